Source: an optimization exercise on an open RTL-to-GDS flow (aim: small area). Production flows keep margins and buffers that such runs may drop. Function was checked by simulation only, so behaviour that the tests miss may differ from the original. Runs are listed by start time; runs that overlapped did not see each other's results, and the first one shown may already differ from the original design. Some runs may be left out. An edit can pass the tests and still lose a function that they never use. The clock cells of runs 5 to 7 come from the design's own scripts or RTL, not from TritonCTS. The flow treats the clock pin as an ideal source. Dropping or thinning the clock tree relies on that and would not hold on a real chip. No activity file was given, so power comes from the tool's default toggle rates.

--- flow/constraint.sdc ---
create_clock -name core_clock -period 5.0 [get_ports {clk}]
set_input_delay 1.0000 -clock core_clock [delete_from_list [all_inputs] [get_ports {clk}]]
set_output_delay 1.0000 -clock core_clock [all_outputs]
set_load 0.01 [all_outputs]
--- flow/config.mk ---
export PLATFORM = sky130hd
export DESIGN_NAME = mfe_lcd1602_controller_wrapper
export DESIGN_NICKNAME = mfe_lcd1602_controller_wrapper
export VERILOG_FILES = /design/flow/design.v
export SDC_FILE = /design/flow/constraint.sdc
export NUM_CORES = 4
export LEC_CHECK = 0
export CAP_MARGIN = 20
export CORE_MARGIN = 2
export CORE_UTILIZATION = 40
export SLEW_MARGIN = 20
--- flow/design.v ---
`timescale 1ns / 1ps
module mfe_lcd1602_controller(
    clk,
    rst,
    cmd,
    dat,
    vld,
    lwt,
    ready,
    lcd_rs,
    lcd_rw,
    lcd_en,
    lcd_data
);
parameter T_AS_MAX          = 6;          
parameter T_PW_MAX          = 24;         
parameter T_LW_MAX          = 180000;     
parameter T_SW_MAX          = 5000;       
parameter T_WIDTH           = 18;         
parameter SHORT_WAIT_ENABLE = 1;          
localparam S_IDLE = 2'b00;                
localparam S_INST = 2'b01;                
localparam S_ENAB = 2'b10;                
localparam S_WAIT = 2'b11;                
input          clk;
input          rst;
input          cmd;
input  [7 : 0] dat;
input          vld;
input          lwt;
output         ready;
output         lcd_rs;
output         lcd_rw;
output         lcd_en;
output [7 : 0] lcd_data;
reg [1 : 0] cur_state;
reg [1 : 0] nxt_state;
reg [7 : 0] dat_reg;
reg         cmd_reg;
reg         enb_reg;
reg         lwt_reg;
reg [T_WIDTH - 1 : 0] cnt;
wire                  cnt_enb;
wire                  cnt_max_vld;
always @(posedge clk) begin
    if (rst) begin
        dat_reg <= 8'b0;
        cmd_reg <= 1'b0;
        lwt_reg <= 1'b0;
    end
    else if (vld) begin
        dat_reg <= dat;
        cmd_reg <= ~cmd;
        lwt_reg <= lwt;
    end
end
assign lcd_rs   = cmd_reg;
assign lcd_data = dat_reg;
assign lcd_rw   = 1'b0;
assign lcd_en   = enb_reg;
assign ready    = cur_state == S_IDLE;
always @(posedge clk) begin
    if (rst) begin
        cur_state <= S_IDLE;
    end
    else begin
        cur_state <= nxt_state;
    end
end
always @(*) begin
    if (rst) begin
        nxt_state = S_IDLE;
    end
    else begin
        case (cur_state)
            S_IDLE: begin
                nxt_state = vld ? S_INST : S_IDLE;
            end
            S_INST: begin
                nxt_state = cnt_max_vld ? S_ENAB : S_INST;
            end
            S_ENAB: begin
                nxt_state = cnt_max_vld ? S_WAIT : S_ENAB;
            end
            S_WAIT: begin
                nxt_state = cnt_max_vld ? S_IDLE : S_WAIT;
            end
            default: begin
                nxt_state = S_IDLE;
            end
        endcase
    end
end
always @(posedge clk) begin
    if (rst) begin
        enb_reg <= 1'b0;
    end
    else begin
        enb_reg <= cur_state == S_ENAB;
    end
end
generate;
    if (SHORT_WAIT_ENABLE) begin
        assign cnt_max_vld = (cur_state == S_INST) ? cnt == T_AS_MAX :
                     (cur_state == S_ENAB) ? cnt == T_PW_MAX :
                     (cur_state == S_WAIT) ? lwt_reg ? cnt == T_LW_MAX : cnt == T_SW_MAX : 1'b0;
    end
    else begin
        assign cnt_max_vld = (cur_state == S_INST) ? cnt == T_AS_MAX :
                     (cur_state == S_ENAB) ? cnt == T_PW_MAX :
                     (cur_state == S_WAIT) ? cnt == T_LW_MAX : 1'b0;
    end
endgenerate
assign cnt_enb = cur_state != S_IDLE;
always @(posedge clk) begin
    if (rst) begin
        cnt <= {T_WIDTH{1'b0}};
    end
    else if (cnt_enb) begin
        cnt <= (cnt_max_vld) ? {T_WIDTH{1'b0}} : cnt + 1'b1;
    end
end
endmodule
`timescale 1ns / 1ps
module mfe_lcd1602_controller_wrapper(
    clk,
    rst,
    clear,
    home,
    cenb,
    disp,
    dat,
    cmd,
    vld,
    shift,
    ready,
    lcd_rs,
    lcd_rw,
    lcd_en,
    lcd_data
    );
parameter T_AS_MAX          = 6;          
parameter T_PW_MAX          = 24;         
parameter T_LW_MAX          = 200000;     
parameter T_SW_MAX          = 5000;       
parameter T_WIDTH           = 18;         
parameter SHORT_WAIT_ENABLE = 0;          
parameter CURSOR_ON         = 0;
parameter SHIFT_CNT_MAX     = 25'd31249999;
parameter SHIFT_CNT_WIDTH   = 25;
parameter FSM_WIDTH         = 3;
localparam S_IDLE           = 'd0;       
localparam S_INIT           = 'd1;       
localparam S_LCMD           = 'd2;       
localparam S_SCMD           = 'd3;       
localparam S_SHIF           = 'd4;       
localparam S_DATA           = 'd5;       
input           clk;
input           rst;
input           clear;
input           home;
input           cenb;
input           disp;
input  [7 : 0]  dat;
input           cmd;
input           vld;
input  [1 : 0]  shift;
output          ready;
output          lcd_rs;
output          lcd_rw;
output          lcd_en;
output [7 : 0]  lcd_data;
reg [FSM_WIDTH - 1 : 0] cur_state;
reg [FSM_WIDTH - 1 : 0] nxt_state;
reg [            4 : 0] func_reg;
reg [            7 : 0] data_reg;
reg         lcdctrl_cmd;
reg [7 : 0] lcdctrl_dat;
reg         lcdctrl_vld;
reg         lcdctrl_lwt;
reg         lcdctrl_ready_cache;
wire        lcdctrl_ready;
wire        lcdctrl_accept;
wire        lcdctrl_done;
reg         init_reg;
reg [2 : 0] init_cnt;
wire        init_cnt_max_vld;
wire        lcmd_cnt_max_vld;
reg [SHIFT_CNT_WIDTH - 1 : 0] shift_cnt;
wire                          shift_vld;
wire                          disp_vld;
assign lcdctrl_accept = lcdctrl_ready & lcdctrl_vld;
assign lcdctrl_done   = ~lcdctrl_ready_cache & lcdctrl_ready;
always @(posedge clk) begin
    func_reg <= {cmd, disp, cenb, home, clear};
    data_reg <= dat;
    lcdctrl_ready_cache <= lcdctrl_ready;
end
assign disp_vld = disp ^ func_reg[3];
always @(posedge clk) begin
    if (rst) begin
        cur_state <= S_INIT;
    end
    else begin
        cur_state <= nxt_state;
    end
end
always @(*) begin
    case (cur_state)
        S_IDLE: begin
            lcdctrl_cmd = 1'b0;
            lcdctrl_dat = 8'b0;
            lcdctrl_vld = 1'b0;
            lcdctrl_lwt = 1'b0;
            if (!init_reg) begin
                nxt_state = lcdctrl_ready ? S_INIT : S_IDLE;
            end
            else begin
                nxt_state = (clear | home) ? S_LCMD :
                            (disp_vld | cenb | cmd) ? S_SCMD :
                            (|shift)       ? S_SHIF :
                            (vld)          ? S_DATA : S_IDLE;
            end
        end
        S_INIT: begin    
            lcdctrl_cmd = 1'b1;
            lcdctrl_vld = 1'b1;
            lcdctrl_lwt = 1'b1;
            case (init_cnt)
                3'd0: lcdctrl_dat = 8'h38;   
                3'd1: lcdctrl_dat = 8'h0C;   
                3'd2: lcdctrl_dat = 8'h01;   
                3'd3: lcdctrl_dat = 8'h06;   
                3'd4: lcdctrl_dat = 8'h80;   
                default: begin
                    lcdctrl_dat = 8'h80;
                    lcdctrl_vld = 1'b0;
                end
            endcase
            nxt_state = (init_cnt_max_vld & lcdctrl_done) ? S_IDLE : S_INIT;
        end
        S_LCMD: begin
            lcdctrl_cmd = 1'b1;
            lcdctrl_vld = 1'b1;
            lcdctrl_lwt = 1'b1;
            lcdctrl_dat = {6'b0, func_reg[1:0]};     
            nxt_state = lcdctrl_done ? S_IDLE : S_LCMD;
        end
        S_SCMD: begin
            lcdctrl_cmd = 1'b1;
            lcdctrl_vld = lcdctrl_ready & ~lcdctrl_done;
            lcdctrl_lwt = 1'b0;
            if (func_reg[4]) begin
                lcdctrl_dat = {1'b1, data_reg[6:0]};     
            end
            else begin
                lcdctrl_dat = {5'b1, func_reg[3:2], 1'b0};
            end
            nxt_state = lcdctrl_done ? S_IDLE : S_SCMD;
        end
        S_DATA: begin
            lcdctrl_cmd = 1'b0;
            lcdctrl_vld = lcdctrl_ready & ~lcdctrl_done;
            lcdctrl_lwt = 1'b0;
            lcdctrl_dat = data_reg;
            nxt_state = lcdctrl_done ? S_IDLE : S_DATA;
        end
        S_SHIF: begin
            lcdctrl_cmd = 1'b1;
            lcdctrl_vld = shift_vld;
            lcdctrl_lwt = 1'b0;
            lcdctrl_dat = {4'b0001, shift, 2'b00};
            nxt_state = (~|shift & lcdctrl_done) ? S_IDLE : S_SHIF;
        end
        default: begin
            nxt_state = S_IDLE;
            lcdctrl_cmd = 1'b0;
            lcdctrl_dat = 8'b0;
            lcdctrl_vld = 1'b0;
            lcdctrl_lwt = 1'b0;
        end
    endcase
end
assign ready = (cur_state == S_IDLE) & init_reg;
localparam INIT_CNT_MAX = 3'd5;
always @(posedge clk) begin
    if (rst) begin
        init_reg <= 1'b0;
    end
    else if (init_cnt_max_vld) begin
        init_reg <= 1'b1;
    end
end
assign init_cnt_max_vld = init_cnt == INIT_CNT_MAX;
always @(posedge clk) begin
    if (rst) begin
        init_cnt <= 3'b0;
    end
    else if (cur_state == S_INIT) begin
        init_cnt <= (lcdctrl_accept) ? init_cnt + 1'b1 : init_cnt;
    end
    else begin
        init_cnt <= 3'b0;
    end
end
assign shift_vld = shift_cnt == 25'b0;
always @(posedge clk) begin
    if (rst)begin
        shift_cnt <= 25'b0;
    end
    else if (cur_state == S_SHIF) begin
        shift_cnt <= (shift_vld) ? SHIFT_CNT_MAX : shift_cnt - 1'b1;
    end
end
mfe_lcd1602_controller 
    #(
    .T_AS_MAX           (T_AS_MAX),
    .T_PW_MAX           (T_PW_MAX),
    .T_LW_MAX           (T_LW_MAX),
    .T_SW_MAX           (T_SW_MAX),
    .T_WIDTH            (T_WIDTH),
    .SHORT_WAIT_ENABLE  (SHORT_WAIT_ENABLE)
    )
lcd_ctrl_i (
    .clk                (clk),
    .rst                (rst),
    .cmd                (lcdctrl_cmd),
    .dat                (lcdctrl_dat),
    .vld                (lcdctrl_vld),
    .lwt                (lcdctrl_lwt),
    .ready              (lcdctrl_ready),
    .lcd_rs             (lcd_rs),
    .lcd_rw             (lcd_rw),
    .lcd_en             (lcd_en),
    .lcd_data           (lcd_data)
);
endmodule
--- flow/run.sh ---
#!/bin/bash
# synth_recipe.tcl (not shown) runs the flow's synth.tcl, then flattens the netlist and writes it again
# the make line also repeats each setting of config.mk as NAME=value (left out here)
make -C /OpenROAD-flow-scripts/flow DESIGN_CONFIG=/design/flow/config.mk WORK_HOME=/design/flow/orfs CLKGATE_MAP_FILE= SYNTH_SCRIPT=/design/flow/synth_recipe.tcl finish
==> impl_results.md, run 1 <==
- Routed vias: 3,003
- Post-synthesis mux area share: 0.0110
- DR WL/cell: around 14 µm
- First-pass GRT wire length: 13,300 µm
- Post-Syn Instances: 407
- Final Wtd Congestion: ~0.81
- Most frequent cell after synthesis: dfxtp_1
- Sequential share of the synthesized area: 0.419
- DR pass1 iterations: 4
- Layout cell share with drive strength beyond 1: 0.0845
- Min Clock Period, post-route: 3.06 ns
- FF-to-FF Start: cur_state[2]
- Vias per Instance: 5.50
- Top post-synthesis cells by area: dfxtp_1, nor2_1, xor2_1, ha_1, a21oi_1
- GRT Util Overall: 0.166
- Final worst path period share: 0.612
- DRC errors left: 0
- Multi-input gate area: 2000 µm²
- FF/Latch Area: 1520 µm²
- Initial antenna violation count: 0
- VDD IR max: 0.000158 V
- Share of flip-flops with an asynchronous set or reset: 0
- # Post-CTS Setup Buffers: 0
- Pwr/cell area: around 350 nW/µm²
- Status: no timing/DRC/antenna violations
- Clock Tree Root: clkbuf_8
- Non-filler cells, final: 546
- Placeable core area: just under 9000 µm²
- Pleak: around 1.5 nW
- Final net count: 462
- Crit-path max FO: 17
- Area Overhead vs Synth: 14.6%
- Syn nets: approximately 440
- Placed cell count: 530
- Worst min path class: flip-flop to flip-flop
- Worst-case reg-to-reg path depth: 5
- Setup TNS: 0 ns
- Synth top cells by count: dfxtp_1, nor2_1, nand2_1
- Required time worst endpoint: ~4.0 ns
- Final WS setup: between 1.5 and 2 ns
- Fin Hold WS: ~0.48 ns
- R2r setup slk: 2.51 ns
- Die Ht: 99.3 µm
- # rows: 34
- Class of the most critical setup path: flip-flop to primary output
- Worst Hold Path EP: lcd_ctrl_i.dat_reg[6]
- Gr ovfl total: 0
- Max Fclk: 327 MHz
- Cell taking the most area after synthesis: dfxtp_1
- Hold path depth: 2
- Detailed placer's ending HPWL: between 5000 and 6000 µm
- Die Wd: slightly below 100 µm
- Most flops, register: shift_cnt
- Adder-cell share of the synthesized area: 0.0379
- Max-Cap Viols: 0
- End of the worst register-to-register path: shift_cnt[12]
- Main combinational cell family by area after synthesis: simple AND/OR/NAND/NOR gates
- Worst rel slew slack: 0.496
- Port Buffers: 28
- CTS Sinks: 76
- Drt total wl: a little under 8000 µm
- Max-slew violations: 0
- Synth Area in Simple Gates: 0.285
- Vias in the first global route: 2,889
- PostCTS Resize Cnt: 0
- Clk_skew: a little over 0.02 ns
- Setup violations, final: 0
- Num CTS Buffers: 9
- Max reg flops: 25
- Hold_sp: lcd_ctrl_i.dat_reg[6]
- Iteration-0 DRC Markers: 118
- Ys Warns: 2
- Filler cell count: 864
- CTS max path bufs: 2
- Worst Setup End Kind: primary output
- Final hold violation count: 0
- Initial Util: 0.414
- CTS H-tree depth: 3
- Post-synth EDFFs: 0
- Die area: just under 10,000 µm²
- Hold Buf Count CTS: 0
- Startpoint class of the critical path: flip-flop
- Largest net degree at the start of global routing: 40
- I/O pins: 30
- Yosys cell types: 61
- Ys flop type: dfxtp_1
- Clk slew on worst S/H paths: about 0.090 ns
- Clock latency on the worst-skew pair: roughly 0.36 ns
- Place WS: ~2.3 ns
- #FFs+latches synth: 76
- Synth Area per Inst: 8.92 µm²
- Worst-Margin Slew: between 0.7 and 0.8 ns
- Cell area after placement: approximately 4000 µm²
- Antenna Nets Post-Route: 0
- XOR/XNOR Fraction of Synth Area: 0.0844
- Synth Area in Compound Gates: 0.131
- Synth Cell Area: approximately 3600 µm²
- Clock tree from TritonCTS: yes
- Worst Path Arrival: around 2.1 ns
- RSZ-0062 raised after global routing: false
- Final instance area: ~4200 µm²
- Share of the synthesized area in the top cell type: 0.419
- ANT cells: 0
[report_power, final]
part           switching [mW]  internal [mW]  total, mW  leakage (nW)
registers              0.0545          0.661      0.715         0.620
logic                   0.184          0.163      0.347         0.826
clock network           0.234          0.181      0.415        0.0760
total                   0.472           1.00       1.48          1.52
[per-stage QoR]
stage | power (mW) | utilization
after floorplan | 0.953 | -
after global placement | 1.07 | 0.456
after detailed placement | 1.07 | 0.456
after CTS | 1.49 | 0.475
after global routing | 1.56 | 0.475
final | 1.48 | 0.475
[logic make-up after synthesis]
group,count (synthesis)
simple gates,184
flops,76
compound gates,68
xor+xnor,35
buf+inv,28
fa+ha+maj,11
mux,4
other cells,1
[cell type report]
class | count | share of cell area
Multi-Input combinational cell | 303 | 0.480
Sequential cell | 76 | 0.365
Timing Repair Buffer | 29 | 0.0691
Tap cell | 108 | 0.0325
Clock buffer | 11 | 0.0316
Inverter | 14 | 0.0126
Clock inverter | 5 | 0.00872
[cell usage in the layout, fill, tap and decap left out, types with 6 or more instances in the layout]
cell / instances
xor2_1: 22
clkbuf_8: 9
or3_1: 8
a21oi_1: 24
nand2b_1: 6
xnor2_1: 13
nor3_1: 19
nor2_1: 52
o21ai_0: 9
clkdlybuf4s50_1: 28
dfxtp_1: 76
ha_1: 11
nand4_1: 7
or4_4: 6
nand3_1: 13
nand2_1: 27
inv_1: 14
[worst max path at each step]
stage | startpoint | end | slack [ns] | cells after the start
after detailed placement | rst | shift_cnt[4] | 2.33 | 5
after global placement | rst | shift_cnt[5] | 2.37 | 5
final | cur_state[0] | ready | 1.94 | 2
after CTS | cur_state[0] | ready | 1.93 | 2
after floorplan | cur_state[0] | ready | 2.70 | 3
after global routing | cur_state[0] | ready | 1.79 | 2
[layer usage]
layer	up-vias	part of all wire	track usage	wire length (µm)
met5	-	0	0	0
met4	0	0.019	0.0790	149
met1	1421	0.49	0.224	3840
li1	1516	-	-	-
met3	12	0.032	0.0274	252
met2	54	0.46	0.259	3570
[worst max-delay path, stage by stage (launching register included)]
cell and delay, ns:
dfxtp_1 0.50, nor4b_1 0.56, clkdlybuf4s50_1 0.64
==> run 2, diff against run 1 <==
==> flow/design.v (replaced) <==
module mfe_lcd1602_controller(
    input          clk,
    input          rst,
    input          start,      
    input          load,       
    input          cmd,
    input  [7 : 0] dat,
    output         ready,      
    output         done,       
    output         first,      
    output         lcd_rs,
    output         lcd_rw,
    output         lcd_en,
    output [7 : 0] lcd_data
);
reg [1 : 0]  cs;
reg [17 : 0] k;
reg [7 : 0]  dat_reg;
reg          rs_reg;
wire idle = cs == 2'b00;
wire tc_a = k[6];
wire tc_e = k[5] & k[17];
wire tc_w = k[0] & k[1] & ~k[2] & ~k[3] & ~k[4] & k[5] & k[6] & k[7] & ~k[8] & ~k[9] & ~k[10] & k[11] & ~k[12] & ~k[13] & ~k[14] & k[15] & ~k[16] & k[17];
wire clr  = rst | idle | (cs == 2'b01 & tc_a) | (cs == 2'b11 & tc_e);
always @(posedge clk) begin
    k <= clr ? 18'd0 : {k[16:0], ~(k[17] ^ k[10])};
end
always @(posedge clk) begin
    if (rst) begin
        cs <= 2'b00;
    end
    else begin
        case (cs)
            2'b00: cs <= start ? 2'b01 : 2'b00;
            2'b01: cs <= tc_a  ? 2'b11 : 2'b01;
            2'b11: cs <= tc_e  ? 2'b10 : 2'b11;
            default: cs <= tc_w ? 2'b00 : 2'b10;
        endcase
    end
end
always @(posedge clk) begin
    if (rst) begin
        dat_reg <= 8'b0;
        rs_reg  <= 1'b0;
    end
    else if (load) begin
        dat_reg <= dat;
        rs_reg  <= ~cmd;
    end
end
assign ready    = idle;
assign done     = idle & k[1];
assign first    = cs == 2'b01 & ~k[0];
assign lcd_rs   = rs_reg;
assign lcd_rw   = 1'b0;
assign lcd_en   = cs == 2'b11;
assign lcd_data = dat_reg;
endmodule
module mfe_lcd1602_controller_wrapper(
    clk,
    rst,
    clear,
    home,
    cenb,
    disp,
    dat,
    cmd,
    vld,
    shift,
    ready,
    lcd_rs,
    lcd_rw,
    lcd_en,
    lcd_data
    );
input           clk;
input           rst;
input           clear;
input           home;
input           cenb;
input           disp;
input  [7 : 0]  dat;
input           cmd;
input           vld;
input  [1 : 0]  shift;
output          ready;
output          lcd_rs;
output          lcd_rw;
output          lcd_en;
output [7 : 0]  lcd_data;
localparam S_IDLE = 3'd0;
localparam S_LCMD = 3'd1;
localparam S_SCMD = 3'd2;
localparam S_DATA = 3'd3;
localparam S_SHIF = 3'd4;
localparam S_INA  = 3'd5;
localparam S_INB  = 3'd6;
reg [2 : 0]  ws;
reg          disp_q;
reg [7 : 0]  nb;         
reg [24 : 0] s;
wire        c_ready, c_done, c_first;
reg         c_start, c_load, c_cmd;
reg [7 : 0] c_dat;
wire [7 : 0] q = lcd_data;
wire disp_vld = disp ^ disp_q;
wire z        = ~s[0] & s[1] & ~s[2] & s[3] & ~s[4] & s[5] & s[6] & ~s[7] & ~s[8] & ~s[9] & ~s[10] & ~s[11] & ~s[12] & s[13] & ~s[14] & s[15] & s[16] & ~s[17] & s[18] & ~s[19] & ~s[20] & s[21] & ~s[22] & s[23] & ~s[24];
wire n0 = c_ready & ~c_done;    
wire [7 : 0] succ = {q[7] | q[1], 1'b0, n0, n0, q[5] | n0, q[5] | q[0], q[0], q[3] & q[2]};
always @(posedge clk) begin
    disp_q <= disp;
    if (ws != S_IDLE | clear | home)
        nb <= {6'b0, home, clear};
    else if (cmd)
        nb <= {1'b1, dat[6:0]};
    else if (disp_vld | cenb)
        nb <= {5'b1, disp, cenb, 1'b0};
    else
        nb <= dat;
end
always @(*) begin
    c_start = 1'b0;
    c_load  = 1'b0;
    c_cmd   = 1'b1;
    c_dat   = nb;
    case (ws)
        S_INA: begin
            c_start = 1'b1;
            c_load  = c_first | n0;
            c_dat   = succ;
        end
        S_LCMD: begin
            c_start = 1'b1;
            c_load  = 1'b1;
        end
        S_SCMD: begin
            c_start = ~c_done;
            c_load  = c_ready & ~c_done;
        end
        S_DATA: begin
            c_start = ~c_done;
            c_load  = c_ready & ~c_done;
            c_cmd   = 1'b0;
        end
        S_SHIF: begin
            c_start = z;
            c_load  = z;
            c_dat   = {4'b0001, shift, 2'b00};
        end
        default: begin
        end
    endcase
end
always @(posedge clk) begin
    if (rst) begin
        ws <= S_INA;
    end
    else begin
        case (ws)
            S_IDLE: ws <= (clear | home)           ? S_LCMD :
                          (disp_vld | cenb | cmd)  ? S_SCMD :
                          (|shift)                 ? S_SHIF :
                          vld                      ? S_DATA : S_IDLE;
            S_INA:  ws <= (c_ready & q[7]) ? S_INB : S_INA;
            S_SHIF: ws <= (~|shift & c_done) ? S_IDLE : S_SHIF;
            S_LCMD, S_SCMD, S_DATA, S_INB:
                    ws <= c_done ? S_IDLE : ws;
            default: ws <= S_IDLE;
        endcase
    end
end
always @(posedge clk) begin
    if (rst)
        s <= 25'd10854506;
    else if (ws == S_SHIF)
        s <= {s[23], s[22], s[21], s[20], s[19], s[18], s[17], s[16], s[15], s[14], s[13], s[12], s[11], s[10], s[9], s[8], s[7], s[6], s[5], s[4], s[3], s[2], s[1], s[0], ~(s[24] ^ s[21]) ^ z};
end
assign ready = ws == S_IDLE;
mfe_lcd1602_controller lcd_ctrl_i (
    .clk      (clk),
    .rst      (rst),
    .start    (c_start),
    .load     (c_load),
    .cmd      (c_cmd),
    .dat      (c_dat),
    .ready    (c_ready),
    .done     (c_done),
    .first    (c_first),
    .lcd_rs   (lcd_rs),
    .lcd_rw   (lcd_rw),
    .lcd_en   (lcd_en),
    .lcd_data (lcd_data)
);
endmodule
==> impl_results.md, run 2 <==
- Most flops, register: s
- Vias in the first global route: approximately 2,000
- Initial antenna violation count: 0
- Worst-Margin Slew: around 0.75 ns
- Hold_sp: lcd_ctrl_i.k[2]
- CTS H-tree depth: 3
- # Post-CTS Setup Buffers: 0
- Clk_skew: around 0.011 ns
- Vias per Instance: between 5 and 6
- Clock tree from TritonCTS: yes
- Detailed placer's ending HPWL: between 3000 and 4000 µm
- Worst Hold Path EP: lcd_ctrl_i.k[3]
- Synth Area in Simple Gates: 0.300
- Setup TNS: 0 ns
- Hold Buf Count CTS: 0
- Required time worst endpoint: 4.00 ns
- Slowest stage cell, crit path: clkdlybuf4s50_1
- Post-synthesis mux area share: 0.00806
- CTS max path bufs: 2
- Share of the synthesized area in the top cell type: 0.501
- Final net count: between 300 and 400
- Clock Tree Root: clkbuf_8
- Worst rel slew slack: 0.498
- Max-slew violations: 0
- Pwr/cell area: ~520 nW/µm²
- Placed cell count: just under 400
- First-pass GRT wire length: approximately 9400 µm
- CP top delay family: buffers and inverters
- Most frequent cells in the layout: dfxtp_1, nand2_1, clkdlybuf4s50_1
- Gr ovfl total: 0
- Antenna Nets Post-Route: 0
- Placeable core area: ~6300 µm²
- Initial Util: 0.415
- RSZ-0062 raised after global routing: false
- Hold path depth: 1
- Synth Area per Inst: around 8.7 µm²
- Max Fclk: 345 MHz
- Post-synth EDFFs: 0
- Slowest Stage Delay on Critical Path: roughly 0.52 ns
- DRC errors left: 0
- VDD IR max: 0.000300 V
- DR WL/cell: around 13 µm
- ANT cells: 0
- PostCTS Resize Cnt: 0
- End of the worst register-to-register path: lcd_ctrl_i.dat_reg[0]
- Most frequent cell after synthesis: dfxtp_1
- FF-to-FF Start: ws[2]
- Main combinational cell family by area after synthesis: simple AND/OR/NAND/NOR gates
- Port Buffers: 28
- Adder-cell share of the synthesized area: 0
- Final worst path period share: 0.580
- Yosys cell types: 43
- Final WS setup: 2.10 ns
- Worst-case reg-to-reg path depth: 5
- Worst Path Buf+Inv: 2
- Crit-path max FO: 17
- Min Clock Period, post-route: 2.90 ns
- Final hold violation count: 0
- Worst Setup End Kind: primary output
- Die Wd: ~85 µm
- Class of the most critical setup path: flip-flop to primary output
- Top post-synthesis cells by area: dfxtp_1, nand2_1, and2_1, a21oi_1, nand3b_1
- Non-filler cells, final: 410
- # rows: 29
- Status: no timing/DRC/antenna violations
- Synth top cells by count: dfxtp_1, nand2_1, a21oi_1
- Setup violations, final: 0
- Cell taking the most area after synthesis: dfxtp_1
- Worst min path class: flip-flop to flip-flop
- Drt total wl: roughly 5400 µm
- Largest net degree at the start of global routing: 41
- Worst Path Arrival: roughly 1.9 ns
- Layout cell share with drive strength beyond 1: 0.0751
- R2r setup slk: 2.74 ns
- Max reg flops: 25
- GRT Util Overall: 0.163
- Place WS: 2.38 ns
- Die area: between 7000 and 8000 µm²
- Clock latency on the worst-skew pair: approximately 0.34 ns
- Final instance area: 3180 µm²
- CTS Sinks: 66
- Post-Syn Instances: ~300
- Startpoint class of the critical path: flip-flop
- Synth Cell Area: approximately 2600 µm²
- I/O pins: 30
- Iteration-0 DRC Markers: about 150
- Pleak: roughly 1.2 nW
- Routed vias: between 2,000 and 2,500
- Sequential share of the synthesized area: 0.501
- Crit path cell chain: or3_1 > inv_1 > clkdlybuf4s50_1
- Die Ht: between 80 and 90 µm
- Ys flop type: dfxtp_1
- Ys Warns: 2
- Share of flip-flops with an asynchronous set or reset: 0
- Commonest non-fill, non-tap cell in the layout: dfxtp_1
- Syn nets: approximately 320
- Core Util, Final: 0.501
- Synth Area in Compound Gates: 0.144
- Area Overhead vs Synth: 20.5%
- Cell area after placement: 2950 µm²
- Final Wtd Congestion: between 0.7 and 0.8
- XOR/XNOR Fraction of Synth Area: 0.00664
- Clk slew on worst S/H paths: 0.08 ns
- #FFs+latches synth: 66
- Max-Cap Viols: 0
- DR pass1 iterations: 4
- Num CTS Buffers: 9
run 2: routing by layer:
metal | wire (µm) | vias up | GRT usage
met3 | 225 | 5 | 0.0603
met2 | 2390 | 45 | 0.249
met4 | 73 | 0 | 0.0606
met1 | 2680 | 988 | 0.210
li1 | - | 1099 | -
met5 | 0 | - | 0
run 2: stage by stage:
step                      hold WS, ns  power (mW)
after floorplan                 0.421        1.03
after global placement          0.428        1.17
after detailed placement        0.442        1.18
after CTS                       0.456        1.68
after global routing            0.473        1.77
final                           0.450        1.67
run 2: area by class of cell:
cell class / instances / area, µm²
Tap cell: 77 / 96.3
Sequential cell: 66 / 1320
Timing Repair Buffer: 30 / 295
Clock inverter: 6 / 90.1
Multi-Input combinational cell: 216 / 1220
Clock buffer: 10 / 138
Fill cell: 637 / 3170
Inverter: 5 / 21.3
run 2: power by group:
| group | total, mW | internal, mW | leakage [nW] | switching (mW) |
|---|---|---|---|---|
| combinational | 0.468 | 0.210 | 0.575 | 0.258 |
| sequential | 0.697 | 0.610 | 0.538 | 0.0873 |
| clock | 0.501 | 0.295 | 0.112 | 0.206 |
run 2: worst max path at each step:
stage | start | to | slack, ns | cells past startpoint
2_1_floorplan | ws[1] | ready | 3.08 | 3
3_3_place_gp | rst | lcd_ctrl_i.k[0] | 2.39 | 4
3_5_place_dp | rst | lcd_ctrl_i.k[14] | 2.38 | 4
4_1_cts | ws[0] | ready | 2.09 | 3
5_1_grt | ws[0] | ready | 2.02 | 3
6_report | ws[0] | ready | 2.10 | 3
run 2: cells by family (layout without fill, tap and decap cells):
kind of cell    after synthesis  in the layout
simple gates                151            151
mux                           2              2
flops                        66             66
compound gates               60             60
xor+xnor                      2              2
buf+inv                      22             51
other cells                   1              1
==> run 3, diff against run 2 <==
==> flow/design.v (replaced) <==
module mfe_lcd1602_controller(
    input  clk,
    input  rst,
    input  start,      
    output ready,      
    output done,       
    output first,      
    output lcd_en
);
localparam [17 : 0] KMASK = 18'h2aaaa;
localparam [1 : 0]  C_IDLE = 2'd0;
localparam [1 : 0]  C_SET  = 2'd1;
localparam [1 : 0]  C_ENB  = 2'd3;
localparam [1 : 0]  C_WAIT = 2'd2;
reg  [1 : 0]  cs;
reg  [17 : 0] kq;
wire [17 : 0] k = kq ^ KMASK;
wire idle = cs == C_IDLE;
wire tc_a = k[6];
wire tc_e = k[5] & k[17];
wire tc_w = k[0] & k[1] & ~k[2] & ~k[3] & ~k[4] & k[5] & k[6] & k[7] & ~k[8] & ~k[9] & ~k[10] & k[11] & ~k[12] & ~k[13] & ~k[14] & k[15] & ~k[16] & k[17];
wire clr  = rst | idle | (cs == C_SET & tc_a) | (cs == C_ENB & tc_e);
always @(posedge clk) begin
    kq <= (clr ? 18'd0 : {k[16:0], ~(k[17] ^ k[10])}) ^ KMASK;
end
always @(posedge clk) begin
    if (rst) begin
        cs <= C_IDLE;
    end
    else begin
        case (cs)
            C_IDLE:  cs <= start ? C_SET  : C_IDLE;
            C_SET:   cs <= tc_a  ? C_ENB  : C_SET;
            C_ENB:   cs <= tc_e  ? C_WAIT : C_ENB;
            default: cs <= tc_w  ? C_IDLE : C_WAIT;
        endcase
    end
end
assign ready  = idle;
assign done   = idle & k[1];
assign first  = cs == C_SET & ~k[0];
assign lcd_en = cs == C_ENB;
endmodule
module mfe_lcd1602_controller_wrapper(
    clk,
    rst,
    clear,
    home,
    cenb,
    disp,
    dat,
    cmd,
    vld,
    shift,
    ready,
    lcd_rs,
    lcd_rw,
    lcd_en,
    lcd_data
    );
input           clk;
input           rst;
input           clear;
input           home;
input           cenb;
input           disp;
input  [7 : 0]  dat;
input           cmd;
input           vld;
input  [1 : 0]  shift;
output          ready;
output          lcd_rs;
output          lcd_rw;
output          lcd_en;
output [7 : 0]  lcd_data;
localparam [2 : 0] S_IDLE = 3'd0;
localparam [2 : 0] S_LCMD = 3'd7;
localparam [2 : 0] S_SCMD = 3'd3;
localparam [2 : 0] S_DATA = 3'd1;
localparam [2 : 0] S_SHIF = 3'd4;
localparam [2 : 0] S_INA  = 3'd6;
localparam [2 : 0] S_INB  = 3'd5;
reg [2 : 0]  ws;
reg          disp_q;
reg [7 : 0]  nb;         
reg [24 : 0] s;
reg [7 : 0]  dat_reg;
reg          rs_reg;
wire c_ready, c_done, c_first;
wire [7 : 0] q = dat_reg;
wire in_idle = ws == S_IDLE;
wire in_lcmd = ws == S_LCMD;
wire in_scmd = ws == S_SCMD;
wire in_data = ws == S_DATA;
wire in_shif = ws == S_SHIF;
wire in_ina  = ws == S_INA;
wire in_inb  = ws == S_INB;
wire disp_vld = disp ^ disp_q;
wire z        = ~s[0] & s[1] & ~s[2] & s[3] & ~s[4] & s[5] & s[6] & ~s[7] & ~s[8] & ~s[9] & ~s[10] & ~s[11] & ~s[12] & s[13] & ~s[14] & s[15] & s[16] & ~s[17] & s[18] & ~s[19] & ~s[20] & s[21] & ~s[22] & s[23] & ~s[24];
wire n0 = c_ready & ~c_done;    
wire [7 : 0] succ = {q[7] | q[1], 1'b0, n0, n0, q[5] | n0, q[5] | q[0], q[0], q[3] & q[2]};
wire nb_z  = ~in_idle | clear | home;
wire nb_dc = ~cmd & (disp_vld | cenb);
always @(posedge clk) begin
    disp_q <= disp;
    nb[7]   <= ~nb_z & (cmd | ~nb_dc & dat[7]);
    nb[6:4] <= {3{~nb_z & ~nb_dc}} & dat[6:4];
    nb[3]   <= ~nb_z & (dat[3] | nb_dc);
    nb[2]   <= ~nb_z & (nb_dc ? disp : dat[2]);
    nb[1]   <= nb_z ? home : (nb_dc ? cenb : dat[1]);
    nb[0]   <= nb_z ? clear : ~nb_dc & dat[0];
end
wire c_start = in_ina | in_lcmd | ((in_scmd | in_data) & ~c_done) | (in_shif & z);
wire ld_a    = ~rst & in_ina & (c_first | n0);
wire ld_n    = ~rst & (in_lcmd | ((in_scmd | in_data) & c_ready & ~c_done));
wire ld_s    = ~rst & in_shif & z;
wire hold    = ~rst & ~(ld_a | ld_n | ld_s);
always @(posedge clk) begin
    dat_reg <= ({8{ld_a}} & succ) | ({8{ld_n}} & nb) |
               ({8{ld_s}} & {4'b0001, shift, 2'b00}) | ({8{hold}} & dat_reg);
    rs_reg  <= (ld_n & in_data) | (hold & rs_reg);
end
always @(posedge clk) begin
    if (rst) begin
        ws <= S_INA;
    end
    else begin
        case (ws)
            S_IDLE: ws <= (clear | home)           ? S_LCMD :
                          (disp_vld | cenb | cmd)  ? S_SCMD :
                          (|shift)                 ? S_SHIF :
                          vld                      ? S_DATA : S_IDLE;
            S_INA:  ws <= (c_ready & q[7]) ? S_INB : S_INA;
            S_SHIF: ws <= (~|shift & c_done) ? S_IDLE : S_SHIF;
            S_LCMD, S_SCMD, S_DATA, S_INB:
                    ws <= c_done ? S_IDLE : ws;
            default: ws <= S_IDLE;
        endcase
    end
end
wire s_en1 = ~rst & in_shif;
wire s_en0 = ~rst & ~in_shif;
always @(posedge clk) begin
    s <= ({25{s_en1}} & {s[23], s[22], s[21], s[20], s[19], s[18], s[17], s[16], s[15], s[14], s[13], s[12], s[11], s[10], s[9], s[8], s[7], s[6], s[5], s[4], s[3], s[2], s[1], s[0], ~(s[24] ^ s[21]) ^ z}) | ({25{s_en0}} & s) | ({25{rst}} & 25'd10854506);
end
assign ready    = in_idle;
assign lcd_rs   = rs_reg;
assign lcd_rw   = 1'b0;
assign lcd_data = dat_reg;
mfe_lcd1602_controller lcd_ctrl_i (
    .clk      (clk),
    .rst      (rst),
    .start    (c_start),
    .ready    (c_ready),
    .done     (c_done),
    .first    (c_first),
    .lcd_en   (lcd_en)
);
endmodule
==> flow/flow/run.sh (new file) <==
#!/bin/bash
# Own layout flow: the standard layout (standard.sh) with three changes that
# only make the layout smaller:
#  - synthesis is the standard flow's own script (synth_recipe.tcl), except that ABC maps the
#    logic for area (flow/abc_area.script) instead of for speed; the registers,
#    their names and cell types are the standard synthesis's;
#  - the port buffers are sky130_fd_sc_hd__buf_1 (every input and output port
#    still gets its own buffer);
#  - clock tree synthesis uses clkbuf_4 buffers and no dummy loads.
# Each tool's output goes to a log file in the work folder (and ORFS's own logs
# stay under orfs/logs/).
set -euo pipefail
W=$(pwd)
F=$W/flow

# synthesis script: synth_recipe.tcl with an abc that uses the area script
{
  head -n 1 "$W/synth_recipe.tcl"
  cat <<EOT
proc abc {args} {
  puts "abc: mapping with $F/abc_area.script"
  set out {}
  set skip 0
  foreach a \$args {
    if {\$skip} { lappend out {$F/abc_area.script}; set skip 0; continue }
    if {\$a eq "-script"} { set skip 1 }
    lappend out \$a
  }
  yosys abc {*}\$out
}
EOT
  tail -n +2 "$W/synth_recipe.tcl"
} > "$W/own_synth.tcl"

bash "$W/standard.sh" \
  SYNTH_SCRIPT="$W/own_synth.tcl" \
  "BUFFER_PORTS_ARGS=-buffer_cell sky130_fd_sc_hd__buf_1" \
  "CTS_ARGS=-sink_clustering_enable -repair_clock_nets -buf_list sky130_fd_sc_hd__clkbuf_4 -dont_use_dummy_load" \
  finish > "$W/orfs_make.log" 2>&1

test -s "$W/out/final.def"
==> flow/flow/abc_area.script (new file) <==
strash
dch -f
map -a
topo
==> flow/standard.sh (new file) <==
#!/bin/bash
# synth_recipe.tcl (not shown) runs the flow's synth.tcl, then flattens the netlist and writes it again
# the make line also repeats each setting of config.mk as NAME=value (left out here)
make -C /OpenROAD-flow-scripts/flow DESIGN_CONFIG=/design/flow/config.mk WORK_HOME=/design/flow/orfs CLKGATE_MAP_FILE= SYNTH_SCRIPT=/design/flow/synth_recipe.tcl "${@:-finish}"
removed: flow/run.sh
==> impl_results.md, run 3 <==
- Status: no timing/DRC/antenna violations
- RSZ-0062 raised after global routing: false
- PostCTS Resize Cnt: 0
- Final Wtd Congestion: about 0.85
- DRC errors left: 0
- Worst rel slew slack: 0.461
- Final net count: approximately 340
- Commonest non-fill, non-tap cell in the layout: dfxtp_1
- Clock latency on the worst-skew pair: roughly 0.41 ns
- # rows: 27
- Gr ovfl total: 0
- Final instance area: around 2600 µm²
- Crit-path max FO: 6
- Hold path depth: 1
- GRT Util Overall: 0.169
- DR top layer: met4
- Clock tree from TritonCTS: yes
- Die Ht: ~80 µm
- Ys Warns: 2
- Synth Area per Inst: 8.38 µm²
- CTS max path bufs: 2
- Worst-Margin Slew: around 0.8 ns
- Cell area after placement: approximately 2500 µm²
- End of the worst register-to-register path: dat_reg[1]
- Hold Buf Count CTS: 0
- Switching share of power: 0.362
- Area Overhead vs Synth: 10.8%
- Worst-case reg-to-reg path depth: 8
- Ys flop type: dfxtp_1
- Metal3 WL: about 290 µm
- Setup violations, final: 0
- Max-Cap Viols: 0
- Clk slew on worst S/H paths: about 0.11 ns
- Placeable core area: about 5600 µm²
- VDD IR max: 0.000178 V
- Die Wd: between 80 and 90 µm
- Clk_skew: around 0.027 ns
- Drt total wl: about 5000 µm
- Synth top cells by count: dfxtp_1, clkinv_1, nor2_1
- Largest net degree at the start of global routing: 16
- Syn nets: approximately 300
- ANT cells: 0
- DR pass1 iterations: 4
- Share of flip-flops with an asynchronous set or reset: 0
- Initial antenna violation count: 0
- Pleak: roughly 0.92 nW
- Vias per Instance: a little over 5
- Die area: 6510 µm²
- Routed vias: 1,984
- Initial Util: 0.420
- Most frequent cells in the layout: dfxtp_1, clkinv_1, nor2_1
- Clock Tree Root: clkbuf_4
- Num CTS Buffers: 9
- Sequential share of the synthesized area: 0.561
- Comb pwr share: 0.316
- I/O pins: 30
- Startpoint class of the critical path: flip-flop
- Min Clock Period, post-route: about 2.5 ns
- Required time worst endpoint: about 5.3 ns
- Synth Cell Area: 2350 µm²
- #FFs+latches synth: 66
- Hold_sp: lcd_ctrl_i.kq[16]
- Max reg flops: 25
- Final hold violation count: 0
- Setup TNS: 0 ns
- Worst min path class: flip-flop to flip-flop
- Pwr/cell area: slightly above 500 nW/µm²
- Internal power: approximately 0.85 mW
- Layout cell share with drive strength beyond 1: 0.0410
- Antenna Nets Post-Route: 0
- Vias in the first global route: around 1,800
- FF-to-FF Start: s[13]
- # Post-CTS Setup Buffers: 0
- Worst Setup End Kind: flip-flop
- Core Util, Final: 0.465
- Post-synth EDFFs: 0
- Detailed placer's ending HPWL: 3660 µm
- Switch Pwr: a little under 0.5 mW
- Most flops, register: s
- Max Fclk: around 390 MHz
- Worst Hold Path EP: lcd_ctrl_i.kq[17]
- Max-slew violations: 0
- Worst Path Arrival: between 2 and 3 ns
- Final worst path period share: 0.506
- Share of the synthesized area in the top cell type: 0.561
- Port Buffers: 28
- Clock share of power: 0.180
- DR WL/cell: 12.6 µm
- Most frequent cell after synthesis: dfxtp_1
- Flop pwr share: 0.504
- M1 wire length: ~2500 µm
- Iteration-0 DRC Markers: 130
- Filler cell count: between 500 and 600
- Post-Syn Instances: 281
- Top post-synthesis cells by area: dfxtp_1, clkinv_1, nor2_1, nand2_1, a22oi_1
- CTS Sinks: 66
- Yosys cell types: 26
- First-pass GRT wire length: around 8300 µm
- CTS H-tree depth: 3
- Class of the most critical setup path: flip-flop to flip-flop
- Cell taking the most area after synthesis: dfxtp_1
- R2r setup slk: approximately 2.5 ns
- Routed wl met2: 2090 µm
-- run 3: changes by cell type after synthesis, sizes merged, moves of 10 or more --
cell	previous run	this run
clkinv	0	57
and2	22	0
nor2	17	42
a21oi	26	10
clkbuf	14	0
a22oi	2	12
nand3b	10	0
nand2	62	33
o22ai	0	14
-- run 3: per-layer routing --
metal,vias up,track usage
met4,0,0.0695
met5,-,0
met1,903,0.242
met3,9,0.0640
li1,1024,-
met2,48,0.227
-- run 3: worst max-delay path, cell delays in order, from the launching register on --
cell and delay [ns]:
dfxtp_1 0.32, clkinv_1 0.09, nor4_1 0.29, nand4_1 0.13, nor4_1 0.55, nand3_1 0.28
nand2_1 0.20, clkinv_1 0.19, a221o_2 0.37
-- run 3: area by class of cell --
cell class	count	area, µm²	share of cell area
clock buffers	9	67.6	0.0259
inverters	57	214	0.0820
multi-input cells	157	811	0.311
flip-flops and latches	66	1320	0.506
well taps	72	90.1	0.0345
repair buffers	28	105	0.0403
-- run 3: how the worst max path moves through the flow --
stage / start / to / slack [ns] / depth (start not counted)
finish: s[13] / dat_reg[1] / 2.47 / 8
global placement: rst / s[11] / 2.27 / 4
CTS: s[13] / dat_reg[1] / 2.52 / 8
floorplan: rst / s[10] / 2.83 / 3
global route: s[13] / dat_reg[1] / 2.17 / 8
detailed placement: rst / s[4] / 2.15 / 4
-- run 3: power by group through the flow --
stage	clock network, mW	registers [mW]	logic (mW)
global placement	0	0.685	0.418
detailed placement	0	0.685	0.417
CTS	0.255	0.673	0.421
floorplan	0	0.681	0.303
finish	0.240	0.673	0.422
global route	0.269	0.685	0.484
-- run 3: cells by family (layout without fill, tap and decap cells) --
kind of cell | count (synthesis) | count (layout) | synth area share
other | 1 | 1 | 0.00159
DFF | 66 | 66 | 0.561
and+or+nand+nor | 100 | 100 | 0.182
buffers and inverters | 58 | 94 | 0.0941
AOI/OAI and AO/OA | 56 | 56 | 0.161
-- run 3: stage by stage --
stage	total power, mW	instances	setup WS [ns]	hold slack (ns)
2_1_floorplan	0.983	281	2.83	0.366
3_5_place_dp	1.10	380	2.15	0.373
5_1_grt	1.44	389	2.17	0.381
4_1_cts	1.35	389	2.52	0.373
6_report	1.33	389	2.47	0.387
3_3_place_gp	1.10	380	2.27	0.370
==> run 4, diff against run 3 <==
==> flow/flow/abc_area.script (replaced) <==
strash
dch -f
map -a
&get -n
&st
&dch -f
&nf -a -p -R 1000
&put
--- a/flow/config.mk
+++ b/flow/config.mk
@@ -7,5 +7,5 @@
 export LEC_CHECK = 0
 export CAP_MARGIN = 20
 export CORE_MARGIN = 2
-export CORE_UTILIZATION = 40
+export CORE_UTILIZATION = 60
 export SLEW_MARGIN = 20
==> impl_results.md, run 4 <==
- Status: no timing/DRC/antenna violations
- Min Clock Period, post-route: between 2 and 3 ns
- Setup violations, final: 0
- Clk_skew: between 0.02 and 0.03 ns
- Drt total wl: 4360 µm
- Post-synth EDFFs: 0
- Cell taking the most area after synthesis: dfxtp_1
- Area Overhead vs Synth: 10.5%
- RSZ-0062 raised after global routing: false
- PostCTS Resize Cnt: 0
- FF/Latch Area: roughly 1300 µm²
- CTS H-tree depth: 3
- Slowest stage cell, crit path: nor3_1
- Slowest Stage Delay on Critical Path: 0.54 ns
- Synth Cell Area: about 2200 µm²
- Commonest non-fill, non-tap cell in the layout: dfxtp_1
- Post-Syn Instances: 227
- Pwr/cell area: ~500 nW/µm²
- ANT cells: 0
- Worst Setup End Kind: primary output
- Num CTS Buffers: 9
- Most flops, register: s
- GRT Util Overall: 0.225
- Clock share of power: 0.185
- DR pass1 iterations: 4
- Initial Util: 0.618
- Clk slew on worst S/H paths: ~0.1 ns
- Comb pwr share: 0.267
- # Post-CTS Setup Buffers: 0
- Vias in the first global route: about 1,600
- Port Buffers: 28
- Iteration-0 DRC Markers: approximately 130
- I/O pins: 30
- Flop pwr share: 0.548
- Gr ovfl total: 0
- Sequential share of the synthesized area: 0.588
- Final net count: 284
- Internal power: 0.834 mW
- Clock latency on the worst-skew pair: approximately 0.39 ns
- Worst rel slew slack: 0.321
- Fin Hold WS: around 0.4 ns
- Final Wtd Congestion: around 0.81
- Worst Path Arrival: approximately 1.5 ns
- Core Util, Final: 0.683
- First-pass GRT wire length: between 7000 and 8000 µm
- Most frequent cell after synthesis: dfxtp_1
- CTS max path bufs: 2
- Max reg flops: 25
- Max-Cap Viols: 0
- Synth Area per Inst: 9.89 µm²
- Pleak: 0.941 nW
- Startpoint class of the critical path: flip-flop
- CP top delay family: simple AND/OR/NAND/NOR gates
- Share of the synthesized area in the top cell type: 0.588
- Switching share of power: 0.334
- Clock tree from TritonCTS: yes
- Crit-path max FO: 7
- Final worst path period share: 0.502
- Share of flip-flops with an asynchronous set or reset: 0
- Final hold violation count: 0
- Clock Tree Root: clkbuf_4
- Syn nets: 245
- #FFs+latches synth: 66
- VDD IR max: around 0.00035 V
- Most frequent cells in the layout: dfxtp_1, nand2_1, buf_1
- Die Wd: roughly 65 µm
- Hold Buf Count CTS: 0
- Multi-input gate area: a little over 900 µm²
- Filler cell count: ~310
- Routed vias: about 1,800
- Die Ht: about 65 µm
- Top post-synthesis cells by area: dfxtp_1, nand2_1, a22o_1, nor2_1, o22a_1
- Worst Path Buf+Inv: 1
- Largest net degree at the start of global routing: 17
- Worst-Margin Slew: ~1 ns
- Setup TNS: 0 ns
- CTS Sinks: 66
- Required time worst endpoint: roughly 4.0 ns
- Vias per Instance: ~5.8
- Placeable core area: around 3600 µm²
- Die area: approximately 4200 µm²
- Switch Pwr: about 0.42 mW
- Class of the most critical setup path: flip-flop to primary output
- DRC errors left: 0
- Layout cell share with drive strength beyond 1: 0.0417
- Initial antenna violation count: 0
- Yosys cell types: 37
- # rows: 22
- Detailed placer's ending HPWL: between 3000 and 4000 µm
- DR WL/cell: ~14 µm
- Ys flop type: dfxtp_1
- Worst min path class: flip-flop to flip-flop
- Crit path cell chain: nor3_1 > buf_1
- Antenna Nets Post-Route: 0
- Max-slew violations: 0
- Tot Pwr: 1.25 mW
- Ys Warns: 2
- Synth top cells by count: dfxtp_1, nand2_1, nor2_1
- Max Fclk: about 400 MHz
## run 4: cell types whose count changed after synthesis, moves of 5 or more
cell	change
a22o_1	+15
and2_0	+5
o22ai_1	-14
a22oi_1	-10
o22a_1	+10
nor2_1	-17
nand2_1	+5
clkinv_1	-54
nand4_1	-5
## run 4: routing by layer
layer	track usage	part of all wire
met5	0	0
met2	0.328	0.45
met1	0.304	0.49
met3	0.0565	0.056
met4	0.125	0.0076
## run 4: path summary, 6_finish.rpt
path | from | end | slack, ns | cells after the start
setup / recovery | ws[2] | ready | 2.49 | 2
hold / removal | lcd_ctrl_i.kq[4] | lcd_ctrl_i.kq[5] | 0.40 | 1
setup reg to reg | s[22] | dat_reg[2] | 2.96 | 7
hold reg to reg | lcd_ctrl_i.kq[4] | lcd_ctrl_i.kq[5] | 0.40 | 1
## run 4: final cells by class
| cell class | count | area share |
|---|---|---|
| flip-flops and latches | 66 | 0.532 |
| multi-input cells | 157 | 0.366 |
| repair buffers | 29 | 0.0454 |
| clock buffers | 9 | 0.0272 |
| well taps | 48 | 0.0242 |
| inverters | 3 | 0.00454 |
## run 4: logic make-up (layout without fill, tap and decap cells)
kind of cell / after synthesis / in the layout / synth area share
AND/OR/NAND/NOR: 98 / 98 / 0.204
flip-flops: 66 / 66 / 0.588
AO/OA/AOI/OAI: 58 / 58 / 0.198
buffers and inverters: 4 / 41 / 0.00836
other: 1 / 1 / 0.00167
## run 4: per-stage QoR
stage / area (µm²) / instances / setup slack, ns
global placement: 2410 / 303 / 2.47
floorplan: 2250 / 227 / 2.79
detailed placement: 2410 / 303 / 2.44
global route: 2480 / 312 / 2.36
finish: 2480 / 312 / 2.49
CTS: 2480 / 312 / 2.48
## run 4: power by group through the flow
| stage | sequential, mW | combinational [mW] | clock [mW] |
|---|---|---|---|
| finish | 0.687 | 0.335 | 0.232 |
| detailed placement | 0.696 | 0.334 | 0 |
| floorplan | 0.686 | 0.246 | 0 |
| CTS | 0.685 | 0.335 | 0.240 |
| global route | 0.697 | 0.379 | 0.266 |
| global placement | 0.696 | 0.329 | 0 |
==> run 5, diff against run 4 <==
--- a/flow/design.v
+++ b/flow/design.v
@@ -1,11 +1,14 @@
 module mfe_lcd1602_controller(
-    input  clk,
-    input  rst,
-    input  start,      
-    output ready,      
-    output done,       
-    output first,      
-    output lcd_en
+    input          clk,
+    input          rst,
+    input          start,      
+    input          nb_load,    
+    input  [5 : 0] nbv,
+    output         ready,      
+    output         done,       
+    output         first,      
+    output [5 : 0] kv,         
+    output         lcd_en
 );
 localparam [17 : 0] KMASK = 18'h2aaaa;
 localparam [1 : 0]  C_IDLE = 2'd0;
@@ -20,8 +23,11 @@
 wire tc_e = k[5] & k[17];
 wire tc_w = k[0] & k[1] & ~k[2] & ~k[3] & ~k[4] & k[5] & k[6] & k[7] & ~k[8] & ~k[9] & ~k[10] & k[11] & ~k[12] & ~k[13] & ~k[14] & k[15] & ~k[16] & k[17];
 wire clr  = rst | idle | (cs == C_SET & tc_a) | (cs == C_ENB & tc_e);
+wire keep = ~rst & idle & nb_load;
+wire [17 : 0] kn = clr ? 18'd0 : {k[16:0], ~(k[17] ^ k[10])};
+wire [17 : 0] kk = (nbv[5] ? 18'h20000 : 18'h0) | (nbv[4] ? 18'h10000 : 18'h0) | (nbv[3] ? 18'h08000 : 18'h0) | (nbv[2] ? 18'h04000 : 18'h0) | (nbv[1] ? 18'h02000 : 18'h0) | (nbv[0] ? 18'h01000 : 18'h0);
 always @(posedge clk) begin
-    kq <= (clr ? 18'd0 : {k[16:0], ~(k[17] ^ k[10])}) ^ KMASK;
+    kq <= (kn | ({18{keep}} & kk)) ^ KMASK;
 end
 always @(posedge clk) begin
     if (rst) begin
@@ -39,6 +45,7 @@
 assign ready  = idle;
 assign done   = idle & k[1];
 assign first  = cs == C_SET & ~k[0];
+assign kv     = {k[17], k[16], k[15], k[14], k[13], k[12]};
 assign lcd_en = cs == C_ENB;
 endmodule
 module mfe_lcd1602_controller_wrapper(
@@ -82,11 +89,12 @@
 localparam [2 : 0] S_INB  = 3'd5;
 reg [2 : 0]  ws;
 reg          disp_q;
-reg [7 : 0]  nb;         
+reg [1 : 0]  nb;         
 reg [24 : 0] s;
 reg [7 : 0]  dat_reg;
 reg          rs_reg;
-wire c_ready, c_done, c_first;
+wire         c_ready, c_done, c_first;
+wire [5 : 0] c_kv;
 wire [7 : 0] q = dat_reg;
 wire in_idle = ws == S_IDLE;
 wire in_lcmd = ws == S_LCMD;
@@ -99,26 +107,24 @@
 wire z        = ~s[0] & s[1] & ~s[2] & s[3] & ~s[4] & s[5] & s[6] & ~s[7] & ~s[8] & ~s[9] & ~s[10] & ~s[11] & ~s[12] & s[13] & ~s[14] & s[15] & s[16] & ~s[17] & s[18] & ~s[19] & ~s[20] & s[21] & ~s[22] & s[23] & ~s[24];
 wire n0 = c_ready & ~c_done;    
 wire [7 : 0] succ = {q[7] | q[1], 1'b0, n0, n0, q[5] | n0, q[5] | q[0], q[0], q[3] & q[2]};
-wire nb_z  = ~in_idle | clear | home;
-wire nb_dc = ~cmd & (disp_vld | cenb);
+wire       nb_dc = ~cmd & (disp_vld | cenb);
+wire [7:0] nbyte = {cmd | ~nb_dc & dat[7], {3{~nb_dc}} & dat[6:4], dat[3] | nb_dc,
+                    nb_dc ? disp : dat[2], nb_dc ? cenb : dat[1], ~nb_dc & dat[0]};
+wire       nb_z  = ~in_idle | clear | home;
 always @(posedge clk) begin
     disp_q <= disp;
-    nb[7]   <= ~nb_z & (cmd | ~nb_dc & dat[7]);
-    nb[6:4] <= {3{~nb_z & ~nb_dc}} & dat[6:4];
-    nb[3]   <= ~nb_z & (dat[3] | nb_dc);
-    nb[2]   <= ~nb_z & (nb_dc ? disp : dat[2]);
-    nb[1]   <= nb_z ? home : (nb_dc ? cenb : dat[1]);
-    nb[0]   <= nb_z ? clear : ~nb_dc & dat[0];
+    nb     <= nb_z ? {home, clear} : nbyte[1:0];
 end
 wire c_start = in_ina | in_lcmd | ((in_scmd | in_data) & ~c_done) | (in_shif & z);
 wire ld_a    = ~rst & in_ina & (c_first | n0);
-wire ld_n    = ~rst & (in_lcmd | ((in_scmd | in_data) & c_ready & ~c_done));
+wire ld_l    = ~rst & in_lcmd;
+wire ld_r    = ~rst & (in_scmd | in_data) & c_ready & ~c_done;
 wire ld_s    = ~rst & in_shif & z;
-wire hold    = ~rst & ~(ld_a | ld_n | ld_s);
+wire hold    = ~rst & ~(ld_a | ld_l | ld_r | ld_s);
 always @(posedge clk) begin
-    dat_reg <= ({8{ld_a}} & succ) | ({8{ld_n}} & nb) |
+    dat_reg <= ({8{ld_a}} & succ) | ({8{ld_r}} & {c_kv, nb}) | ({8{ld_l}} & {6'b0, nb}) |
                ({8{ld_s}} & {4'b0001, shift, 2'b00}) | ({8{hold}} & dat_reg);
-    rs_reg  <= (ld_n & in_data) | (hold & rs_reg);
+    rs_reg  <= (ld_r & in_data) | (hold & rs_reg);
 end
 always @(posedge clk) begin
     if (rst) begin
@@ -151,9 +157,12 @@
     .clk      (clk),
     .rst      (rst),
     .start    (c_start),
+    .nb_load  (in_idle),
+    .nbv      (nbyte[7:2]),
     .ready    (c_ready),
     .done     (c_done),
     .first    (c_first),
+    .kv       (c_kv),
     .lcd_en   (lcd_en)
 );
 endmodule
--- a/flow/flow/run.sh
+++ b/flow/flow/run.sh
@@ -6,7 +6,8 @@
 #    their names and cell types are the standard synthesis's;
 #  - the port buffers are sky130_fd_sc_hd__buf_1 (every input and output port
 #    still gets its own buffer);
-#  - clock tree synthesis uses clkbuf_4 buffers and no dummy loads.
+#  - the clock tree is one level of four clkbuf_8 (flow/manual_cts.tcl)
+#    instead of TritonCTS's tree of nine buffers.
 # Each tool's output goes to a log file in the work folder (and ORFS's own logs
 # stay under orfs/logs/).
 set -euo pipefail
@@ -35,7 +36,7 @@
 bash "$W/standard.sh" \
   SYNTH_SCRIPT="$W/own_synth.tcl" \
   "BUFFER_PORTS_ARGS=-buffer_cell sky130_fd_sc_hd__buf_1" \
-  "CTS_ARGS=-sink_clustering_enable -repair_clock_nets -buf_list sky130_fd_sc_hd__clkbuf_4 -dont_use_dummy_load" \
+  PRE_CTS_TCL="$F/manual_cts.tcl" \
   finish > "$W/orfs_make.log" 2>&1
 
 test -s "$W/out/final.def"
==> flow/flow/manual_cts.tcl (new file) <==
# Sourced before ORFS's clock tree step (PRE_CTS_TCL). The clock has few sinks,
# so instead of TritonCTS's tree this builds a one-level tree: the sinks are
# split into 4 groups by position (left/right, then bottom/top) and each group
# gets one clkbuf_8 at its centre, driven from the clock port. The rest of the
# step (legalisation, timing repair) runs as usual.
proc clock_tree_synthesis {args} {
  set bufname sky130_fd_sc_hd__clkbuf_8
  set nx 2
  set ny 2
  set block [ord::get_db_block]
  set db [ord::get_db]
  set clk [$block findNet clk]
  set sinks {}
  foreach it [$clk getITerms] {
    set bb [[$it getInst] getBBox]
    lappend sinks [list [expr {([$bb xMin] + [$bb xMax]) / 2}] [expr {([$bb yMin] + [$bb yMax]) / 2}] $it]
  }
  set sinks [lsort -integer -index 0 $sinks]
  set n [llength $sinks]
  set groups {}
  for {set i 0} {$i < $nx} {incr i} {
    set strip [lsort -integer -index 1 [lrange $sinks [expr {$i * $n / $nx}] [expr {($i + 1) * $n / $nx - 1}]]]
    set m [llength $strip]
    for {set j 0} {$j < $ny} {incr j} {
      lappend groups [lrange $strip [expr {$j * $m / $ny}] [expr {($j + 1) * $m / $ny - 1}]]
    }
  }
  set master [$db findMaster $bufname]
  set g 0
  foreach grp $groups {
    set inst [odb::dbInst_create $block $master "clkbuf_leaf_$g"]
    set net [odb::dbNet_create $block "clknet_leaf_$g"]
    $net setSigType CLOCK
    set sx 0
    set sy 0
    foreach s $grp {
      set it [lindex $s 2]
      $it disconnect
      $it connect $net
      incr sx [lindex $s 0]
      incr sy [lindex $s 1]
    }
    set k [llength $grp]
    [$inst findITerm A] connect $clk
    [$inst findITerm X] connect $net
    $inst setLocation [expr {$sx / $k}] [expr {$sy / $k}]
    $inst setPlacementStatus PLACED
    puts "manual clock tree: $bufname clkbuf_leaf_$g drives $k sinks"
    incr g
  }
}
==> impl_results.md, run 5 <==
- Status: no timing/DRC/antenna violations
- VDD IR max: around 0.00032 V
- DRC errors left: 0
- Fin Hold WS: 0.403 ns
- Vias in the first global route: roughly 1,600
- Core Util, Final: 0.700
- Pwr/cell area: ~510 nW/µm²
- Cell taking the most area after synthesis: dfxtp_1
- Hold Buf Count CTS: 0
- Pleak: 0.873 nW
- Iteration-0 DRC Markers: between 150 and 200
- Area Overhead vs Synth: 10.3%
- Detailed placer's ending HPWL: 3170 µm
- Initial Util: 0.635
- First-pass GRT wire length: about 7300 µm
- Crit-path max FO: 16
- Post-Syn Instances: 227
- Share of the synthesized area in the top cell type: 0.558
- PostCTS Resize Cnt: 0
- Layout cell share with drive strength beyond 1: 0.0232
- Met3 Use GR: 0.0176
- Max-Cap Viols: 0
- Synth Area in Simple Gates: 0.208
- Worst-Margin Slew: between 0.9 and 1 ns
- Die Wd: approximately 64 µm
- Die area: about 4100 µm²
- # rows: 21
- Place WS: ~2 ns
- Setup violations, final: 0
- # Post-CTS Setup Buffers: 0
- Vias per Instance: 5.77
- Min Clock Period, post-route: between 2 and 3 ns
- GR Util met2: 0.333
- Antenna Nets Post-Route: 0
- Initial antenna violation count: 0
- Worst Setup End Kind: flip-flop
- Die Ht: 63.9 µm
- Post-synth EDFFs: 0
- GRT Util Overall: 0.216
- Final Wtd Congestion: 0.828
- Worst min path class: flip-flop to flip-flop
- Max Fclk: 351 MHz
- Share of flip-flops with an asynchronous set or reset: 0
- Largest net degree at the start of global routing: 17
- #FFs+latches synth: 60
- Gr ovfl total: 0
- Max-slew violations: 0
- Tot Pwr: 1.21 mW
- Clock latency on the worst-skew pair: roughly 0.15 ns
- Clk_skew: between 0.009 and 0.01 ns
- Required time worst endpoint: between 5 and 6 ns
- Syn nets: ~250
- Placed cell count: 301
- Ys Warns: 2
- Post-synthesis mux area share: 0
- Max reg flops: 25
- Final worst path period share: 0.570
- Routed vias: 1,759
- Placeable core area: about 3400 µm²
- ANT cells: 0
- Synth top cells by count: dfxtp_1, nand2_1, nor2_1
- Synth Cell Area: approximately 2200 µm²
- Sequential share of the synthesized area: 0.558
- Non-filler cells, final: between 300 and 400
- Met1 usage: 0.341
- Port Buffers: 28
- Worst rel slew slack: 0.346
- Final hold violation count: 0
- Setup TNS: 0 ns
- DR pass1 iterations: 4
- Most Crowded Layer GR: met1
- Final WS setup: about 2.2 ns
- RSZ-0062 raised after global routing: false
- Clk slew on worst S/H paths: 0.09 ns
- Most frequent cells in the layout: dfxtp_1, nand2_1, buf_1
- Final instance area: 2370 µm²
- Startpoint class of the critical path: primary input
- Synth Area per Inst: 9.48 µm²
- Most frequent cell after synthesis: dfxtp_1
- Adder-cell share of the synthesized area: 0
- Worst Path Arrival: roughly 3.0 ns
- Drt total wl: between 4000 and 5000 µm
- Top post-synthesis cells by area: dfxtp_1, a22o_1, nand2_1, nor2_1, o22a_1
- Class of the most critical setup path: primary input to flip-flop
- Cell area after placement: between 2000 and 2500 µm²
- XOR/XNOR Fraction of Synth Area: 0
- I/O pins: 30
- Ys flop type: dfxtp_1
- Commonest non-fill, non-tap cell in the layout: dfxtp_1
- Filler cell count: 270
- Final net count: 279
- DR WL/cell: around 14 µm
- Yosys cell types: 39
- Synth Area in Compound Gates: 0.220
- Main combinational cell family by area after synthesis: compound AO/OA/AOI/OAI gates
==> run 5: cell types whose count changed in the layout (fill, tap and decap cells not counted), sizes merged, moves of 5 or more <==
cell	previous run	this run
nor3	3	8
clkbuf	9	4
dfxtp	66	60
a21oi	7	12
nand2	38	32
==> run 5: where the power goes <==
group          switching, mW  internal [mW]
Combinational          0.229          0.150
Sequential            0.0772          0.571
Clock                  0.112         0.0738
==> run 5: metal layers <==
layer | vias up | part of all wire
met4 | 0 | 0.0099
met2 | 49 | 0.42
li1 | 902 | -
met3 | 4 | 0.059
met1 | 804 | 0.51
met5 | - | 0
==> run 5: path summary, 6_finish.rpt <==
path                                        from                to  slack [ns]  cells past startpoint
worst max-delay path                         rst        dat_reg[3]        2.15                      6
worst min-delay path            lcd_ctrl_i.kq[2]  lcd_ctrl_i.kq[3]        0.40                      1
worst max register to register  lcd_ctrl_i.cs[1]        dat_reg[3]        2.66                      7
worst min register to register  lcd_ctrl_i.kq[2]  lcd_ctrl_i.kq[3]        0.40                      1
==> run 5: final cells by class <==
cell class | count | area, µm² | area share
well taps | 46 | 57.6 | 0.0242
repair buffers | 29 | 113 | 0.0474
plain buffers | 4 | 55.1 | 0.0232
multi-input cells | 161 | 928 | 0.391
inverters | 5 | 18.8 | 0.00791
flip-flops and latches | 60 | 1200 | 0.506
==> run 5: logic make-up after synthesis <==
logic type             Yosys count
DFF                             60
other                            1
buffers and inverters            6
and+or+nand+nor                 96
AOI/OAI and AO/OA               64
==> run 5: critical path, cell delays in order <==
cell and delay [ns]:
buf_1 0.44, nor3_1 0.14, nand2_1 0.19, nand2_1 0.13, nor3_1 0.76, a221o_1 0.27
==> run 6, diff against run 5 <==
--- a/flow/design.v
+++ b/flow/design.v
@@ -20,9 +20,9 @@
 wire [17 : 0] k = kq ^ KMASK;
 wire idle = cs == C_IDLE;
 wire tc_a = k[6];
-wire tc_e = k[5] & k[17];
-wire tc_w = k[0] & k[1] & ~k[2] & ~k[3] & ~k[4] & k[5] & k[6] & k[7] & ~k[8] & ~k[9] & ~k[10] & k[11] & ~k[12] & ~k[13] & ~k[14] & k[15] & ~k[16] & k[17];
-wire clr  = rst | idle | (cs == C_SET & tc_a) | (cs == C_ENB & tc_e);
+wire tc_e = ~k[7] & ~k[9] & ~k[14];
+wire tc_w = ~k[0] & k[1] & k[2] & k[3] & ~k[4] & k[5] & k[6] & k[7] & ~k[8] & ~k[9] & k[10] & ~k[11] & k[12] & k[13] & ~k[14] & ~k[16] & k[17];
+wire clr  = rst | idle;
 wire keep = ~rst & idle & nb_load;
 wire [17 : 0] kn = clr ? 18'd0 : {k[16:0], ~(k[17] ^ k[10])};
 wire [17 : 0] kk = (nbv[5] ? 18'h20000 : 18'h0) | (nbv[4] ? 18'h10000 : 18'h0) | (nbv[3] ? 18'h08000 : 18'h0) | (nbv[2] ? 18'h04000 : 18'h0) | (nbv[1] ? 18'h02000 : 18'h0) | (nbv[0] ? 18'h01000 : 18'h0);
@@ -43,7 +43,7 @@
     end
 end
 assign ready  = idle;
-assign done   = idle & k[1];
+assign done   = idle & k[0];
 assign first  = cs == C_SET & ~k[0];
 assign kv     = {k[17], k[16], k[15], k[14], k[13], k[12]};
 assign lcd_en = cs == C_ENB;
@@ -81,11 +81,11 @@
 output          lcd_en;
 output [7 : 0]  lcd_data;
 localparam [2 : 0] S_IDLE = 3'd0;
-localparam [2 : 0] S_LCMD = 3'd7;
+localparam [2 : 0] S_LCMD = 3'd1;
 localparam [2 : 0] S_SCMD = 3'd3;
-localparam [2 : 0] S_DATA = 3'd1;
+localparam [2 : 0] S_DATA = 3'd2;
 localparam [2 : 0] S_SHIF = 3'd4;
-localparam [2 : 0] S_INA  = 3'd6;
+localparam [2 : 0] S_INA  = 3'd7;
 localparam [2 : 0] S_INB  = 3'd5;
 reg [2 : 0]  ws;
 reg          disp_q;
@@ -104,7 +104,7 @@
 wire in_ina  = ws == S_INA;
 wire in_inb  = ws == S_INB;
 wire disp_vld = disp ^ disp_q;
-wire z        = ~s[0] & s[1] & ~s[2] & s[3] & ~s[4] & s[5] & s[6] & ~s[7] & ~s[8] & ~s[9] & ~s[10] & ~s[11] & ~s[12] & s[13] & ~s[14] & s[15] & s[16] & ~s[17] & s[18] & ~s[19] & ~s[20] & s[21] & ~s[22] & s[23] & ~s[24];
+wire z        = ~s[0] & s[1] & ~s[2] & s[3] & ~s[4] & s[5] & s[6] & ~s[7] & ~s[8] & ~s[9] & ~s[10] & ~s[12] & s[13] & ~s[14] & s[15] & s[16] & ~s[17] & s[18] & ~s[19] & ~s[20] & s[21] & ~s[22] & s[23] & ~s[24];
 wire n0 = c_ready & ~c_done;    
 wire [7 : 0] succ = {q[7] | q[1], 1'b0, n0, n0, q[5] | n0, q[5] | q[0], q[0], q[3] & q[2]};
 wire       nb_dc = ~cmd & (disp_vld | cenb);
--- a/flow/flow/run.sh
+++ b/flow/flow/run.sh
@@ -6,7 +6,7 @@
 #    their names and cell types are the standard synthesis's;
 #  - the port buffers are sky130_fd_sc_hd__buf_1 (every input and output port
 #    still gets its own buffer);
-#  - the clock tree is one level of four clkbuf_8 (flow/manual_cts.tcl)
+#  - the clock tree is one level of four buf_6 (flow/manual_cts.tcl)
 #    instead of TritonCTS's tree of nine buffers.
 # Each tool's output goes to a log file in the work folder (and ORFS's own logs
 # stay under orfs/logs/).
--- a/flow/flow/manual_cts.tcl
+++ b/flow/flow/manual_cts.tcl
@@ -1,10 +1,10 @@
 # Sourced before ORFS's clock tree step (PRE_CTS_TCL). The clock has few sinks,
 # so instead of TritonCTS's tree this builds a one-level tree: the sinks are
 # split into 4 groups by position (left/right, then bottom/top) and each group
-# gets one clkbuf_8 at its centre, driven from the clock port. The rest of the
+# gets one buf_6 at its centre, driven from the clock port. The rest of the
 # step (legalisation, timing repair) runs as usual.
 proc clock_tree_synthesis {args} {
-  set bufname sky130_fd_sc_hd__clkbuf_8
+  set bufname sky130_fd_sc_hd__buf_6
   set nx 2
   set ny 2
   set block [ord::get_db_block]
==> impl_results.md, run 6 <==
- Status: no timing/DRC/antenna violations
- DR pass1 iterations: 4
- Multi-input gate area: between 800 and 900 µm²
- Top post-synthesis cells by area: dfxtp_1, a22o_1, nand2_1, o22a_1, nor2_1
- Max Fclk: 327 MHz
- FF/Latch Area: 1200 µm²
- Routed vias: approximately 1,800
- Most frequent cells in the layout: dfxtp_1, nand2_1, buf_1
- Synth top cells by count: dfxtp_1, nand2_1, nor2_1
- Die Ht: roughly 63 µm
- Final worst path period share: 0.612
- # Post-CTS Setup Buffers: 0
- Die Wd: around 63 µm
- Setup violations, final: 0
- Ys Warns: 2
- Final hold violation count: 0
- Clock latency on the worst-skew pair: between 0.1 and 0.15 ns
- Vias per Instance: 6.07
- Share of the synthesized area in the top cell type: 0.567
- Final Wtd Congestion: 0.883
- PostCTS Resize Cnt: 0
- Pwr/cell area: 374 nW/µm²
- Setup TNS: 0 ns
- Worst min path class: flip-flop to flip-flop
- Most frequent cell after synthesis: dfxtp_1
- Cell taking the most area after synthesis: dfxtp_1
- Class of the most critical setup path: primary input to flip-flop
- First-pass GRT wire length: approximately 7500 µm
- Hold Buf Count CTS: 0
- Clk slew on worst S/H paths: around 0.10 ns
- CP Launch Point: rst
- Share of flip-flops with an asynchronous set or reset: 0
- Synth Cell Area: between 2000 and 2500 µm²
- Detailed placer's ending HPWL: around 3300 µm
- Tot Pwr: around 0.87 mW
- Min Clock Period, post-route: roughly 3.1 ns
- Initial Util: 0.630
- Initial antenna violation count: 0
- RSZ-0062 raised after global routing: false
- Syn nets: about 240
- Largest net degree at the start of global routing: 16
- # rows: 21
- Gr ovfl total: 0
- Yosys cell types: 38
- Synth Area per Inst: roughly 9.7 µm²
- GRT Util Overall: 0.225
- Die area: roughly 4000 µm²
- I/O pins: 30
- Required time worst endpoint: about 5.1 ns
- Sequential share of the synthesized area: 0.567
- Crit-path max FO: 11
- Post-Syn Instances: approximately 220
- Area Overhead vs Synth: 9.45%
- Vias in the first global route: ~1,600
- Max reg flops: 25
- Pleak: 0.862 nW
- FF-to-FF Start: ws[0]
- DR WL/cell: 15.1 µm
- Worst-Margin Slew: 0.996 ns
- Ys flop type: dfxtp_1
- Max-slew violations: 0
- Post-synth EDFFs: 0
- Commonest non-fill, non-tap cell in the layout: dfxtp_1
- ANT cells: 0
- VDD IR max: about 0.00025 V
- DRC errors left: 0
- Iteration-0 DRC Markers: 90
- Clk_skew: 0.00798 ns
- Max-Cap Viols: 0
- Final net count: ~270
- Placeable core area: between 3000 and 4000 µm²
- Startpoint class of the critical path: primary input
- Filler cell count: roughly 310
- Worst Path Arrival: approximately 3.1 ns
- Worst Setup End Kind: flip-flop
- Layout cell share with drive strength beyond 1: 0.0161
- Hold_sp: lcd_ctrl_i.kq[8]
- Port Buffers: 28
- Worst rel slew slack: 0.329
- Drt total wl: 4470 µm
- Antenna Nets Post-Route: 0
- #FFs+latches synth: 60
run 6: changes by cell type in the layout (fill, tap and decap cells not counted), sizes merged, moves of 3 or more:
cell,previous run,this run
nand2b,5,1
nand3,8,2
o21ai,8,13
a21oi,12,7
clkbuf,4,0
buf,29,32
run 6: through the flow:
stage | hold slack, ns | setup WS [ns] | cells | cell area (µm²) | utilization
finish | 0.412 | 1.94 | 295 | 2320 | 0.689
global route | 0.432 | 1.64 | 295 | 2320 | 0.689
CTS | 0.388 | 1.81 | 295 | 2320 | 0.689
detailed placement | 0.386 | 1.83 | 291 | 2270 | 0.676
global placement | 0.372 | 1.95 | 291 | 2270 | 0.676
floorplan | 0.366 | 2.69 | 218 | 2120 | -
run 6: critical path, cell delays in order:
cell and delay [ns]:
buf_1 0.36, clkinv_1 0.25, nand2_1 0.35, nor2_1 0.17
nor3_1 0.69, nand2_1 0.14, o211ai_1 0.14
run 6: worst paths after layout:
| path | endpoint | slack, ns | cells after the start |
|---|---|---|---|
| min reg2reg | lcd_ctrl_i.kq[9] | 0.41 | 1 |
| max reg2reg | dat_reg[7] | 2.74 | 7 |
| max | dat_reg[7] | 1.94 | 7 |
| min | lcd_ctrl_i.kq[9] | 0.41 | 1 |
run 6: area by class of cell:
cell class	instances	share of cell area
buffer	4	0.0194
timing repair buffer	28	0.0453
multi-input combinational	152	0.384
inverter	5	0.00809
sequential	60	0.518
tap	46	0.0248
run 6: power breakdown:
part	leakage [nW]	total, mW	internal (mW)	switching (mW)
Combinational	0.351	0.143	0.0553	0.0881
Clock	0.0242	0.172	0.0642	0.108
Sequential	0.487	0.551	0.513	0.0387
run 6: per-layer routing:
| layer | up-vias | track usage | wire (µm) |
|---|---|---|---|
| met5 | - | 0 | 0 |
| li1 | 875 | - | - |
| met4 | 0 | 0.0326 | 74 |
| met2 | 60 | 0.404 | 2250 |
| met3 | 9 | 0.0214 | 228 |
| met1 | 848 | 0.299 | 1910 |
run 6: cell families (layout without fill, tap and decap cells):
family | count (synthesis) | after routing | share of synthesized area
AOI/OAI and AO/OA | 65 | 65 | 0.232
xor gates and xnor gates | 1 | 1 | 0.00414
buffers and inverters | 6 | 37 | 0.0124
DFF | 60 | 60 | 0.567
other | 1 | 1 | 0.00177
and+or+nand+nor | 85 | 85 | 0.183
==> run 7, diff against run 6 <==
--- a/flow/design.v
+++ b/flow/design.v
@@ -3,14 +3,14 @@
     input          rst,
     input          start,      
     input          nb_load,    
-    input  [5 : 0] nbv,
+    input  [6 : 0] nbv,
     output         ready,      
     output         done,       
     output         first,      
-    output [5 : 0] kv,         
+    output [6 : 0] kv,         
     output         lcd_en
 );
-localparam [17 : 0] KMASK = 18'h2aaaa;
+localparam [17 : 0] KMASK = 18'h15555;
 localparam [1 : 0]  C_IDLE = 2'd0;
 localparam [1 : 0]  C_SET  = 2'd1;
 localparam [1 : 0]  C_ENB  = 2'd3;
@@ -25,7 +25,7 @@
 wire clr  = rst | idle;
 wire keep = ~rst & idle & nb_load;
 wire [17 : 0] kn = clr ? 18'd0 : {k[16:0], ~(k[17] ^ k[10])};
-wire [17 : 0] kk = (nbv[5] ? 18'h20000 : 18'h0) | (nbv[4] ? 18'h10000 : 18'h0) | (nbv[3] ? 18'h08000 : 18'h0) | (nbv[2] ? 18'h04000 : 18'h0) | (nbv[1] ? 18'h02000 : 18'h0) | (nbv[0] ? 18'h01000 : 18'h0);
+wire [17 : 0] kk = (nbv[6] ? 18'h00800 : 18'h0) | (nbv[5] ? 18'h20000 : 18'h0) | (nbv[4] ? 18'h10000 : 18'h0) | (nbv[3] ? 18'h08000 : 18'h0) | (nbv[2] ? 18'h04000 : 18'h0) | (nbv[1] ? 18'h02000 : 18'h0) | (nbv[0] ? 18'h01000 : 18'h0);
 always @(posedge clk) begin
     kq <= (kn | ({18{keep}} & kk)) ^ KMASK;
 end
@@ -45,7 +45,7 @@
 assign ready  = idle;
 assign done   = idle & k[0];
 assign first  = cs == C_SET & ~k[0];
-assign kv     = {k[17], k[16], k[15], k[14], k[13], k[12]};
+assign kv     = {k[11], k[17], k[16], k[15], k[14], k[13], k[12]};
 assign lcd_en = cs == C_ENB;
 endmodule
 module mfe_lcd1602_controller_wrapper(
@@ -82,11 +82,9 @@
 output [7 : 0]  lcd_data;
 localparam [2 : 0] S_IDLE = 3'd0;
 localparam [2 : 0] S_LCMD = 3'd1;
-localparam [2 : 0] S_SCMD = 3'd3;
-localparam [2 : 0] S_DATA = 3'd2;
+localparam [2 : 0] S_REQ  = 3'd3;
 localparam [2 : 0] S_SHIF = 3'd4;
-localparam [2 : 0] S_INA  = 3'd7;
-localparam [2 : 0] S_INB  = 3'd5;
+localparam [2 : 0] S_INA  = 3'd2;
 reg [2 : 0]  ws;
 reg          disp_q;
 reg [1 : 0]  nb;         
@@ -94,15 +92,13 @@
 reg [7 : 0]  dat_reg;
 reg          rs_reg;
 wire         c_ready, c_done, c_first;
-wire [5 : 0] c_kv;
+wire [6 : 0] c_kv;
 wire [7 : 0] q = dat_reg;
 wire in_idle = ws == S_IDLE;
 wire in_lcmd = ws == S_LCMD;
-wire in_scmd = ws == S_SCMD;
-wire in_data = ws == S_DATA;
+wire in_req  = ws == S_REQ;
 wire in_shif = ws == S_SHIF;
 wire in_ina  = ws == S_INA;
-wire in_inb  = ws == S_INB;
 wire disp_vld = disp ^ disp_q;
 wire z        = ~s[0] & s[1] & ~s[2] & s[3] & ~s[4] & s[5] & s[6] & ~s[7] & ~s[8] & ~s[9] & ~s[10] & ~s[12] & s[13] & ~s[14] & s[15] & s[16] & ~s[17] & s[18] & ~s[19] & ~s[20] & s[21] & ~s[22] & s[23] & ~s[24];
 wire n0 = c_ready & ~c_done;    
@@ -115,16 +111,16 @@
     disp_q <= disp;
     nb     <= nb_z ? {home, clear} : nbyte[1:0];
 end
-wire c_start = in_ina | in_lcmd | ((in_scmd | in_data) & ~c_done) | (in_shif & z);
+wire c_start = in_ina | in_lcmd | (in_req & ~c_done) | (in_shif & z);
 wire ld_a    = ~rst & in_ina & (c_first | n0);
 wire ld_l    = ~rst & in_lcmd;
-wire ld_r    = ~rst & (in_scmd | in_data) & c_ready & ~c_done;
+wire ld_r    = ~rst & in_req & c_ready & ~c_done;
 wire ld_s    = ~rst & in_shif & z;
 wire hold    = ~rst & ~(ld_a | ld_l | ld_r | ld_s);
 always @(posedge clk) begin
-    dat_reg <= ({8{ld_a}} & succ) | ({8{ld_r}} & {c_kv, nb}) | ({8{ld_l}} & {6'b0, nb}) |
+    dat_reg <= ({8{ld_a}} & succ) | ({8{ld_r}} & {c_kv[5:0], nb}) | ({8{ld_l}} & {6'b0, nb}) |
                ({8{ld_s}} & {4'b0001, shift, 2'b00}) | ({8{hold}} & dat_reg);
-    rs_reg  <= (ld_r & in_data) | (hold & rs_reg);
+    rs_reg  <= (ld_r & c_kv[6]) | (hold & rs_reg);
 end
 always @(posedge clk) begin
     if (rst) begin
@@ -133,12 +129,12 @@
     else begin
         case (ws)
             S_IDLE: ws <= (clear | home)           ? S_LCMD :
-                          (disp_vld | cenb | cmd)  ? S_SCMD :
+                          (disp_vld | cenb | cmd)  ? S_REQ  :
                           (|shift)                 ? S_SHIF :
-                          vld                      ? S_DATA : S_IDLE;
-            S_INA:  ws <= (c_ready & q[7]) ? S_INB : S_INA;
+                          vld                      ? S_REQ  : S_IDLE;
+            S_INA:  ws <= (c_ready & q[7]) ? S_REQ : S_INA;
             S_SHIF: ws <= (~|shift & c_done) ? S_IDLE : S_SHIF;
-            S_LCMD, S_SCMD, S_DATA, S_INB:
+            S_LCMD, S_REQ:
                     ws <= c_done ? S_IDLE : ws;
             default: ws <= S_IDLE;
         endcase
@@ -158,7 +154,7 @@
     .rst      (rst),
     .start    (c_start),
     .nb_load  (in_idle),
-    .nbv      (nbyte[7:2]),
+    .nbv      ({~cmd & ~(disp_vld | cenb), nbyte[7:2]}),
     .ready    (c_ready),
     .done     (c_done),
     .first    (c_first),
--- a/flow/config.mk
+++ b/flow/config.mk
@@ -5,7 +5,7 @@
 export SDC_FILE = /design/flow/constraint.sdc
 export NUM_CORES = 4
 export LEC_CHECK = 0
-export CAP_MARGIN = 20
+export CAP_MARGIN = 0
 export CORE_MARGIN = 2
 export CORE_UTILIZATION = 60
-export SLEW_MARGIN = 20
+export SLEW_MARGIN = 0
==> impl_results.md, run 7 <==
- Crit path cell chain: buf_1 > nor3_1 > or3_1 > nor3_1 > a22oi_1 > nand2_1
- Worst-Margin Slew: around 1.2 ns
- Internal power: 0.631 mW
- Detailed placer's ending HPWL: 3260 µm
- Placed cell count: roughly 290
- DR pass1 iterations: 4
- Die Wd: around 63 µm
- Worst Setup End Kind: flip-flop
- Met1 usage: 0.310
- Hold path depth: 1
- Status: no timing/DRC/antenna violations
- Required time worst endpoint: around 5.1 ns
- Most frequent cell after synthesis: dfxtp_1
- Iteration-0 DRC Markers: 156
- Cell taking the most area after synthesis: dfxtp_1
- Top post-synthesis cells by area: dfxtp_1, a22o_1, nand2_1, o22a_1, nor2_1
- Worst rel slew slack: 0.205
- Min Clock Period, post-route: around 2.9 ns
- Die Ht: between 60 and 70 µm
- Ys Warns: 2
- GRT Util Overall: 0.224
- Class of the most critical setup path: primary input to flip-flop
- Final net count: between 200 and 300
- VDD IR max: between 0.0003 and 0.0004 V
- ANT cells: 0
- Commonest non-fill, non-tap cell in the layout: dfxtp_1
- Met3 Use GR: 0.0268
- Synth Cell Area: roughly 2100 µm²
- #FFs+latches synth: 60
- FF-to-FF Start: lcd_ctrl_i.cs[0]
- Non-filler cells, final: about 290
- Switching share of power: 0.268
- Share of the synthesized area in the top cell type: 0.569
- Setup TNS: 0 ns
- Hold_sp: lcd_ctrl_i.kq[5]
- Port Buffers: 28
- Initial Util: 0.627
- Fin Hold WS: roughly 0.4 ns
- R2r setup slk: between 2 and 2.5 ns
- Max reg flops: 25
- Clk_skew: ~0.0089 ns
- DR WL/cell: between 10 and 15 µm
- Final worst path period share: 0.581
- Hold Buf Count CTS: 0
- Clk slew on worst S/H paths: ~0.10 ns
- Tot Pwr: about 0.86 mW
- Most Crowded Layer GR: met2
- Largest net degree at the start of global routing: 17
- Pleak: ~0.85 nW
- PostCTS Resize Cnt: 0
- Top cell by count, worst path: nor3_1
- Worst Hold Path EP: lcd_ctrl_i.kq[6]
- Routed vias: between 1,500 and 2,000
- Worst-case reg-to-reg path depth: 7
- Worst min path class: flip-flop to flip-flop
- End of the worst register-to-register path: dat_reg[1]
- Sequential share of the synthesized area: 0.569
- Layout cell share with drive strength beyond 1: 0.0163
- GR Util met2: 0.384
- Comb pwr share: 0.159
- # rows: 21
- Placeable core area: between 3000 and 4000 µm²
- Clock latency on the worst-skew pair: approximately 0.13 ns
- Multi-input gate area: around 880 µm²
- Post-synth EDFFs: 0
- Slowest Stage Delay on Critical Path: between 0.7 and 0.8 ns
- First-pass GRT wire length: around 7500 µm
- Final Wtd Congestion: around 0.8
- Clock share of power: 0.206
- Vias in the first global route: between 1,500 and 2,000
- I/O pins: 30
- RSZ-0062 raised after global routing: false
- Max-slew violations: 0
- Setup violations, final: 0
- Max Fclk: around 340 MHz
- Filler cell count: a little under 300
- Synth top cells by count: dfxtp_1, nand2_1, nor2_1
- Final hold violation count: 0
- Startpoint class of the critical path: primary input
- Area Overhead vs Synth: 9.49%
- FF/Latch Area: 1200 µm²
- Initial antenna violation count: 0
- Syn nets: 233
- Flop pwr share: 0.636
- # Post-CTS Setup Buffers: 0
- Drt total wl: approximately 4400 µm
- Worst Path Arrival: about 3.0 ns
- Ys flop type: dfxtp_1
- Gr ovfl total: 0
- Die area: 4010 µm²
- Antenna Nets Post-Route: 0
- Yosys cell types: 39
- Vias per Instance: approximately 6
- Max-Cap Viols: 0
- DRC errors left: 0
- Synth Area per Inst: roughly 9.8 µm²
- Crit-path max FO: 13
- Pwr/cell area: about 370 nW/µm²
- Share of flip-flops with an asynchronous set or reset: 0
- Slowest stage cell, crit path: nor3_1
- Post-Syn Instances: between 200 and 250
- Switch Pwr: 0.231 mW
- Most frequent cells in the layout: dfxtp_1, nand2_1, buf_1
run 7: cell types whose count changed after synthesis, sizes merged, moves of 2 or more:
cell   before  now
and2        3    1
nor4        4    6
o21a        2    0
a32oi       1    3
o22ai       0    2
a21oi       7    5
nor2       23   21
nand2      33   30
nand3       2    6
nand4       4    2
run 7: how the worst max path moves through the flow:
stage / from / depth (start not counted) / end
floorplan: rst / 4 / dat_reg[1]
global placement: rst / 5 / dat_reg[3]
detailed placement: rst / 6 / dat_reg[7]
CTS: rst / 6 / dat_reg[7]
global route: rst / 6 / dat_reg[7]
finish: rst / 6 / dat_reg[7]
run 7: cell families after synthesis:
| group | Yosys count | share of synthesized area |
|---|---|---|
| AOI/OAI and AO/OA | 63 | 0.229 |
| xor gates and xnor gates | 1 | 0.00415 |
| buffers and inverters | 6 | 0.0125 |
| DFF | 60 | 0.569 |
| other | 1 | 0.00178 |
| and+or+nand+nor | 84 | 0.183 |
run 7: worst max-delay path: cells and delay by family:
family | cells | cell delay [ns]
compound gates | 1 | 0.16
buf+inv | 1 | 0.39
simple gates | 4 | 1.43
run 7: area by class of cell:
class                      instances  area share
sequential                        60       0.520
multi-input combinational        149       0.382
timing repair buffer              28      0.0455
tap                               46      0.0249
buffer                             4      0.0195
inverter                           5     0.00813
run 7: power groups by stage:
stage	logic [mW]	clock network, mW	registers (mW)
after global placement	0.134	0	0.558
after CTS	0.138	0.136	0.559
after floorplan	0.0849	0	0.560
final	0.137	0.177	0.548
after detailed placement	0.138	0	0.558
after global routing	0.156	0.195	0.553
run 7: stage by stage:
step	setup WS, ns	area, µm²	utilization
floorplan	2.64	2110	-
global placement	2.11	2260	0.673
detailed placement	1.98	2260	0.673
CTS	1.99	2310	0.687
global route	1.89	2310	0.687
finish	2.09	2310	0.687
run 7: layer usage:
layer  vias up  wire length, µm  share of wire
li1        868                -              -
met1       833             1940           0.44
met2        48             2180           0.50
met3         8              214          0.049
met4         0               46          0.011
met5         -                0              0

==> port drivers added, routing unchanged <==
In the flow no input, the clock included, has a driving cell. The finished layouts below were timed again as built, in two steps. Step 1, drivers: a clkbuf_16 drives clk and a buf_2 each remaining input, both assumed. Step 2 times the ports against the registers' clock, not the clock port: input delays grow and output delays shrink by t, the midpoint of the rising clock arrivals with the driver on. a / b / c = ideal / step 1 / step 2; a / b = the first two.
run | t (ns) | setup slack, ns | worst setup path after step 2 | clock arrival spread, ns
run 1 | 0.378 | 1.940 / 1.909 / 2.287 | register to output | 0.020 / 0.020
run 2 | 0.364 | 2.101 / 2.069 / 2.413 | input to register | 0.011 / 0.011
run 3 | 0.418 | 2.468 / 2.468 / 2.078 | input to register | 0.029 / 0.029
run 4 | 0.399 | 2.488 / 2.465 / 2.484 | input to register | 0.030 / 0.030
run 5 | 0.202 | 2.151 / 2.175 / 1.973 | input to register | 0.010 / 0.010
run 6 | 0.180 | 1.939 / 1.970 / 1.790 | input to register | 0.008 / 0.008
run 7 | 0.183 | 2.094 / 2.129 / 1.946 | input to register | 0.009 / 0.009
After both steps setup and hold are still met in every run listed. For run 3, which loses most, drivers alone change the setup slack by 0.000 ns; drivers and shift together by -0.390 ns.
